What follows belongs to an exercise in optimizing a design on an open flow for small area and a short achievable clock period; a production flow would make more cautious choices.
In this exercise RTL edits were held to simulation tests only and were not proved equivalent to the original.
The runs stand in the order in which they began. Some may have run side by side, so a run need not build on the results above it, and the first need not be the original design.
The series may have gaps, and a smaller design here may also do less where the tests do not look.
No activity file was given, so power comes from the tool's default toggle rates.

<file path="flow/config.mk">
export PLATFORM = sky130hd
export DESIGN_NAME = processador
export DESIGN_NICKNAME = processador
export VERILOG_FILES = /design/flow/design.v
export SDC_FILE = /design/flow/constraint.sdc
export NUM_CORES = 4
export LEC_CHECK = 0
export CAP_MARGIN = 20
export CORE_MARGIN = 2
export CORE_UTILIZATION = 40
export SLEW_MARGIN = 20
</file>
<file path="flow/constraint.sdc">
create_clock -name core_clock -period 140.0 [get_ports {clock}]
set_input_delay 28.0000 -clock core_clock [delete_from_list [all_inputs] [get_ports {clock}]]
set_output_delay 28.0000 -clock core_clock [all_outputs]
set_load 0.01 [all_outputs]
</file>
<file path="flow/design.v">
module PC(clock_pc, reset, prox_end, halt, pc);
	input wire clock_pc;
	input wire reset;
	input wire [31:0] prox_end;
	input wire halt;
	output reg [31:0] pc;
	always @(posedge clock_pc)
	begin
		if (reset) begin
            pc <= 32'h0; 
        end
        else if (halt) begin
            pc <= pc; 
        end
		  else begin
				pc <= prox_end; 
		  end
    end
endmodule
module adiciona(entrada1, entrada2, saida_adiciona);
	input[31:0] entrada1;
	input[31:0] entrada2;  
	output [31:0] saida_adiciona;
	assign saida_adiciona = entrada1 + entrada2;
endmodule
module extensor_sinal1
	#(parameter InputWidth = 14,
	  parameter OutputWidth = 32) 
	 (input [InputWidth-1:0]  in_sinal,
     output [OutputWidth-1:0] out_sinal);
assign out_sinal = {{OutputWidth-InputWidth{in_sinal[InputWidth-1]}}, in_sinal};
endmodule 
module extensor_sinal2
	#(parameter InputWidth = 26,
	  parameter OutputWidth = 32) 
	 (input [InputWidth-1:0]  in_sinal,
     output [OutputWidth-1:0] out_sinal);
assign out_sinal = {{OutputWidth-InputWidth{in_sinal[InputWidth-1]}}, in_sinal};
endmodule 
module entrada_fpga(switches, entrada_switch);
input wire [7:0] switches;
output wire [13:0] entrada_switch;
assign entrada_switch = {{14-8{switches[7]}}, switches};
endmodule 
module unidade_controle(
	input [5:0] opcode,
	output reg [3:0] AluOP,
	output reg [1:0] regdst, memtoreg, alusrc, emd, loadi,
	output reg jump, out, jumpreg, branch, memread,
	output reg memwrite, regwrite, halt, nop, in,
	output reg congela_in, congela_out);
	always @ (*) begin
		case(opcode) 
			6'b000000:begin  
				loadi <= 2'b00; 
				jump <= 1'b0;
				out <= 1'b0;
				jumpreg <= 1'b0;
				regdst <= 2'b01;
				branch <= 1'b0;
				memread <= 1'b0;
				memtoreg <= 2'b01;
				AluOP <= 4'b0001;
				memwrite <= 1'b0;
				nop <= 1'b0;
				in <= 1'b0;
				halt <= 1'b0;
				regwrite <= 1'b1;
				alusrc <= 2'b00;
				emd <= 2'b11;  
				congela_in = 0;
				congela_out = 0;
			end
			6'b000001:begin  
				loadi <= 2'b00;
				jump <= 1'b0;
				out <= 1'b0;
				jumpreg <= 1'b0;
				regdst <= 2'b01;
				branch <= 1'b0;
				memread <= 1'b0;
				memtoreg <= 2'b01;
				AluOP <= 4'b0001;
				memwrite <= 1'b0;
				nop <= 1'b0;
				in <= 1'b0;
				halt <= 1'b0;
				regwrite <= 1'b1;
				alusrc <= 2'b10;
				emd <= 2'b11;  
				congela_in = 0;
				congela_out = 0;
			end
			6'b000010:begin  
				loadi <= 2'b11; 
				jump <= 1'b0;
				out <= 1'b0;
				jumpreg <= 1'b1;
				regdst <= 2'b11;  
				branch <= 1'b0;
				memread <= 1'b0;
				memtoreg <= 2'b11; 
				AluOP <= 4'b0001;
				memwrite <= 1'b0;
				nop <= 1'b0;
				in <= 1'b0;
				halt <= 1'b0;
				regwrite <= 1'b0;
				alusrc <= 2'b11; 
				emd <= 2'b11; 
				congela_in = 0;
				congela_out = 0;
			end
			6'b000011:begin  
				loadi <= 2'b00;
				jump <= 1'b0;
				out <= 1'b0;
				jumpreg <= 1'b0;
				regdst <= 2'b00;
				branch <= 1'b0;
				memread <= 1'b0;
				memtoreg <= 2'b01;
				AluOP <= 4'b0110;
				memwrite <= 1'b0;
				nop <= 1'b0;
				in <= 1'b0;
				halt <= 1'b0;
				regwrite <= 1'b1;
				alusrc <= 2'b01;
				emd <= 2'b11;  
				congela_in = 0;
				congela_out = 0;
			end
			6'b000100:begin  
				loadi <= 2'b00;
				jump <= 1'b0;
				out <= 1'b0;
				jumpreg <= 1'b0;
				regdst <= 2'b00;
				branch <= 1'b0;
				memread <= 1'b0;
				memtoreg <= 2'b01;
				AluOP <= 4'b0111;
				memwrite <= 1'b0;
				nop <= 1'b0;
				in <= 1'b0;
				halt <= 1'b0;
				regwrite <= 1'b1;
				alusrc <= 2'b01;
				emd <= 2'b11;  
				congela_in = 0;
				congela_out = 0;
			end
			6'b000101:begin  
				loadi <= 2'b00;
				jump <= 1'b0;
				out <= 1'b0;
				jumpreg <= 1'b0;
				regdst <= 2'b00;
				branch <= 1'b0;
				memread <= 1'b0;
				memtoreg <= 2'b01;
				AluOP <= 4'b1000;
				memwrite <= 1'b0;
				nop <= 1'b0;
				in <= 1'b0;
				halt <= 1'b0;
				regwrite <= 1'b1;
				alusrc <= 2'b01;
				emd <= 2'b11;  
				congela_in = 0;
				congela_out = 0;
			end
			6'b000110:begin  
				loadi <= 2'b00;
				jump <= 1'b0;
				out <= 1'b0;
				jumpreg <= 1'b0;
				regdst <= 2'b00;
				branch <= 1'b0;
				memread <= 1'b0;
				memtoreg <= 2'b01;
				AluOP <= 4'b1001;
				memwrite <= 1'b0;
				nop <= 1'b0;
				in <= 1'b0;
				halt <= 1'b0;
				regwrite <= 1'b1;
				alusrc <= 2'b01;
				emd <= 2'b11;  
				congela_in = 0;
				congela_out = 0;
			end
			6'b000111:begin  
				loadi <= 2'b01;
				jump <= 1'b0;
				out <= 1'b0;
				jumpreg <= 1'b0;
				regdst <= 2'b00;
				branch <= 1'b0;
				memread <= 1'b0;
				memtoreg <= 2'b11; 
				AluOP <= 4'b1111;  
				memwrite <= 1'b0;
				nop <= 1'b0;
				in <= 1'b0;
				halt <= 1'b0;
				regwrite <= 1'b1;
				alusrc <= 2'b11;  
				emd <= 2'b11;  
				congela_in = 0;
				congela_out = 0;
			end
			6'b001000:begin  
				loadi <= 2'b00;
				jump <= 1'b0;
				out <= 1'b0;
				jumpreg <= 1'b0;
				regdst <= 2'b00;
				branch <= 1'b0;
				memread <= 1'b1;
				memtoreg <= 2'b00;
				AluOP <= 4'b0000;
				memwrite <= 1'b0;
				nop <= 1'b0;
				in <= 1'b0;
				halt <= 1'b0;
				regwrite <= 1'b1;
				alusrc <= 2'b01;
				emd <= 2'b00;
				congela_in = 0;
				congela_out = 0;
			end
			6'b001001:begin  
				loadi <= 2'b00;
				jump <= 1'b0;
				out <= 1'b0;
				jumpreg <= 1'b0;
				regdst <= 2'b00;
				branch <= 1'b0;
				memread <= 1'b1;
				memtoreg <= 2'b00;
				AluOP <= 4'b0000;
				memwrite <= 1'b0;
				nop <= 1'b0;
				in <= 1'b0;
				halt <= 1'b0;
				regwrite <= 1'b1;
				alusrc <= 2'b01;
				emd <= 2'b10;
				congela_in = 0;
				congela_out = 0;
			end
			6'b001010:begin  
				loadi <= 2'b00;
				jump <= 1'b0;
				out <= 1'b0;
				jumpreg <= 1'b0;
				regdst <= 2'b00;
				branch <= 1'b0;
				memread <= 1'b1;
				memtoreg <= 2'b00;
				AluOP <= 4'b0000;
				memwrite <= 1'b0;
				nop <= 1'b0;
				in <= 1'b0;
				halt <= 1'b0;
				regwrite <= 1'b1;
				alusrc <= 2'b01;
				emd <= 2'b01;
				congela_in = 0;
				congela_out = 0;
			end
			6'b001011:begin  
				loadi <= 2'b11;  
				jump <= 1'b0;
				out <= 1'b0;
				jumpreg <= 1'b0;
				regdst <= 2'b11;  
				branch <= 1'b0;
				memread <= 1'b0;
				memtoreg <= 2'b11;  
				AluOP <= 4'b0000;
				memwrite <= 1'b1;
				nop <= 1'b0;
				in <= 1'b0;
				halt <= 1'b0;
				regwrite <= 1'b0;
				alusrc <= 2'b01;
				emd <= 2'b00;
				congela_in = 0;
				congela_out = 0;
			end
			6'b001100:begin  
				loadi <= 2'b11;  
				jump <= 1'b0;
				out <= 1'b0;
				jumpreg <= 1'b0;
				regdst <= 2'b11;  
				branch <= 1'b1;
				memread <= 1'b0;
				memtoreg <= 2'b11; 
				AluOP <= 4'b0010;
				memwrite <= 1'b0;
				nop <= 1'b0;
				in <= 1'b0;
				halt <= 1'b0;
				regwrite <= 1'b0;
				alusrc <= 2'b00;
				emd <= 2'b11;  
				congela_in = 0;
				congela_out = 0;
			end
			6'b001101:begin  
				loadi <= 2'b11;  
				jump <= 1'b0;
				out <= 1'b0;
				jumpreg <= 1'b0;
				regdst <= 2'b11;  
				branch <= 1'b1;
				memread <= 1'b0;
				memtoreg <= 2'b11;  
				AluOP <= 4'b0011;
				memwrite <= 1'b0;
				nop <= 1'b0;
				in <= 1'b0;
				halt <= 1'b0;
				regwrite <= 1'b0;
				alusrc <= 2'b00;
				emd <= 2'b11;  
				congela_in = 0;
				congela_out = 0;
			end
			6'b001110:begin  
				loadi <= 2'b11;  
				jump <= 1'b0;
				out <= 1'b0;
				jumpreg <= 1'b0;
				regdst <= 2'b11;  
				branch <= 1'b1;
				memread <= 1'b0;
				memtoreg <= 2'b11;  
				AluOP <= 4'b0100;
				memwrite <= 1'b0;
				nop <= 1'b0;
				in <= 1'b0;
				halt <= 1'b0;
				regwrite <= 1'b0;
				alusrc <= 2'b00;
				emd <= 2'b11;  
				congela_in = 0;
				congela_out = 0;
			end
			6'b001111:begin  
				loadi <= 2'b11;  
				jump <= 1'b0;
				out <= 1'b0;
				jumpreg <= 1'b0;
				regdst <= 2'b11;  
				branch <= 1'b1;
				memread <= 1'b0;
				memtoreg <= 2'b11;  
				AluOP <= 4'b0101;
				memwrite <= 1'b0;
				nop <= 1'b0;
				in <= 1'b0;
				halt <= 1'b0;
				regwrite <= 1'b0;
				alusrc <= 2'b00;
				emd <= 2'b11;  
				congela_in = 0;
				congela_out = 0;
			end
			6'b010000:begin  
				loadi <= 2'b01;
				jump <= 1'b0;
				out <= 1'b1;
				jumpreg <= 1'b0;
				regdst <= 2'b00;
				branch <= 1'b0;
				memread <= 1'b0;
				memtoreg <= 2'b11;  
				AluOP <= 4'b1111;  
				memwrite <= 1'b0;
				nop <= 1'b0;
				in <= 1'b1;
				halt <= 1'b0;
				regwrite <= 1'b1;
				alusrc <= 2'b00;  
				emd <= 2'b01;  
				congela_in = 1;
				congela_out = 0;
			end
			6'b010001:begin  
				loadi <= 2'b00;
				jump <= 1'b0;
				out <= 1'b1;
				jumpreg <= 1'b0;
				regdst <= 2'b00;
				branch <= 1'b0;
				memread <= 1'b0;
				memtoreg <= 2'b11;  
				AluOP <= 4'b1111;
				memwrite <= 1'b0;
				nop <= 1'b1;
				in <= 1'b0;
				halt <= 1'b0;
				regwrite <= 1'b0;
				alusrc <= 2'b11;
				emd <= 2'b11;  
				congela_in = 0;
				congela_out = 1;
			end
			6'b010010:begin  
				loadi <= 2'b10;
				jump <= 1'b0;
				out <= 1'b0;
				jumpreg <= 1'b0;
				regdst <= 2'b00;
				branch <= 1'b0;
				memread <= 1'b0;
				memtoreg <= 2'b01;
				AluOP <= 4'b1111;
				memwrite <= 1'b0;
				nop <= 1'b1;
				in <= 1'b0;
				halt <= 1'b0;
				regwrite <= 1'b1;
				alusrc <= 2'b11;  
				emd <= 2'b11;  
				congela_in = 0;
				congela_out = 0;
			end
			6'b010011:begin  
				loadi <= 2'b11;  
				jump <= 1'b1;
				out <= 1'b0;
				jumpreg <= 1'b0;  
				regdst <= 2'b11;  
				branch <= 1'b0;
				memread <= 1'b0;
				memtoreg <= 2'b11;  
				AluOP <= 4'b1111;  
				memwrite <= 1'b0;
				nop <= 1'b0;
				in <= 1'b0;
				halt <= 1'b0;
				regwrite <= 1'b0;
				alusrc <= 2'b11;  
				emd <= 2'b11;  
				congela_in = 0;
				congela_out = 0;
			end
			6'b010100:begin  
				loadi <= 2'b00;
				jump <= 1'b1;
				out <= 1'b0;
				jumpreg <= 1'b0;  
				regdst <= 2'b10;
				branch <= 1'b0;
				memread <= 1'b0;
				memtoreg <= 2'b10;
				AluOP <= 4'b1111;  
				memwrite <= 1'b0;
				nop <= 1'b0;
				in <= 1'b0;
				halt <= 1'b0;
				regwrite <= 1'b1;
				alusrc <= 2'b11;  
				emd <= 2'b11;  
				congela_in = 0;
				congela_out = 0;
			end
			6'b010101:begin  
				loadi <= 2'b11;  
				jump <= 1'b0;
				out <= 1'b0;
				jumpreg <= 1'b0;
				regdst <= 2'b11; 
				branch <= 1'b0;
				memread <= 1'b0;
				memtoreg <= 2'b11;  
				AluOP <= 4'b1111; 
				memwrite <= 1'b0;
				nop <= 1'b0;
				in <= 1'b0;
				halt <= 1'b1;
				regwrite <= 1'b0;
				alusrc <= 2'b11;  
				emd <= 2'b11;  
				congela_in = 0;
				congela_out = 0;
			end
			6'b010110:begin  
				loadi <= 2'b11;  
				jump <= 1'b1;
				out <= 1'b0;
				jumpreg <= 1'b0;
				regdst <= 2'b11;  
				branch <= 1'b0;
				memread <= 1'b0;
				memtoreg <= 2'b00;
				AluOP <= 4'b1111;  
				memwrite <= 1'b0;
				nop <= 1'b1;
				in <= 1'b0;
				halt <= 1'b0;
				regwrite <= 1'b0;
				alusrc <= 2'b11;  
				emd <= 2'b11;  
				congela_in = 0;
				congela_out = 0;
			end
			6'b010111:begin  
				loadi <= 2'b11;  
				jump <= 1'b0;
				out <= 1'b0;
				jumpreg <= 1'b0;
				regdst <= 2'b11;  
				branch <= 1'b1;
				memread <= 1'b0;
				memtoreg <= 2'b11;  
				AluOP <= 4'b1010;
				memwrite <= 1'b0;
				nop <= 1'b0;
				in <= 1'b0;
				halt <= 1'b0;
				regwrite <= 1'b0;
				alusrc <= 2'b00;
				emd <= 2'b11;  
				congela_in = 0;
				congela_out = 0;
			end
			6'b011000:begin  
				loadi <= 2'b11;  
				jump <= 1'b0;
				out <= 1'b0;
				jumpreg <= 1'b0;
				regdst <= 2'b11;  
				branch <= 1'b1;
				memread <= 1'b0;
				memtoreg <= 2'b11;  
				AluOP <= 4'b1011;
				memwrite <= 1'b0;
				nop <= 1'b0;
				in <= 1'b0;
				halt <= 1'b0;
				regwrite <= 1'b0;
				alusrc <= 2'b00;
				emd <= 2'b11;  
				congela_in = 0;
				congela_out = 0;
			end
			default:
				begin
					loadi <= 2'b11;
					jump <= 1'b1;
					out <= 1'b0;
					jumpreg <= 1'b0;
					regdst <= 2'b11;
					branch <= 1'b0;
					memread <= 1'b0;
					memtoreg <= 2'b00;
					AluOP <= 4'b1111;
					memwrite <= 1'b0;
					nop <= 1'b1;
					in <= 1'b0;
					halt <= 1'b1;
					regwrite <= 1'b0;
					alusrc <= 2'b00;
					emd <= 2'b01;
					congela_in = 0;
					congela_out = 0;
				end
		endcase
	end
endmodule 
module ULA_controle(AluOP, funct, sinal_controle);
input [3:0] AluOP;
input [3:0] funct;
output reg [3:0] sinal_controle;
always @ (*)
begin
	case(AluOP)
		4'b0000: sinal_controle = 2; 
		4'b0001:  
			begin
				case (funct)
					4'b0000: sinal_controle = 0;  
					4'b0001: sinal_controle = 1;  
					4'b0010: sinal_controle = 2;  
					4'b0011: sinal_controle = 3;  
					4'b0100: sinal_controle = 4;  
					4'b0101: sinal_controle = 5;  
					4'b0110: sinal_controle = 6;  
				   4'b0111: sinal_controle = 7;  
					4'b1000: sinal_controle = 8;  
					4'b1001: sinal_controle = 15;  
					default: sinal_controle = 15; 
				endcase
			end
		4'b0010: sinal_controle = 9; 
		4'b0011: sinal_controle = 10; 
		4'b0100: sinal_controle = 11; 
		4'b0101: sinal_controle = 12; 
		4'b0110: sinal_controle = 0; 
		4'b0111: sinal_controle = 1; 
		4'b1000: sinal_controle = 2; 
		4'b1001: sinal_controle = 3; 
		4'b1010: sinal_controle = 13; 
		4'b1011: sinal_controle = 14; 
		default: sinal_controle = 15; 
	endcase
end	
endmodule 
module ULA(A, B, enable, controle_ULA, ZERO, saida);
input [31:0] A;
input [31:0] B;
input enable;  
input [3:0] controle_ULA;
output reg ZERO;
output reg [31:0] saida;
always @ (*)
begin
	if(enable == 1)
	begin
		case (controle_ULA)
       4'b0000: saida= A & B;  
		 4'b0001: saida= A | B;  
		 4'b0010: saida= A + B;  
		 4'b0011: saida= A - B;  
		 4'b0100: saida= A * B;  
		 4'b0101: saida= (B == 32'd0)? 32'hFFFFFFFF : A / B;  
		 4'b0110: saida= A >> B[4:0];  
		 4'b0111: saida= A << B[4:0];  
		 4'b1000: saida= ~(A | B);  
		 4'b1001: saida= (A == B)? 32'd0 : 32'd1;  
		 4'b1010: saida= (A < B)? 32'd0 : 32'd1;  
		 4'b1011: saida= (A > B)? 32'd0 : 32'd1;  
		 4'b1100: saida= (A != B)? 32'd0 : 32'd1;  
		 4'b1101: saida= (A < B)? 32'd1 : 32'd0;  
		 4'b1110: saida= (A > B)? 32'd1 : 32'd0;  
		 default: saida= 32'd0;  
	endcase
		if(saida == 32'd0)
		begin
				ZERO = 1'b1;
		end	
		else
		begin
				ZERO = 1'b0;
		end
	end
	else
	begin
		saida = 32'd0;
		ZERO = 1'b0;
	end
end	
endmodule 
module BANCO_REG(clock, reset, reg_write, reg_leitura1, reg_leitura2, 
					  reg_escrita, escreve_dado, dado1, dado2);
	input clock;
	input reset;
	input reg_write;
	input [5:0] reg_leitura1;  
	input [5:0] reg_leitura2;  
	input [5:0] reg_escrita;  
	input [31:0] escreve_dado;  
	output [31:0] dado1;  
	output [31:0] dado2;  
	reg [31:0] regs [63:0];
	integer i;
	always @  (posedge clock) 
	begin
		if (reset)
		begin
			for (i = 0; i < 64; i = i + 1) begin
				regs[i] <= 32'd0;
			end
			regs[1] <= 32'd9000;
			regs[61] <= 32'd1;
			regs[62] <= 32'd1;
		end
		else if (reg_write == 1)  
		begin
			regs[reg_escrita] <= escreve_dado;
		end
	end
	assign dado1 = regs[reg_leitura1];
	assign dado2 = regs[reg_leitura2];
endmodule
module mux1 (entrada1, entrada2, chave_mux1, saida_mux1); 
input [31:0] entrada1, entrada2;
input chave_mux1;  
output reg [31:0] saida_mux1;
	always @(*) begin
		case(chave_mux1)
			1'b0: saida_mux1 = entrada1;
			1'b1: saida_mux1 = entrada2;
		endcase
	end
endmodule 
module mux2 (entrada1, entrada2, entrada3, chave_mux2, saida_mux2); 
input [31:0] entrada1, entrada2, entrada3;
input [1:0] chave_mux2;  
output reg [31:0] saida_mux2;
	always @(*) begin
		case(chave_mux2)
			2'b00: saida_mux2 = entrada1;
			2'b01: saida_mux2 = entrada2;	
			2'b10: saida_mux2 = entrada3;
			default: saida_mux2 = 32'd0;
		endcase
	end
endmodule
module mux3 (entrada1, entrada2, chave_mux3, saida_mux3); 
input [5:0] entrada1, entrada2;  
input [1:0] chave_mux3;  
output reg [5:0] saida_mux3;
	always @(*) begin
		case(chave_mux3)
			2'b00: saida_mux3 = entrada1;
			2'b01: saida_mux3 = entrada2;	
			2'b10: saida_mux3 = 6'b011111;
			default: saida_mux3 = entrada1;
		endcase
	end
endmodule
module mux4 (entrada1, entrada2, chave_mux4, saida_mux4); 
input [13:0] entrada1, entrada2;
input chave_mux4;  
output reg [13:0] saida_mux4;
	always @(*) begin
		case(chave_mux4)
			1'b0: saida_mux4 = entrada1;
			1'b1: saida_mux4 = entrada2;
		endcase
	end
endmodule 
module mux5 (entrada1, entrada2, sinal_branch, zero, saida_mux5); 
input [31:0] entrada1, entrada2;
input sinal_branch, zero;  
output reg [31:0] saida_mux5;
	always @(*) begin
		case(sinal_branch & zero)
			1'b0: saida_mux5 = entrada1;
			1'b1: saida_mux5 = entrada2;
		endcase
	end
endmodule 
module mux6 (entrada1, entrada2, shamt, chave_mux6, saida_mux6); 
input [31:0] entrada1, entrada2; 
input [3:0] shamt;
input [1:0] chave_mux6;  
output reg [31:0] saida_mux6;
wire [31:0] entrada3 = {{32-4{shamt[3]}}, shamt};
	always @(*) begin
		case(chave_mux6)
			2'b00: saida_mux6 = entrada1;
			2'b01: saida_mux6 = entrada2;	
			2'b10: saida_mux6 = entrada3;
			default: saida_mux6 = entrada1;
		endcase
	end
endmodule
module processador
				  (clock, reset,
				   imem_addr, imem_data,
				   dmem_addr, dmem_wdata, dmem_we, dmem_re, dmem_rdata,
				   switches, in_read, out_valid, out_data, halt);
input clock, reset;
output [31:0] imem_addr;
input [31:0] imem_data;
output [7:0] dmem_addr;
output [31:0] dmem_wdata;
output dmem_we, dmem_re;
input [31:0] dmem_rdata;
input [7:0] switches;
output in_read, out_valid;
output [31:0] out_data;
output halt;
PC Chamada1 (.clock_pc(clock), .reset(reset), .prox_end(aux_saida_jump), .halt(halt), .pc(aux_pc));
wire [31:0] aux_pc;
localparam soma1 = 32'd1;
adiciona Chamada2 (.entrada1(aux_pc), .entrada2(soma1), .saida_adiciona(aux_saida_adic));
wire [31:0] aux_saida_adic;
assign imem_addr = aux_pc;
wire [31:0] saida_rom = imem_data;
reg [5:0] opcode, rs, rt, rd;		
reg [3:0] shamt, funct; 
reg [13:0] imediato; 
reg [25:0] salto;
always @(*)
begin
	opcode = saida_rom[31:26];
	rs = saida_rom[25:20];
	rt = saida_rom[19:14];
	rd = saida_rom[13:8];
	shamt = saida_rom[7:4];
	funct = saida_rom[3:0];
	imediato = saida_rom[13:0];
	salto = saida_rom[25:0];
end
extensor_sinal2 Chamada4 (.in_sinal(salto), .out_sinal(aux_out_sinal2));
wire [31:0] aux_out_sinal2;
unidade_controle Chamada5 (.opcode(opcode), .AluOP(AluOP), .regdst(regdst),
									.memtoreg(memtoreg), .alusrc(alusrc), .emd(emd),
									.loadi(loadi), .jump(jump), .out(out), .jumpreg(jumpreg),
									.branch(branch), .memread(memread), .memwrite(memwrite),
									.regwrite(regwrite), .halt(halt), .nop(nop), .in(in),
									.congela_in(congela_in), .congela_out(congela_out));
wire [3:0] AluOP;
wire [1:0] regdst, memtoreg, alusrc, emd, loadi;
wire jump, out, jumpreg, branch, memread, memwrite, regwrite, nop, in;
wire congela_in, congela_out;
assign in_read = congela_in;
assign out_valid = congela_out;
assign out_data = dado1;
ULA_controle Chamada6(.AluOP(AluOP), .funct(funct), .sinal_controle(sinal_aux_con));
wire [3:0] sinal_aux_con;
mux3 Chamada7 (.entrada1(rt), .entrada2(rd), .chave_mux3(regdst), 
					.saida_mux3(aux_saida_reg_mux3)); 
wire [5:0] aux_saida_reg_mux3;
BANCO_REG Chamada8(.clock(clock), .reset(reset), .reg_write(regwrite), .reg_leitura1(rs), 
          .reg_leitura2(rt), .reg_escrita(aux_saida_reg_mux3), 
			 .escreve_dado(aux_saida_mux_loadi), 
			 .dado1(dado1), .dado2(dado2));
wire [31:0] dado1, dado2;
mux6 Chamada9(.entrada1(dado2), .entrada2(aux_out_sinal1), .shamt(shamt), 
				  .chave_mux6(alusrc), .saida_mux6(aux_saida_mux6));
wire [31:0] aux_saida_mux6;
ULA Chamada10(.A(dado1), .B(aux_saida_mux6), .enable(~nop), 
              .controle_ULA(sinal_aux_con), .ZERO(ZERO), .saida(aux_saida_ULA));
wire [31:0] aux_saida_ULA;
wire ZERO;
entrada_fpga Chamada11 (.switches(switches), .entrada_switch(aux_switch));
wire [13:0] aux_switch;
mux4 Chamada12(.entrada1(imediato), .entrada2(aux_switch), 
               .chave_mux4(in), .saida_mux4(aux_saida_mux_in));
wire[13:0] aux_saida_mux_in;
extensor_sinal1 Chamada13 (.in_sinal(aux_saida_mux_in), .out_sinal(aux_out_sinal1));
wire [31:0] aux_out_sinal1;
mux2 Chamada14 (.entrada1(aux_saida_mux_mem), .entrada2(aux_out_sinal1), .entrada3(dado1), 
                .chave_mux2(loadi), .saida_mux2(aux_saida_mux_loadi));
wire [31:0] aux_saida_mux_loadi;
mux2 Chamada15 (.entrada1(aux_saida_ULA), .entrada2(dado2), .entrada3(aux_out_sinal1), 
					 .chave_mux2(emd), .saida_mux2(aux_saida_emd)); 
wire [31:0] aux_saida_emd;
assign dmem_addr = aux_saida_emd[7:0];
assign dmem_wdata = dado2;
assign dmem_we = memwrite;
assign dmem_re = memread;
wire [31:0] aux_saida_ram = dmem_rdata;
mux1 Chamada17 (.entrada1(aux_saida_adic), .entrada2(dado2), 
               .chave_mux1(jumpreg), .saida_mux1(aux_saida_jumpreg));
wire [31:0] aux_saida_jumpreg;
mux5 Chamada19 (.entrada1(aux_saida_jumpreg), .entrada2(aux_out_sinal1), 
              .sinal_branch(branch), .zero(ZERO), .saida_mux5(aux_saida_branch));
wire [31:0] aux_saida_branch;
mux1 Chamada20 (.entrada1(aux_saida_branch), .entrada2(entrada_jump), 
               .chave_mux1(jump), .saida_mux1(aux_saida_jump));
wire [31:0] entrada_jump = {aux_saida_adic[31:28], aux_out_sinal2[27:0]};				
wire [31:0] aux_saida_jump;				
mux2 Chamada21 (.entrada1(aux_saida_ram), .entrada2(aux_saida_ULA), 
					 .entrada3(aux_saida_adic), .chave_mux2(memtoreg), 
					 .saida_mux2(aux_saida_mux_mem));
wire [31:0] aux_saida_mux_mem;
endmodule
</file>
<file path="flow/run.sh">
#!/bin/bash
# synth_recipe.tcl (not shown) runs the flow's synth.tcl, then flattens the netlist and writes it again
# the make line also repeats each setting of config.mk as NAME=value (left out here)
make -C /OpenROAD-flow-scripts/flow DESIGN_CONFIG=/design/flow/config.mk WORK_HOME=/design/flow/orfs CLKGATE_MAP_FILE= SYNTH_SCRIPT=/design/flow/synth_recipe.tcl finish
</file>
==> results_dict.tcl, run 1 <==
set metrics [dict create \
    synth-simple-area-share 0.138 \
    final_common_cell "nor2_1" \
    drt-initial-drc-count 22100 \
    r2r-end "Chamada8.regs[62][0]" \
    endpoint_kind "output port" \
    io_pins 183 \
    path_max_fanout 24 \
    clock_skew_ns 0.0543 \
    ant_nets 0 \
    reg2reg_from "Chamada8.regs[23][27]" \
    dp_hpwl_mm 539 \
    nNetsFinal 16300 \
    drt_pass1_iterations 9 \
    synth_fa_ha_area_frac 0.110 \
    startpoint "imem_data[16]" \
    place_inst 20100 \
    antenna_found_initial 51 \
    wl_per_cell_microns 37.4 \
    ir_drop_mv 0.0835 \
    min_path_type "flip-flop to flip-flop" \
    cts_buffers 210 \
    tns_ns 0 \
    grt_pass1_vias 131000 \
    syn_avg_cell_area_sq_um 10.8 \
    rows 233 \
    start_util 0.401 \
    dieWidth_microns 638 \
    period_needed_ns 135.85 \
    final_util 0.448 \
    cp_slowest_stage_delay_ns 0.94 \
    ys_ff_latch 2080 \
    track_usage 0.368 \
    die_y_microns 638 \
    fmax_mhz 7.36 \
    report.final.slew_viol_count 0 \
    ys_seq_area_frac 0.386 \
    hold_viol_final 0 \
    cp.arrival_ns 107.85 \
    clk_path_buf_depth 4 \
    critical_path_class "primary input to output port" \
    r2r_slack_ns 59.05 \
    ys.flop_type "edfxtp_1" \
    cts_hold_buf 0 \
    synth_edf_count 2048 \
    grt_max_degree 109 \
    start_kind "primary input" \
    area_growth_pct 11.7 \
    cts_root_buffer "clkbuf_16" \
    clkLatencyLatePin_ns 0.90 \
    dieArea_sq_mm 0.408 \
    synth_area_sq_mm 0.161 \
    gp_congestion 1.06 \
    worstSetupEndpoint "dmem_addr[0]" \
    portBuffers 182 \
    slew_headroom 0.0740 \
    gr-total-overflow 0 \
    status "finished clean" \
    h-tree-depth 4 \
    cap_violations 0 \
    cts.sink_count 2080 \
    synth_fp_nets 16200 \
    drc 0 \
    cts_tree "yes" \
    grt_pass1_wl_mm 1050 \
    synth-compound-area-share 0.110 \
    setup-violations-final 0 \
    core_area_sq_mm 0.402 \
    worst_pin_slew_ns 1.39 \
    layout-drive-gt1-share 0.191 \
    crit_slowest_cell "a2111oi_0" \
    clkTransAtPathRegs_ns 0.06 \
    fillers 37300 \
    viasPerCell 6.74 \
    p_per_area_mw_per_mm2 29.4 \
    r2r.worst_path.cells 368 \
    final_cells 20600 \
    cp_common_cell "o21a_1" \
    wl_mm 768 \
    synth_top_family_by_area "multiplexers" \
    synth-warning-count 12 \
    syn_inst 14900 \
    required_ns 112.00 \
    synth_mux_area_frac 0.183 \
    finalCritPeriodShare 0.970 \
    layout_common_cells "nor2_1, edfxtp_1, mux4_2, nand2_1, buf_4" \
    async_flop_share 0 \
    synth_cell_types 117 \
    p_leak_nw 67.3 \
    vias 139000 \
    synth-xor-area-share 0.0225 \
]
per-stage QoR:
stage,power (W),setup slack [ns],area [sq um],hold slack [ns]
after detailed placement,0.00454,-1.99,172000,0.504
final,0.00529,4.15,180000,0.513
after global routing,0.00564,-0.268,180000,0.536
after CTS,0.00512,0.00294,179000,0.513
after global placement,0.00453,-1.37,172000,0.501
after floorplan,0.00344,1.64,161000,0.511
final cells by class:
| cell class | count | area [sq um] | share of cell area |
|---|---|---|---|
| timing repair buffer | 1068 | 9000 | 0.0500 |
| sequential | 2080 | 62100 | 0.346 |
| clock buffer | 248 | 5440 | 0.0302 |
| clock inverter | 124 | 1070 | 0.00593 |
| inverter | 751 | 2820 | 0.0157 |
| antenna | 47 | 118 | 0.000654 |
| multi-input combinational | 11000 | 92700 | 0.515 |
| tap | 5287 | 6620 | 0.0368 |
worst max-delay path: cells and delay by family:
family	cells	cell delay, ns
buffers and inverters	32	6.37
adders and majority gates	31	8.82
and+or+nand+nor	90	18.95
AOI/OAI and AO/OA	210	43.73
muxes	7	1.77
worst min-delay path by stage:
stage          cells after the start  slack (ns)       startpoint         endpoint
4_1_cts                            2        0.51  Chamada1.pc[24]  Chamada1.pc[24]
2_1_floorplan                      2        0.51  Chamada1.pc[16]  Chamada1.pc[16]
6_report                           2        0.51  Chamada1.pc[24]  Chamada1.pc[24]
3_5_place_dp                       2        0.50  Chamada1.pc[24]  Chamada1.pc[24]
5_1_grt                            2        0.54  Chamada1.pc[20]  Chamada1.pc[20]
3_3_place_gp                       2        0.50  Chamada1.pc[24]  Chamada1.pc[24]
cell families after synthesis:
group	count (synthesis)
AND/OR/NAND/NOR	5213
multiplexers	1533
flip-flops	2080
adder cells (fa/ha/maj)	1173
XOR/XNOR	412
AO/OA/AOI/OAI	2620
buffers and inverters	1875
timing repair:
action                                  in CTS  in global routing
gates cloned                                 0                  1
endpoints found under the setup margin       2                  3
endpoints found under the hold margin        0                  0
pin swaps                                    2                 30
buffers inserted                             2                 31
gates resized for setup                     26                158
sequential cells by signal, summed over array words and instances (netlist names):
signal         cells
Chamada1.pc       32
Chamada8.regs   2048
layer usage:
metal / track usage / up-vias / routed length (microns)
li1: - / 55400 / -
met1: 0.446 / 68700 / 255000
met2: 0.528 / 11700 / 317000
met3: 0.125 / 2893 / 115000
met4: 0.306 / 42 / 80700
met5: 0.00626 / - / 597
power by group:
part | switching (W) | total, W | internal [W]
sequential | 0.0000121 | 0.000717 | 0.000704
combinational | 0.00244 | 0.00401 | 0.00157
clock | 0.000254 | 0.000561 | 0.000308
total | 0.00271 | 0.00529 | 0.00258
synthesized netlist by cell type (128+ instances only):
cell         n  area, sq um
a21o_1     164         1230
a21oi_1    593         2970
a22oi_1    175         1310
a31oi_1    128          801
buf_2      229         1150
clkbuf_1   615         2310
edfxtp_1  2048        61500
fa_1       410         8210
ha_1       763         9550
inv_1      732         2750
mux2i_1    323         3230
mux4_2    1108        25000
nand2_1   1144         4290
nand2b_1   137          857
nand3_1    203         1020
nor2_1    2878        10800
nor3_1     244         1220
o21a_1     183         1370
o21ai_0    462         2310
xnor2_1    257         2250
xor2_1     154         1350
==> run 2, diff against run 1 <==
==> flow/design.v (replaced) <==
module ULA(A, B, sel, sub, saida, lt, eq);
	input [31:0] A, B;
	input [3:0] sel;
	input sub;
	output reg [31:0] saida;
	output lt, eq;
	wire [32:0] s = {1'b0, A} + {1'b0, B ^ {32{sub}}} + {32'd0, sub};
	assign lt = ~s[32];             
	assign eq = (A == B);
	wire shift = (sel[3:1] == 3'b011);
	wire right = shift & ~sel[0];
	reg [31:0] xin, pw, sh;
	integer k;
	always @(*) begin
		for (k = 0; k < 32; k = k + 1) xin[k] = right ? A[31-k] : A[k];
		pw = 32'd1 << B[4:0];
	end
	wire [31:0] prod;
	mult_lo mul (.x(xin), .y(shift ? pw : B), .p(prod));
	always @(*) begin
		for (k = 0; k < 32; k = k + 1) sh[k] = right ? prod[31-k] : prod[k];
	end
	always @(*) begin
		case (sel)
			4'd0: saida = A & B;
			4'd1: saida = A | B;
			4'd2, 4'd3: saida = s[31:0];
			4'd4, 4'd6, 4'd7: saida = sh;
			4'd8: saida = ~(A | B);
			default: saida = 32'd0;
		endcase
	end
endmodule
module divisor_r4 #(parameter S0 = 0, parameter S1 = 8)
	(input [31:0] rin, input [31:0] a, input [31:0] b, input [33:0] b3,
	 output [31:0] rout, output [31:0] q);
	wire [32*17-1:0] R;    
	genvar s;
	generate
		for (s = S0; s < S1; s = s + 1) begin : st
			localparam integer W = 2 * s + 2;
			wire [W-1:0] y;
			if (s == S0) begin : first
				if (s == 0) begin : z
					assign y = a[31:30];
				end else begin : nz
					assign y = {rin[W-3:0], a[33-W:32-W]};
				end
			end else begin : next
				assign y = {R[32*(s-1) +: W-2], a[33-W:32-W]};
			end
			wire z1, z2, z3;
			if (W == 32) begin : top
				assign z1 = 1'b1;
			end else begin : ntop
				assign z1 = ~|b[31:W];
			end
			assign z2 = ~|b[31:W-1];
			if (W == 32) begin : top3
				assign z3 = (b <= 32'h55555555);
			end else begin : ntop3
				assign z3 = ~|b[31:W] & (b[W-1:0] <= ((64'd1 << W) - 1) / 3);
			end
			wire [W:0] d1 = {1'b0, y} - {1'b0, b[W-1:0]};
			wire [W:0] d2 = {1'b0, y} - {1'b0, b[W-2:0], 1'b0};
			wire [W:0] d3 = {1'b0, y} - {1'b0, b3[W-1:0]};
			wire g1 = z1 & ~d1[W];
			wire g2 = z2 & ~d2[W];
			wire g3 = z3 & ~d3[W];
			assign q[33-W] = g2;
			assign q[32-W] = g3 | (g1 & ~g2);
			wire [W-1:0] rr = g2 ? (g3 ? d3[W-1:0] : d2[W-1:0]) : (g1 ? d1[W-1:0] : y);
			if (W == 32) begin : full
				assign R[32*s +: 32] = rr;
			end else begin : part
				assign R[32*s +: 32] = {{(32-W){1'b0}}, rr};
			end
		end
		for (s = 0; s < 16; s = s + 1) begin : qz
			if (s < S0 || s >= S1) begin : z
				assign q[31-2*s] = 1'b0;
				assign q[30-2*s] = 1'b0;
			end
		end
	endgenerate
	assign rout = R[32*(S1-1) +: 32];
endmodule
module divisor_linhas #(parameter J0 = 0, parameter J1 = 16)
	(input [31:0] rin, input [31:0] a, input [31:0] b,
	 output [31:0] rout, output [31:0] q);
	localparam integer W = 32 * 33;
	wire [W-1:0] R;    
	genvar j;
	generate
		for (j = J0; j < J1; j = j + 1) begin : row
			wire [j:0] x;
			if (j == J0) begin : first
				if (j == 0) begin : z
					assign x = a[31];
				end else begin : nz
					assign x = {rin[j-1:0], a[31-j]};
				end
			end else begin : next
				assign x = {R[32*(j-1) +: j], a[31-j]};
			end
			wire [j+1:0] d = {1'b0, x} - {1'b0, b[j:0]};
			wire hi_zero;
			if (j == 31) begin : top
				assign hi_zero = 1'b1;
			end else begin : ntop
				assign hi_zero = ~|b[31:j+1];
			end
			wire ge = hi_zero & ~d[j+1];
			assign q[31-j] = ge;
			wire [j:0] rr = ge ? d[j:0] : x;
			if (j == 31) begin : full
				assign R[32*j +: 32] = rr;
			end else begin : part
				assign R[32*j +: 32] = {{(31-j){1'b0}}, rr};
			end
		end
	endgenerate
	generate
		for (j = 0; j < 32; j = j + 1) begin : qz
			if (j < J0 || j >= J1) begin : z
				assign q[31-j] = 1'b0;
			end
		end
	endgenerate
	assign rout = R[32*(J1-1) +: 32];
endmodule
module BANCO_REG(clock, reset, we, waddr, wdata, ra1, ra2, rd1, rd2);
	input clock;
	input reset;
	input we;
	input [5:0] waddr;
	input [31:0] wdata;
	input [5:0] ra1, ra2;
	output [31:0] rd1, rd2;
	wire [31:0] d0   = reset ? 32'd0    : wdata;
	wire [31:0] d1   = reset ? 32'd9000 : wdata;
	wire [31:0] d61  = reset ? 32'd1    : wdata;
	wire [31:0] q [0:63];
	genvar i;
	generate
		for (i = 0; i < 64; i = i + 1) begin : r
			reg [31:0] val;
			wire en = reset | (we & (waddr == i));
			always @(posedge clock)
				if (en) val <= (i == 1) ? d1 : ((i == 61 || i == 62) ? d61 : d0);
			assign q[i] = val;
		end
	endgenerate
	wire [31:0] o1 = q[ra1];
	wire [31:0] o2 = q[ra2];
	assign rd1 = o1;
	assign rd2 = o2;
endmodule
module mult_lo(input [31:0] x, input [31:0] y, output [31:0] p);
	wire m0 = x[0] & y[0];
	wire m1 = x[1] & y[0];
	wire m2 = x[2] & y[0];
	wire m3 = x[3] & y[0];
	wire m4 = x[4] & y[0];
	wire m5 = x[5] & y[0];
	wire m6 = x[6] & y[0];
	wire m7 = x[7] & y[0];
	wire m8 = x[8] & y[0];
	wire m9 = x[9] & y[0];
	wire m10 = x[10] & y[0];
	wire m11 = x[11] & y[0];
	wire m12 = x[12] & y[0];
	wire m13 = x[13] & y[0];
	wire m14 = x[14] & y[0];
	wire m15 = x[15] & y[0];
	wire m16 = x[16] & y[0];
	wire m17 = x[17] & y[0];
	wire m18 = x[18] & y[0];
	wire m19 = x[19] & y[0];
	wire m20 = x[20] & y[0];
	wire m21 = x[21] & y[0];
	wire m22 = x[22] & y[0];
	wire m23 = x[23] & y[0];
	wire m24 = x[24] & y[0];
	wire m25 = x[25] & y[0];
	wire m26 = x[26] & y[0];
	wire m27 = x[27] & y[0];
	wire m28 = x[28] & y[0];
	wire m29 = x[29] & y[0];
	wire m30 = x[30] & y[0];
	wire m31 = x[31] & y[0];
	wire m32 = x[0] & y[1];
	wire m33 = x[1] & y[1];
	wire m34 = x[2] & y[1];
	wire m35 = x[3] & y[1];
	wire m36 = x[4] & y[1];
	wire m37 = x[5] & y[1];
	wire m38 = x[6] & y[1];
	wire m39 = x[7] & y[1];
	wire m40 = x[8] & y[1];
	wire m41 = x[9] & y[1];
	wire m42 = x[10] & y[1];
	wire m43 = x[11] & y[1];
	wire m44 = x[12] & y[1];
	wire m45 = x[13] & y[1];
	wire m46 = x[14] & y[1];
	wire m47 = x[15] & y[1];
	wire m48 = x[16] & y[1];
	wire m49 = x[17] & y[1];
	wire m50 = x[18] & y[1];
	wire m51 = x[19] & y[1];
	wire m52 = x[20] & y[1];
	wire m53 = x[21] & y[1];
	wire m54 = x[22] & y[1];
	wire m55 = x[23] & y[1];
	wire m56 = x[24] & y[1];
	wire m57 = x[25] & y[1];
	wire m58 = x[26] & y[1];
	wire m59 = x[27] & y[1];
	wire m60 = x[28] & y[1];
	wire m61 = x[29] & y[1];
	wire m62 = x[30] & y[1];
	wire m63 = x[0] & y[2];
	wire m64 = x[1] & y[2];
	wire m65 = x[2] & y[2];
	wire m66 = x[3] & y[2];
	wire m67 = x[4] & y[2];
	wire m68 = x[5] & y[2];
	wire m69 = x[6] & y[2];
	wire m70 = x[7] & y[2];
	wire m71 = x[8] & y[2];
	wire m72 = x[9] & y[2];
	wire m73 = x[10] & y[2];
	wire m74 = x[11] & y[2];
	wire m75 = x[12] & y[2];
	wire m76 = x[13] & y[2];
	wire m77 = x[14] & y[2];
	wire m78 = x[15] & y[2];
	wire m79 = x[16] & y[2];
	wire m80 = x[17] & y[2];
	wire m81 = x[18] & y[2];
	wire m82 = x[19] & y[2];
	wire m83 = x[20] & y[2];
	wire m84 = x[21] & y[2];
	wire m85 = x[22] & y[2];
	wire m86 = x[23] & y[2];
	wire m87 = x[24] & y[2];
	wire m88 = x[25] & y[2];
	wire m89 = x[26] & y[2];
	wire m90 = x[27] & y[2];
	wire m91 = x[28] & y[2];
	wire m92 = x[29] & y[2];
	wire m93 = x[0] & y[3];
	wire m94 = x[1] & y[3];
	wire m95 = x[2] & y[3];
	wire m96 = x[3] & y[3];
	wire m97 = x[4] & y[3];
	wire m98 = x[5] & y[3];
	wire m99 = x[6] & y[3];
	wire m100 = x[7] & y[3];
	wire m101 = x[8] & y[3];
	wire m102 = x[9] & y[3];
	wire m103 = x[10] & y[3];
	wire m104 = x[11] & y[3];
	wire m105 = x[12] & y[3];
	wire m106 = x[13] & y[3];
	wire m107 = x[14] & y[3];
	wire m108 = x[15] & y[3];
	wire m109 = x[16] & y[3];
	wire m110 = x[17] & y[3];
	wire m111 = x[18] & y[3];
	wire m112 = x[19] & y[3];
	wire m113 = x[20] & y[3];
	wire m114 = x[21] & y[3];
	wire m115 = x[22] & y[3];
	wire m116 = x[23] & y[3];
	wire m117 = x[24] & y[3];
	wire m118 = x[25] & y[3];
	wire m119 = x[26] & y[3];
	wire m120 = x[27] & y[3];
	wire m121 = x[28] & y[3];
	wire m122 = x[0] & y[4];
	wire m123 = x[1] & y[4];
	wire m124 = x[2] & y[4];
	wire m125 = x[3] & y[4];
	wire m126 = x[4] & y[4];
	wire m127 = x[5] & y[4];
	wire m128 = x[6] & y[4];
	wire m129 = x[7] & y[4];
	wire m130 = x[8] & y[4];
	wire m131 = x[9] & y[4];
	wire m132 = x[10] & y[4];
	wire m133 = x[11] & y[4];
	wire m134 = x[12] & y[4];
	wire m135 = x[13] & y[4];
	wire m136 = x[14] & y[4];
	wire m137 = x[15] & y[4];
	wire m138 = x[16] & y[4];
	wire m139 = x[17] & y[4];
	wire m140 = x[18] & y[4];
	wire m141 = x[19] & y[4];
	wire m142 = x[20] & y[4];
	wire m143 = x[21] & y[4];
	wire m144 = x[22] & y[4];
	wire m145 = x[23] & y[4];
	wire m146 = x[24] & y[4];
	wire m147 = x[25] & y[4];
	wire m148 = x[26] & y[4];
	wire m149 = x[27] & y[4];
	wire m150 = x[0] & y[5];
	wire m151 = x[1] & y[5];
	wire m152 = x[2] & y[5];
	wire m153 = x[3] & y[5];
	wire m154 = x[4] & y[5];
	wire m155 = x[5] & y[5];
	wire m156 = x[6] & y[5];
	wire m157 = x[7] & y[5];
	wire m158 = x[8] & y[5];
	wire m159 = x[9] & y[5];
	wire m160 = x[10] & y[5];
	wire m161 = x[11] & y[5];
	wire m162 = x[12] & y[5];
	wire m163 = x[13] & y[5];
	wire m164 = x[14] & y[5];
	wire m165 = x[15] & y[5];
	wire m166 = x[16] & y[5];
	wire m167 = x[17] & y[5];
	wire m168 = x[18] & y[5];
	wire m169 = x[19] & y[5];
	wire m170 = x[20] & y[5];
	wire m171 = x[21] & y[5];
	wire m172 = x[22] & y[5];
	wire m173 = x[23] & y[5];
	wire m174 = x[24] & y[5];
	wire m175 = x[25] & y[5];
	wire m176 = x[26] & y[5];
	wire m177 = x[0] & y[6];
	wire m178 = x[1] & y[6];
	wire m179 = x[2] & y[6];
	wire m180 = x[3] & y[6];
	wire m181 = x[4] & y[6];
	wire m182 = x[5] & y[6];
	wire m183 = x[6] & y[6];
	wire m184 = x[7] & y[6];
	wire m185 = x[8] & y[6];
	wire m186 = x[9] & y[6];
	wire m187 = x[10] & y[6];
	wire m188 = x[11] & y[6];
	wire m189 = x[12] & y[6];
	wire m190 = x[13] & y[6];
	wire m191 = x[14] & y[6];
	wire m192 = x[15] & y[6];
	wire m193 = x[16] & y[6];
	wire m194 = x[17] & y[6];
	wire m195 = x[18] & y[6];
	wire m196 = x[19] & y[6];
	wire m197 = x[20] & y[6];
	wire m198 = x[21] & y[6];
	wire m199 = x[22] & y[6];
	wire m200 = x[23] & y[6];
	wire m201 = x[24] & y[6];
	wire m202 = x[25] & y[6];
	wire m203 = x[0] & y[7];
	wire m204 = x[1] & y[7];
	wire m205 = x[2] & y[7];
	wire m206 = x[3] & y[7];
	wire m207 = x[4] & y[7];
	wire m208 = x[5] & y[7];
	wire m209 = x[6] & y[7];
	wire m210 = x[7] & y[7];
	wire m211 = x[8] & y[7];
	wire m212 = x[9] & y[7];
	wire m213 = x[10] & y[7];
	wire m214 = x[11] & y[7];
	wire m215 = x[12] & y[7];
	wire m216 = x[13] & y[7];
	wire m217 = x[14] & y[7];
	wire m218 = x[15] & y[7];
	wire m219 = x[16] & y[7];
	wire m220 = x[17] & y[7];
	wire m221 = x[18] & y[7];
	wire m222 = x[19] & y[7];
	wire m223 = x[20] & y[7];
	wire m224 = x[21] & y[7];
	wire m225 = x[22] & y[7];
	wire m226 = x[23] & y[7];
	wire m227 = x[24] & y[7];
	wire m228 = x[0] & y[8];
	wire m229 = x[1] & y[8];
	wire m230 = x[2] & y[8];
	wire m231 = x[3] & y[8];
	wire m232 = x[4] & y[8];
	wire m233 = x[5] & y[8];
	wire m234 = x[6] & y[8];
	wire m235 = x[7] & y[8];
	wire m236 = x[8] & y[8];
	wire m237 = x[9] & y[8];
	wire m238 = x[10] & y[8];
	wire m239 = x[11] & y[8];
	wire m240 = x[12] & y[8];
	wire m241 = x[13] & y[8];
	wire m242 = x[14] & y[8];
	wire m243 = x[15] & y[8];
	wire m244 = x[16] & y[8];
	wire m245 = x[17] & y[8];
	wire m246 = x[18] & y[8];
	wire m247 = x[19] & y[8];
	wire m248 = x[20] & y[8];
	wire m249 = x[21] & y[8];
	wire m250 = x[22] & y[8];
	wire m251 = x[23] & y[8];
	wire m252 = x[0] & y[9];
	wire m253 = x[1] & y[9];
	wire m254 = x[2] & y[9];
	wire m255 = x[3] & y[9];
	wire m256 = x[4] & y[9];
	wire m257 = x[5] & y[9];
	wire m258 = x[6] & y[9];
	wire m259 = x[7] & y[9];
	wire m260 = x[8] & y[9];
	wire m261 = x[9] & y[9];
	wire m262 = x[10] & y[9];
	wire m263 = x[11] & y[9];
	wire m264 = x[12] & y[9];
	wire m265 = x[13] & y[9];
	wire m266 = x[14] & y[9];
	wire m267 = x[15] & y[9];
	wire m268 = x[16] & y[9];
	wire m269 = x[17] & y[9];
	wire m270 = x[18] & y[9];
	wire m271 = x[19] & y[9];
	wire m272 = x[20] & y[9];
	wire m273 = x[21] & y[9];
	wire m274 = x[22] & y[9];
	wire m275 = x[0] & y[10];
	wire m276 = x[1] & y[10];
	wire m277 = x[2] & y[10];
	wire m278 = x[3] & y[10];
	wire m279 = x[4] & y[10];
	wire m280 = x[5] & y[10];
	wire m281 = x[6] & y[10];
	wire m282 = x[7] & y[10];
	wire m283 = x[8] & y[10];
	wire m284 = x[9] & y[10];
	wire m285 = x[10] & y[10];
	wire m286 = x[11] & y[10];
	wire m287 = x[12] & y[10];
	wire m288 = x[13] & y[10];
	wire m289 = x[14] & y[10];
	wire m290 = x[15] & y[10];
	wire m291 = x[16] & y[10];
	wire m292 = x[17] & y[10];
	wire m293 = x[18] & y[10];
	wire m294 = x[19] & y[10];
	wire m295 = x[20] & y[10];
	wire m296 = x[21] & y[10];
	wire m297 = x[0] & y[11];
	wire m298 = x[1] & y[11];
	wire m299 = x[2] & y[11];
	wire m300 = x[3] & y[11];
	wire m301 = x[4] & y[11];
	wire m302 = x[5] & y[11];
	wire m303 = x[6] & y[11];
	wire m304 = x[7] & y[11];
	wire m305 = x[8] & y[11];
	wire m306 = x[9] & y[11];
	wire m307 = x[10] & y[11];
	wire m308 = x[11] & y[11];
	wire m309 = x[12] & y[11];
	wire m310 = x[13] & y[11];
	wire m311 = x[14] & y[11];
	wire m312 = x[15] & y[11];
	wire m313 = x[16] & y[11];
	wire m314 = x[17] & y[11];
	wire m315 = x[18] & y[11];
	wire m316 = x[19] & y[11];
	wire m317 = x[20] & y[11];
	wire m318 = x[0] & y[12];
	wire m319 = x[1] & y[12];
	wire m320 = x[2] & y[12];
	wire m321 = x[3] & y[12];
	wire m322 = x[4] & y[12];
	wire m323 = x[5] & y[12];
	wire m324 = x[6] & y[12];
	wire m325 = x[7] & y[12];
	wire m326 = x[8] & y[12];
	wire m327 = x[9] & y[12];
	wire m328 = x[10] & y[12];
	wire m329 = x[11] & y[12];
	wire m330 = x[12] & y[12];
	wire m331 = x[13] & y[12];
	wire m332 = x[14] & y[12];
	wire m333 = x[15] & y[12];
	wire m334 = x[16] & y[12];
	wire m335 = x[17] & y[12];
	wire m336 = x[18] & y[12];
	wire m337 = x[19] & y[12];
	wire m338 = x[0] & y[13];
	wire m339 = x[1] & y[13];
	wire m340 = x[2] & y[13];
	wire m341 = x[3] & y[13];
	wire m342 = x[4] & y[13];
	wire m343 = x[5] & y[13];
	wire m344 = x[6] & y[13];
	wire m345 = x[7] & y[13];
	wire m346 = x[8] & y[13];
	wire m347 = x[9] & y[13];
	wire m348 = x[10] & y[13];
	wire m349 = x[11] & y[13];
	wire m350 = x[12] & y[13];
	wire m351 = x[13] & y[13];
	wire m352 = x[14] & y[13];
	wire m353 = x[15] & y[13];
	wire m354 = x[16] & y[13];
	wire m355 = x[17] & y[13];
	wire m356 = x[18] & y[13];
	wire m357 = x[0] & y[14];
	wire m358 = x[1] & y[14];
	wire m359 = x[2] & y[14];
	wire m360 = x[3] & y[14];
	wire m361 = x[4] & y[14];
	wire m362 = x[5] & y[14];
	wire m363 = x[6] & y[14];
	wire m364 = x[7] & y[14];
	wire m365 = x[8] & y[14];
	wire m366 = x[9] & y[14];
	wire m367 = x[10] & y[14];
	wire m368 = x[11] & y[14];
	wire m369 = x[12] & y[14];
	wire m370 = x[13] & y[14];
	wire m371 = x[14] & y[14];
	wire m372 = x[15] & y[14];
	wire m373 = x[16] & y[14];
	wire m374 = x[17] & y[14];
	wire m375 = x[0] & y[15];
	wire m376 = x[1] & y[15];
	wire m377 = x[2] & y[15];
	wire m378 = x[3] & y[15];
	wire m379 = x[4] & y[15];
	wire m380 = x[5] & y[15];
	wire m381 = x[6] & y[15];
	wire m382 = x[7] & y[15];
	wire m383 = x[8] & y[15];
	wire m384 = x[9] & y[15];
	wire m385 = x[10] & y[15];
	wire m386 = x[11] & y[15];
	wire m387 = x[12] & y[15];
	wire m388 = x[13] & y[15];
	wire m389 = x[14] & y[15];
	wire m390 = x[15] & y[15];
	wire m391 = x[16] & y[15];
	wire m392 = x[0] & y[16];
	wire m393 = x[1] & y[16];
	wire m394 = x[2] & y[16];
	wire m395 = x[3] & y[16];
	wire m396 = x[4] & y[16];
	wire m397 = x[5] & y[16];
	wire m398 = x[6] & y[16];
	wire m399 = x[7] & y[16];
	wire m400 = x[8] & y[16];
	wire m401 = x[9] & y[16];
	wire m402 = x[10] & y[16];
	wire m403 = x[11] & y[16];
	wire m404 = x[12] & y[16];
	wire m405 = x[13] & y[16];
	wire m406 = x[14] & y[16];
	wire m407 = x[15] & y[16];
	wire m408 = x[0] & y[17];
	wire m409 = x[1] & y[17];
	wire m410 = x[2] & y[17];
	wire m411 = x[3] & y[17];
	wire m412 = x[4] & y[17];
	wire m413 = x[5] & y[17];
	wire m414 = x[6] & y[17];
	wire m415 = x[7] & y[17];
	wire m416 = x[8] & y[17];
	wire m417 = x[9] & y[17];
	wire m418 = x[10] & y[17];
	wire m419 = x[11] & y[17];
	wire m420 = x[12] & y[17];
	wire m421 = x[13] & y[17];
	wire m422 = x[14] & y[17];
	wire m423 = x[0] & y[18];
	wire m424 = x[1] & y[18];
	wire m425 = x[2] & y[18];
	wire m426 = x[3] & y[18];
	wire m427 = x[4] & y[18];
	wire m428 = x[5] & y[18];
	wire m429 = x[6] & y[18];
	wire m430 = x[7] & y[18];
	wire m431 = x[8] & y[18];
	wire m432 = x[9] & y[18];
	wire m433 = x[10] & y[18];
	wire m434 = x[11] & y[18];
	wire m435 = x[12] & y[18];
	wire m436 = x[13] & y[18];
	wire m437 = x[0] & y[19];
	wire m438 = x[1] & y[19];
	wire m439 = x[2] & y[19];
	wire m440 = x[3] & y[19];
	wire m441 = x[4] & y[19];
	wire m442 = x[5] & y[19];
	wire m443 = x[6] & y[19];
	wire m444 = x[7] & y[19];
	wire m445 = x[8] & y[19];
	wire m446 = x[9] & y[19];
	wire m447 = x[10] & y[19];
	wire m448 = x[11] & y[19];
	wire m449 = x[12] & y[19];
	wire m450 = x[0] & y[20];
	wire m451 = x[1] & y[20];
	wire m452 = x[2] & y[20];
	wire m453 = x[3] & y[20];
	wire m454 = x[4] & y[20];
	wire m455 = x[5] & y[20];
	wire m456 = x[6] & y[20];
	wire m457 = x[7] & y[20];
	wire m458 = x[8] & y[20];
	wire m459 = x[9] & y[20];
	wire m460 = x[10] & y[20];
	wire m461 = x[11] & y[20];
	wire m462 = x[0] & y[21];
	wire m463 = x[1] & y[21];
	wire m464 = x[2] & y[21];
	wire m465 = x[3] & y[21];
	wire m466 = x[4] & y[21];
	wire m467 = x[5] & y[21];
	wire m468 = x[6] & y[21];
	wire m469 = x[7] & y[21];
	wire m470 = x[8] & y[21];
	wire m471 = x[9] & y[21];
	wire m472 = x[10] & y[21];
	wire m473 = x[0] & y[22];
	wire m474 = x[1] & y[22];
	wire m475 = x[2] & y[22];
	wire m476 = x[3] & y[22];
	wire m477 = x[4] & y[22];
	wire m478 = x[5] & y[22];
	wire m479 = x[6] & y[22];
	wire m480 = x[7] & y[22];
	wire m481 = x[8] & y[22];
	wire m482 = x[9] & y[22];
	wire m483 = x[0] & y[23];
	wire m484 = x[1] & y[23];
	wire m485 = x[2] & y[23];
	wire m486 = x[3] & y[23];
	wire m487 = x[4] & y[23];
	wire m488 = x[5] & y[23];
	wire m489 = x[6] & y[23];
	wire m490 = x[7] & y[23];
	wire m491 = x[8] & y[23];
	wire m492 = x[0] & y[24];
	wire m493 = x[1] & y[24];
	wire m494 = x[2] & y[24];
	wire m495 = x[3] & y[24];
	wire m496 = x[4] & y[24];
	wire m497 = x[5] & y[24];
	wire m498 = x[6] & y[24];
	wire m499 = x[7] & y[24];
	wire m500 = x[0] & y[25];
	wire m501 = x[1] & y[25];
	wire m502 = x[2] & y[25];
	wire m503 = x[3] & y[25];
	wire m504 = x[4] & y[25];
	wire m505 = x[5] & y[25];
	wire m506 = x[6] & y[25];
	wire m507 = x[0] & y[26];
	wire m508 = x[1] & y[26];
	wire m509 = x[2] & y[26];
	wire m510 = x[3] & y[26];
	wire m511 = x[4] & y[26];
	wire m512 = x[5] & y[26];
	wire m513 = x[0] & y[27];
	wire m514 = x[1] & y[27];
	wire m515 = x[2] & y[27];
	wire m516 = x[3] & y[27];
	wire m517 = x[4] & y[27];
	wire m518 = x[0] & y[28];
	wire m519 = x[1] & y[28];
	wire m520 = x[2] & y[28];
	wire m521 = x[3] & y[28];
	wire m522 = x[0] & y[29];
	wire m523 = x[1] & y[29];
	wire m524 = x[2] & y[29];
	wire m525 = x[0] & y[30];
	wire m526 = x[1] & y[30];
	wire m527 = x[0] & y[31];
	wire m528 = m2 ^ m33 ^ m63;
	wire m529 = (m2 & m33) | (m2 & m63) | (m33 & m63);
	wire m530 = m3 ^ m34 ^ m64;
	wire m531 = (m3 & m34) | (m3 & m64) | (m34 & m64);
	wire m532 = m4 ^ m35 ^ m65;
	wire m533 = (m4 & m35) | (m4 & m65) | (m35 & m65);
	wire m534 = m5 ^ m36 ^ m66;
	wire m535 = (m5 & m36) | (m5 & m66) | (m36 & m66);
	wire m536 = m95 ^ m123 ^ m150;
	wire m537 = (m95 & m123) | (m95 & m150) | (m123 & m150);
	wire m538 = m6 ^ m37 ^ m67;
	wire m539 = (m6 & m37) | (m6 & m67) | (m37 & m67);
	wire m540 = m96 ^ m124 ^ m151;
	wire m541 = (m96 & m124) | (m96 & m151) | (m124 & m151);
	wire m542 = m7 ^ m38 ^ m68;
	wire m543 = (m7 & m38) | (m7 & m68) | (m38 & m68);
	wire m544 = m97 ^ m125 ^ m152;
	wire m545 = (m97 & m125) | (m97 & m152) | (m125 & m152);
	wire m546 = m8 ^ m39 ^ m69;
	wire m547 = (m8 & m39) | (m8 & m69) | (m39 & m69);
	wire m548 = m98 ^ m126 ^ m153;
	wire m549 = (m98 & m126) | (m98 & m153) | (m126 & m153);
	wire m550 = m179 ^ m204 ^ m228;
	wire m551 = (m179 & m204) | (m179 & m228) | (m204 & m228);
	wire m552 = m9 ^ m40 ^ m70;
	wire m553 = (m9 & m40) | (m9 & m70) | (m40 & m70);
	wire m554 = m99 ^ m127 ^ m154;
	wire m555 = (m99 & m127) | (m99 & m154) | (m127 & m154);
	wire m556 = m180 ^ m205 ^ m229;
	wire m557 = (m180 & m205) | (m180 & m229) | (m205 & m229);
	wire m558 = m10 ^ m41 ^ m71;
	wire m559 = (m10 & m41) | (m10 & m71) | (m41 & m71);
	wire m560 = m100 ^ m128 ^ m155;
	wire m561 = (m100 & m128) | (m100 & m155) | (m128 & m155);
	wire m562 = m181 ^ m206 ^ m230;
	wire m563 = (m181 & m206) | (m181 & m230) | (m206 & m230);
	wire m564 = m11 ^ m42 ^ m72;
	wire m565 = (m11 & m42) | (m11 & m72) | (m42 & m72);
	wire m566 = m101 ^ m129 ^ m156;
	wire m567 = (m101 & m129) | (m101 & m156) | (m129 & m156);
	wire m568 = m182 ^ m207 ^ m231;
	wire m569 = (m182 & m207) | (m182 & m231) | (m207 & m231);
	wire m570 = m254 ^ m276 ^ m297;
	wire m571 = (m254 & m276) | (m254 & m297) | (m276 & m297);
	wire m572 = m12 ^ m43 ^ m73;
	wire m573 = (m12 & m43) | (m12 & m73) | (m43 & m73);
	wire m574 = m102 ^ m130 ^ m157;
	wire m575 = (m102 & m130) | (m102 & m157) | (m130 & m157);
	wire m576 = m183 ^ m208 ^ m232;
	wire m577 = (m183 & m208) | (m183 & m232) | (m208 & m232);
	wire m578 = m255 ^ m277 ^ m298;
	wire m579 = (m255 & m277) | (m255 & m298) | (m277 & m298);
	wire m580 = m13 ^ m44 ^ m74;
	wire m581 = (m13 & m44) | (m13 & m74) | (m44 & m74);
	wire m582 = m103 ^ m131 ^ m158;
	wire m583 = (m103 & m131) | (m103 & m158) | (m131 & m158);
	wire m584 = m184 ^ m209 ^ m233;
	wire m585 = (m184 & m209) | (m184 & m233) | (m209 & m233);
	wire m586 = m256 ^ m278 ^ m299;
	wire m587 = (m256 & m278) | (m256 & m299) | (m278 & m299);
	wire m588 = m14 ^ m45 ^ m75;
	wire m589 = (m14 & m45) | (m14 & m75) | (m45 & m75);
	wire m590 = m104 ^ m132 ^ m159;
	wire m591 = (m104 & m132) | (m104 & m159) | (m132 & m159);
	wire m592 = m185 ^ m210 ^ m234;
	wire m593 = (m185 & m210) | (m185 & m234) | (m210 & m234);
	wire m594 = m257 ^ m279 ^ m300;
	wire m595 = (m257 & m279) | (m257 & m300) | (m279 & m300);
	wire m596 = m320 ^ m339 ^ m357;
	wire m597 = (m320 & m339) | (m320 & m357) | (m339 & m357);
	wire m598 = m15 ^ m46 ^ m76;
	wire m599 = (m15 & m46) | (m15 & m76) | (m46 & m76);
	wire m600 = m105 ^ m133 ^ m160;
	wire m601 = (m105 & m133) | (m105 & m160) | (m133 & m160);
	wire m602 = m186 ^ m211 ^ m235;
	wire m603 = (m186 & m211) | (m186 & m235) | (m211 & m235);
	wire m604 = m258 ^ m280 ^ m301;
	wire m605 = (m258 & m280) | (m258 & m301) | (m280 & m301);
	wire m606 = m321 ^ m340 ^ m358;
	wire m607 = (m321 & m340) | (m321 & m358) | (m340 & m358);
	wire m608 = m16 ^ m47 ^ m77;
	wire m609 = (m16 & m47) | (m16 & m77) | (m47 & m77);
	wire m610 = m106 ^ m134 ^ m161;
	wire m611 = (m106 & m134) | (m106 & m161) | (m134 & m161);
	wire m612 = m187 ^ m212 ^ m236;
	wire m613 = (m187 & m212) | (m187 & m236) | (m212 & m236);
	wire m614 = m259 ^ m281 ^ m302;
	wire m615 = (m259 & m281) | (m259 & m302) | (m281 & m302);
	wire m616 = m322 ^ m341 ^ m359;
	wire m617 = (m322 & m341) | (m322 & m359) | (m341 & m359);
	wire m618 = m17 ^ m48 ^ m78;
	wire m619 = (m17 & m48) | (m17 & m78) | (m48 & m78);
	wire m620 = m107 ^ m135 ^ m162;
	wire m621 = (m107 & m135) | (m107 & m162) | (m135 & m162);
	wire m622 = m188 ^ m213 ^ m237;
	wire m623 = (m188 & m213) | (m188 & m237) | (m213 & m237);
	wire m624 = m260 ^ m282 ^ m303;
	wire m625 = (m260 & m282) | (m260 & m303) | (m282 & m303);
	wire m626 = m323 ^ m342 ^ m360;
	wire m627 = (m323 & m342) | (m323 & m360) | (m342 & m360);
	wire m628 = m377 ^ m393 ^ m408;
	wire m629 = (m377 & m393) | (m377 & m408) | (m393 & m408);
	wire m630 = m18 ^ m49 ^ m79;
	wire m631 = (m18 & m49) | (m18 & m79) | (m49 & m79);
	wire m632 = m108 ^ m136 ^ m163;
	wire m633 = (m108 & m136) | (m108 & m163) | (m136 & m163);
	wire m634 = m189 ^ m214 ^ m238;
	wire m635 = (m189 & m214) | (m189 & m238) | (m214 & m238);
	wire m636 = m261 ^ m283 ^ m304;
	wire m637 = (m261 & m283) | (m261 & m304) | (m283 & m304);
	wire m638 = m324 ^ m343 ^ m361;
	wire m639 = (m324 & m343) | (m324 & m361) | (m343 & m361);
	wire m640 = m378 ^ m394 ^ m409;
	wire m641 = (m378 & m394) | (m378 & m409) | (m394 & m409);
	wire m642 = m19 ^ m50 ^ m80;
	wire m643 = (m19 & m50) | (m19 & m80) | (m50 & m80);
	wire m644 = m109 ^ m137 ^ m164;
	wire m645 = (m109 & m137) | (m109 & m164) | (m137 & m164);
	wire m646 = m190 ^ m215 ^ m239;
	wire m647 = (m190 & m215) | (m190 & m239) | (m215 & m239);
	wire m648 = m262 ^ m284 ^ m305;
	wire m649 = (m262 & m284) | (m262 & m305) | (m284 & m305);
	wire m650 = m325 ^ m344 ^ m362;
	wire m651 = (m325 & m344) | (m325 & m362) | (m344 & m362);
	wire m652 = m379 ^ m395 ^ m410;
	wire m653 = (m379 & m395) | (m379 & m410) | (m395 & m410);
	wire m654 = m20 ^ m51 ^ m81;
	wire m655 = (m20 & m51) | (m20 & m81) | (m51 & m81);
	wire m656 = m110 ^ m138 ^ m165;
	wire m657 = (m110 & m138) | (m110 & m165) | (m138 & m165);
	wire m658 = m191 ^ m216 ^ m240;
	wire m659 = (m191 & m216) | (m191 & m240) | (m216 & m240);
	wire m660 = m263 ^ m285 ^ m306;
	wire m661 = (m263 & m285) | (m263 & m306) | (m285 & m306);
	wire m662 = m326 ^ m345 ^ m363;
	wire m663 = (m326 & m345) | (m326 & m363) | (m345 & m363);
	wire m664 = m380 ^ m396 ^ m411;
	wire m665 = (m380 & m396) | (m380 & m411) | (m396 & m411);
	wire m666 = m425 ^ m438 ^ m450;
	wire m667 = (m425 & m438) | (m425 & m450) | (m438 & m450);
	wire m668 = m21 ^ m52 ^ m82;
	wire m669 = (m21 & m52) | (m21 & m82) | (m52 & m82);
	wire m670 = m111 ^ m139 ^ m166;
	wire m671 = (m111 & m139) | (m111 & m166) | (m139 & m166);
	wire m672 = m192 ^ m217 ^ m241;
	wire m673 = (m192 & m217) | (m192 & m241) | (m217 & m241);
	wire m674 = m264 ^ m286 ^ m307;
	wire m675 = (m264 & m286) | (m264 & m307) | (m286 & m307);
	wire m676 = m327 ^ m346 ^ m364;
	wire m677 = (m327 & m346) | (m327 & m364) | (m346 & m364);
	wire m678 = m381 ^ m397 ^ m412;
	wire m679 = (m381 & m397) | (m381 & m412) | (m397 & m412);
	wire m680 = m426 ^ m439 ^ m451;
	wire m681 = (m426 & m439) | (m426 & m451) | (m439 & m451);
	wire m682 = m22 ^ m53 ^ m83;
	wire m683 = (m22 & m53) | (m22 & m83) | (m53 & m83);
	wire m684 = m112 ^ m140 ^ m167;
	wire m685 = (m112 & m140) | (m112 & m167) | (m140 & m167);
	wire m686 = m193 ^ m218 ^ m242;
	wire m687 = (m193 & m218) | (m193 & m242) | (m218 & m242);
	wire m688 = m265 ^ m287 ^ m308;
	wire m689 = (m265 & m287) | (m265 & m308) | (m287 & m308);
	wire m690 = m328 ^ m347 ^ m365;
	wire m691 = (m328 & m347) | (m328 & m365) | (m347 & m365);
	wire m692 = m382 ^ m398 ^ m413;
	wire m693 = (m382 & m398) | (m382 & m413) | (m398 & m413);
	wire m694 = m427 ^ m440 ^ m452;
	wire m695 = (m427 & m440) | (m427 & m452) | (m440 & m452);
	wire m696 = m23 ^ m54 ^ m84;
	wire m697 = (m23 & m54) | (m23 & m84) | (m54 & m84);
	wire m698 = m113 ^ m141 ^ m168;
	wire m699 = (m113 & m141) | (m113 & m168) | (m141 & m168);
	wire m700 = m194 ^ m219 ^ m243;
	wire m701 = (m194 & m219) | (m194 & m243) | (m219 & m243);
	wire m702 = m266 ^ m288 ^ m309;
	wire m703 = (m266 & m288) | (m266 & m309) | (m288 & m309);
	wire m704 = m329 ^ m348 ^ m366;
	wire m705 = (m329 & m348) | (m329 & m366) | (m348 & m366);
	wire m706 = m383 ^ m399 ^ m414;
	wire m707 = (m383 & m399) | (m383 & m414) | (m399 & m414);
	wire m708 = m428 ^ m441 ^ m453;
	wire m709 = (m428 & m441) | (m428 & m453) | (m441 & m453);
	wire m710 = m464 ^ m474 ^ m483;
	wire m711 = (m464 & m474) | (m464 & m483) | (m474 & m483);
	wire m712 = m24 ^ m55 ^ m85;
	wire m713 = (m24 & m55) | (m24 & m85) | (m55 & m85);
	wire m714 = m114 ^ m142 ^ m169;
	wire m715 = (m114 & m142) | (m114 & m169) | (m142 & m169);
	wire m716 = m195 ^ m220 ^ m244;
	wire m717 = (m195 & m220) | (m195 & m244) | (m220 & m244);
	wire m718 = m267 ^ m289 ^ m310;
	wire m719 = (m267 & m289) | (m267 & m310) | (m289 & m310);
	wire m720 = m330 ^ m349 ^ m367;
	wire m721 = (m330 & m349) | (m330 & m367) | (m349 & m367);
	wire m722 = m384 ^ m400 ^ m415;
	wire m723 = (m384 & m400) | (m384 & m415) | (m400 & m415);
	wire m724 = m429 ^ m442 ^ m454;
	wire m725 = (m429 & m442) | (m429 & m454) | (m442 & m454);
	wire m726 = m465 ^ m475 ^ m484;
	wire m727 = (m465 & m475) | (m465 & m484) | (m475 & m484);
	wire m728 = m25 ^ m56 ^ m86;
	wire m729 = (m25 & m56) | (m25 & m86) | (m56 & m86);
	wire m730 = m115 ^ m143 ^ m170;
	wire m731 = (m115 & m143) | (m115 & m170) | (m143 & m170);
	wire m732 = m196 ^ m221 ^ m245;
	wire m733 = (m196 & m221) | (m196 & m245) | (m221 & m245);
	wire m734 = m268 ^ m290 ^ m311;
	wire m735 = (m268 & m290) | (m268 & m311) | (m290 & m311);
	wire m736 = m331 ^ m350 ^ m368;
	wire m737 = (m331 & m350) | (m331 & m368) | (m350 & m368);
	wire m738 = m385 ^ m401 ^ m416;
	wire m739 = (m385 & m401) | (m385 & m416) | (m401 & m416);
	wire m740 = m430 ^ m443 ^ m455;
	wire m741 = (m430 & m443) | (m430 & m455) | (m443 & m455);
	wire m742 = m466 ^ m476 ^ m485;
	wire m743 = (m466 & m476) | (m466 & m485) | (m476 & m485);
	wire m744 = m26 ^ m57 ^ m87;
	wire m745 = (m26 & m57) | (m26 & m87) | (m57 & m87);
	wire m746 = m116 ^ m144 ^ m171;
	wire m747 = (m116 & m144) | (m116 & m171) | (m144 & m171);
	wire m748 = m197 ^ m222 ^ m246;
	wire m749 = (m197 & m222) | (m197 & m246) | (m222 & m246);
	wire m750 = m269 ^ m291 ^ m312;
	wire m751 = (m269 & m291) | (m269 & m312) | (m291 & m312);
	wire m752 = m332 ^ m351 ^ m369;
	wire m753 = (m332 & m351) | (m332 & m369) | (m351 & m369);
	wire m754 = m386 ^ m402 ^ m417;
	wire m755 = (m386 & m402) | (m386 & m417) | (m402 & m417);
	wire m756 = m431 ^ m444 ^ m456;
	wire m757 = (m431 & m444) | (m431 & m456) | (m444 & m456);
	wire m758 = m467 ^ m477 ^ m486;
	wire m759 = (m467 & m477) | (m467 & m486) | (m477 & m486);
	wire m760 = m494 ^ m501 ^ m507;
	wire m761 = (m494 & m501) | (m494 & m507) | (m501 & m507);
	wire m762 = m27 ^ m58 ^ m88;
	wire m763 = (m27 & m58) | (m27 & m88) | (m58 & m88);
	wire m764 = m117 ^ m145 ^ m172;
	wire m765 = (m117 & m145) | (m117 & m172) | (m145 & m172);
	wire m766 = m198 ^ m223 ^ m247;
	wire m767 = (m198 & m223) | (m198 & m247) | (m223 & m247);
	wire m768 = m270 ^ m292 ^ m313;
	wire m769 = (m270 & m292) | (m270 & m313) | (m292 & m313);
	wire m770 = m333 ^ m352 ^ m370;
	wire m771 = (m333 & m352) | (m333 & m370) | (m352 & m370);
	wire m772 = m387 ^ m403 ^ m418;
	wire m773 = (m387 & m403) | (m387 & m418) | (m403 & m418);
	wire m774 = m432 ^ m445 ^ m457;
	wire m775 = (m432 & m445) | (m432 & m457) | (m445 & m457);
	wire m776 = m468 ^ m478 ^ m487;
	wire m777 = (m468 & m478) | (m468 & m487) | (m478 & m487);
	wire m778 = m495 ^ m502 ^ m508;
	wire m779 = (m495 & m502) | (m495 & m508) | (m502 & m508);
	wire m780 = m28 ^ m59 ^ m89;
	wire m781 = (m28 & m59) | (m28 & m89) | (m59 & m89);
	wire m782 = m118 ^ m146 ^ m173;
	wire m783 = (m118 & m146) | (m118 & m173) | (m146 & m173);
	wire m784 = m199 ^ m224 ^ m248;
	wire m785 = (m199 & m224) | (m199 & m248) | (m224 & m248);
	wire m786 = m271 ^ m293 ^ m314;
	wire m787 = (m271 & m293) | (m271 & m314) | (m293 & m314);
	wire m788 = m334 ^ m353 ^ m371;
	wire m789 = (m334 & m353) | (m334 & m371) | (m353 & m371);
	wire m790 = m388 ^ m404 ^ m419;
	wire m791 = (m388 & m404) | (m388 & m419) | (m404 & m419);
	wire m792 = m433 ^ m446 ^ m458;
	wire m793 = (m433 & m446) | (m433 & m458) | (m446 & m458);
	wire m794 = m469 ^ m479 ^ m488;
	wire m795 = (m469 & m479) | (m469 & m488) | (m479 & m488);
	wire m796 = m496 ^ m503 ^ m509;
	wire m797 = (m496 & m503) | (m496 & m509) | (m503 & m509);
	wire m798 = m29 ^ m60 ^ m90;
	wire m799 = (m29 & m60) | (m29 & m90) | (m60 & m90);
	wire m800 = m119 ^ m147 ^ m174;
	wire m801 = (m119 & m147) | (m119 & m174) | (m147 & m174);
	wire m802 = m200 ^ m225 ^ m249;
	wire m803 = (m200 & m225) | (m200 & m249) | (m225 & m249);
	wire m804 = m272 ^ m294 ^ m315;
	wire m805 = (m272 & m294) | (m272 & m315) | (m294 & m315);
	wire m806 = m335 ^ m354 ^ m372;
	wire m807 = (m335 & m354) | (m335 & m372) | (m354 & m372);
	wire m808 = m389 ^ m405 ^ m420;
	wire m809 = (m389 & m405) | (m389 & m420) | (m405 & m420);
	wire m810 = m434 ^ m447 ^ m459;
	wire m811 = (m434 & m447) | (m434 & m459) | (m447 & m459);
	wire m812 = m470 ^ m480 ^ m489;
	wire m813 = (m470 & m480) | (m470 & m489) | (m480 & m489);
	wire m814 = m497 ^ m504 ^ m510;
	wire m815 = (m497 & m504) | (m497 & m510) | (m504 & m510);
	wire m816 = m515 ^ m519 ^ m522;
	wire m817 = (m515 & m519) | (m515 & m522) | (m519 & m522);
	wire m818 = m30 ^ m61 ^ m91;
	wire m819 = (m30 & m61) | (m30 & m91) | (m61 & m91);
	wire m820 = m120 ^ m148 ^ m175;
	wire m821 = (m120 & m148) | (m120 & m175) | (m148 & m175);
	wire m822 = m201 ^ m226 ^ m250;
	wire m823 = (m201 & m226) | (m201 & m250) | (m226 & m250);
	wire m824 = m273 ^ m295 ^ m316;
	wire m825 = (m273 & m295) | (m273 & m316) | (m295 & m316);
	wire m826 = m336 ^ m355 ^ m373;
	wire m827 = (m336 & m355) | (m336 & m373) | (m355 & m373);
	wire m828 = m390 ^ m406 ^ m421;
	wire m829 = (m390 & m406) | (m390 & m421) | (m406 & m421);
	wire m830 = m435 ^ m448 ^ m460;
	wire m831 = (m435 & m448) | (m435 & m460) | (m448 & m460);
	wire m832 = m471 ^ m481 ^ m490;
	wire m833 = (m471 & m481) | (m471 & m490) | (m481 & m490);
	wire m834 = m498 ^ m505 ^ m511;
	wire m835 = (m498 & m505) | (m498 & m511) | (m505 & m511);
	wire m836 = m516 ^ m520 ^ m523;
	wire m837 = (m516 & m520) | (m516 & m523) | (m520 & m523);
	wire m838 = m31 ^ m62 ^ m92;
	wire m839 = m121 ^ m149 ^ m176;
	wire m840 = m202 ^ m227 ^ m251;
	wire m841 = m274 ^ m296 ^ m317;
	wire m842 = m337 ^ m356 ^ m374;
	wire m843 = m391 ^ m407 ^ m422;
	wire m844 = m436 ^ m449 ^ m461;
	wire m845 = m472 ^ m482 ^ m491;
	wire m846 = m499 ^ m506 ^ m512;
	wire m847 = m517 ^ m521 ^ m524;
	wire m848 = m529 ^ m530 ^ m93;
	wire m849 = (m529 & m530) | (m529 & m93) | (m530 & m93);
	wire m850 = m531 ^ m532 ^ m94;
	wire m851 = (m531 & m532) | (m531 & m94) | (m532 & m94);
	wire m852 = m533 ^ m534 ^ m536;
	wire m853 = (m533 & m534) | (m533 & m536) | (m534 & m536);
	wire m854 = m535 ^ m537 ^ m538;
	wire m855 = (m535 & m537) | (m535 & m538) | (m537 & m538);
	wire m856 = m539 ^ m541 ^ m542;
	wire m857 = (m539 & m541) | (m539 & m542) | (m541 & m542);
	wire m858 = m544 ^ m178 ^ m203;
	wire m859 = (m544 & m178) | (m544 & m203) | (m178 & m203);
	wire m860 = m543 ^ m545 ^ m546;
	wire m861 = (m543 & m545) | (m543 & m546) | (m545 & m546);
	wire m862 = m547 ^ m549 ^ m551;
	wire m863 = (m547 & m549) | (m547 & m551) | (m549 & m551);
	wire m864 = m552 ^ m554 ^ m556;
	wire m865 = (m552 & m554) | (m552 & m556) | (m554 & m556);
	wire m866 = m553 ^ m555 ^ m557;
	wire m867 = (m553 & m555) | (m553 & m557) | (m555 & m557);
	wire m868 = m558 ^ m560 ^ m562;
	wire m869 = (m558 & m560) | (m558 & m562) | (m560 & m562);
	wire m870 = m559 ^ m561 ^ m563;
	wire m871 = (m559 & m561) | (m559 & m563) | (m561 & m563);
	wire m872 = m564 ^ m566 ^ m568;
	wire m873 = (m564 & m566) | (m564 & m568) | (m566 & m568);
	wire m874 = m565 ^ m567 ^ m569;
	wire m875 = (m565 & m567) | (m565 & m569) | (m567 & m569);
	wire m876 = m571 ^ m572 ^ m574;
	wire m877 = (m571 & m572) | (m571 & m574) | (m572 & m574);
	wire m878 = m576 ^ m578 ^ m318;
	wire m879 = (m576 & m578) | (m576 & m318) | (m578 & m318);
	wire m880 = m573 ^ m575 ^ m577;
	wire m881 = (m573 & m575) | (m573 & m577) | (m575 & m577);
	wire m882 = m579 ^ m580 ^ m582;
	wire m883 = (m579 & m580) | (m579 & m582) | (m580 & m582);
	wire m884 = m584 ^ m586 ^ m319;
	wire m885 = (m584 & m586) | (m584 & m319) | (m586 & m319);
	wire m886 = m581 ^ m583 ^ m585;
	wire m887 = (m581 & m583) | (m581 & m585) | (m583 & m585);
	wire m888 = m587 ^ m588 ^ m590;
	wire m889 = (m587 & m588) | (m587 & m590) | (m588 & m590);
	wire m890 = m592 ^ m594 ^ m596;
	wire m891 = (m592 & m594) | (m592 & m596) | (m594 & m596);
	wire m892 = m589 ^ m591 ^ m593;
	wire m893 = (m589 & m591) | (m589 & m593) | (m591 & m593);
	wire m894 = m595 ^ m597 ^ m598;
	wire m895 = (m595 & m597) | (m595 & m598) | (m597 & m598);
	wire m896 = m600 ^ m602 ^ m604;
	wire m897 = (m600 & m602) | (m600 & m604) | (m602 & m604);
	wire m898 = m599 ^ m601 ^ m603;
	wire m899 = (m599 & m601) | (m599 & m603) | (m601 & m603);
	wire m900 = m605 ^ m607 ^ m608;
	wire m901 = (m605 & m607) | (m605 & m608) | (m607 & m608);
	wire m902 = m610 ^ m612 ^ m614;
	wire m903 = (m610 & m612) | (m610 & m614) | (m612 & m614);
	wire m904 = m616 ^ m376 ^ m392;
	wire m905 = (m616 & m376) | (m616 & m392) | (m376 & m392);
	wire m906 = m609 ^ m611 ^ m613;
	wire m907 = (m609 & m611) | (m609 & m613) | (m611 & m613);
	wire m908 = m615 ^ m617 ^ m618;
	wire m909 = (m615 & m617) | (m615 & m618) | (m617 & m618);
	wire m910 = m620 ^ m622 ^ m624;
	wire m911 = (m620 & m622) | (m620 & m624) | (m622 & m624);
	wire m912 = m619 ^ m621 ^ m623;
	wire m913 = (m619 & m621) | (m619 & m623) | (m621 & m623);
	wire m914 = m625 ^ m627 ^ m629;
	wire m915 = (m625 & m627) | (m625 & m629) | (m627 & m629);
	wire m916 = m630 ^ m632 ^ m634;
	wire m917 = (m630 & m632) | (m630 & m634) | (m632 & m634);
	wire m918 = m636 ^ m638 ^ m640;
	wire m919 = (m636 & m638) | (m636 & m640) | (m638 & m640);
	wire m920 = m631 ^ m633 ^ m635;
	wire m921 = (m631 & m633) | (m631 & m635) | (m633 & m635);
	wire m922 = m637 ^ m639 ^ m641;
	wire m923 = (m637 & m639) | (m637 & m641) | (m639 & m641);
	wire m924 = m642 ^ m644 ^ m646;
	wire m925 = (m642 & m644) | (m642 & m646) | (m644 & m646);
	wire m926 = m648 ^ m650 ^ m652;
	wire m927 = (m648 & m650) | (m648 & m652) | (m650 & m652);
	wire m928 = m643 ^ m645 ^ m647;
	wire m929 = (m643 & m645) | (m643 & m647) | (m645 & m647);
	wire m930 = m649 ^ m651 ^ m653;
	wire m931 = (m649 & m651) | (m649 & m653) | (m651 & m653);
	wire m932 = m654 ^ m656 ^ m658;
	wire m933 = (m654 & m656) | (m654 & m658) | (m656 & m658);
	wire m934 = m660 ^ m662 ^ m664;
	wire m935 = (m660 & m662) | (m660 & m664) | (m662 & m664);
	wire m936 = m655 ^ m657 ^ m659;
	wire m937 = (m655 & m657) | (m655 & m659) | (m657 & m659);
	wire m938 = m661 ^ m663 ^ m665;
	wire m939 = (m661 & m663) | (m661 & m665) | (m663 & m665);
	wire m940 = m667 ^ m668 ^ m670;
	wire m941 = (m667 & m668) | (m667 & m670) | (m668 & m670);
	wire m942 = m672 ^ m674 ^ m676;
	wire m943 = (m672 & m674) | (m672 & m676) | (m674 & m676);
	wire m944 = m678 ^ m680 ^ m462;
	wire m945 = (m678 & m680) | (m678 & m462) | (m680 & m462);
	wire m946 = m669 ^ m671 ^ m673;
	wire m947 = (m669 & m671) | (m669 & m673) | (m671 & m673);
	wire m948 = m675 ^ m677 ^ m679;
	wire m949 = (m675 & m677) | (m675 & m679) | (m677 & m679);
	wire m950 = m681 ^ m682 ^ m684;
	wire m951 = (m681 & m682) | (m681 & m684) | (m682 & m684);
	wire m952 = m686 ^ m688 ^ m690;
	wire m953 = (m686 & m688) | (m686 & m690) | (m688 & m690);
	wire m954 = m692 ^ m694 ^ m463;
	wire m955 = (m692 & m694) | (m692 & m463) | (m694 & m463);
	wire m956 = m683 ^ m685 ^ m687;
	wire m957 = (m683 & m685) | (m683 & m687) | (m685 & m687);
	wire m958 = m689 ^ m691 ^ m693;
	wire m959 = (m689 & m691) | (m689 & m693) | (m691 & m693);
	wire m960 = m695 ^ m696 ^ m698;
	wire m961 = (m695 & m696) | (m695 & m698) | (m696 & m698);
	wire m962 = m700 ^ m702 ^ m704;
	wire m963 = (m700 & m702) | (m700 & m704) | (m702 & m704);
	wire m964 = m706 ^ m708 ^ m710;
	wire m965 = (m706 & m708) | (m706 & m710) | (m708 & m710);
	wire m966 = m697 ^ m699 ^ m701;
	wire m967 = (m697 & m699) | (m697 & m701) | (m699 & m701);
	wire m968 = m703 ^ m705 ^ m707;
	wire m969 = (m703 & m705) | (m703 & m707) | (m705 & m707);
	wire m970 = m709 ^ m711 ^ m712;
	wire m971 = (m709 & m711) | (m709 & m712) | (m711 & m712);
	wire m972 = m714 ^ m716 ^ m718;
	wire m973 = (m714 & m716) | (m714 & m718) | (m716 & m718);
	wire m974 = m720 ^ m722 ^ m724;
	wire m975 = (m720 & m722) | (m720 & m724) | (m722 & m724);
	wire m976 = m713 ^ m715 ^ m717;
	wire m977 = (m713 & m715) | (m713 & m717) | (m715 & m717);
	wire m978 = m719 ^ m721 ^ m723;
	wire m979 = (m719 & m721) | (m719 & m723) | (m721 & m723);
	wire m980 = m725 ^ m727 ^ m728;
	wire m981 = (m725 & m727) | (m725 & m728) | (m727 & m728);
	wire m982 = m730 ^ m732 ^ m734;
	wire m983 = (m730 & m732) | (m730 & m734) | (m732 & m734);
	wire m984 = m736 ^ m738 ^ m740;
	wire m985 = (m736 & m738) | (m736 & m740) | (m738 & m740);
	wire m986 = m742 ^ m493 ^ m500;
	wire m987 = (m742 & m493) | (m742 & m500) | (m493 & m500);
	wire m988 = m729 ^ m731 ^ m733;
	wire m989 = (m729 & m731) | (m729 & m733) | (m731 & m733);
	wire m990 = m735 ^ m737 ^ m739;
	wire m991 = (m735 & m737) | (m735 & m739) | (m737 & m739);
	wire m992 = m741 ^ m743 ^ m744;
	wire m993 = (m741 & m743) | (m741 & m744) | (m743 & m744);
	wire m994 = m746 ^ m748 ^ m750;
	wire m995 = (m746 & m748) | (m746 & m750) | (m748 & m750);
	wire m996 = m752 ^ m754 ^ m756;
	wire m997 = (m752 & m754) | (m752 & m756) | (m754 & m756);
	wire m998 = m745 ^ m747 ^ m749;
	wire m999 = (m745 & m747) | (m745 & m749) | (m747 & m749);
	wire m1000 = m751 ^ m753 ^ m755;
	wire m1001 = (m751 & m753) | (m751 & m755) | (m753 & m755);
	wire m1002 = m757 ^ m759 ^ m761;
	wire m1003 = (m757 & m759) | (m757 & m761) | (m759 & m761);
	wire m1004 = m762 ^ m764 ^ m766;
	wire m1005 = (m762 & m764) | (m762 & m766) | (m764 & m766);
	wire m1006 = m768 ^ m770 ^ m772;
	wire m1007 = (m768 & m770) | (m768 & m772) | (m770 & m772);
	wire m1008 = m774 ^ m776 ^ m778;
	wire m1009 = (m774 & m776) | (m774 & m778) | (m776 & m778);
	wire m1010 = m763 ^ m765 ^ m767;
	wire m1011 = (m763 & m765) | (m763 & m767) | (m765 & m767);
	wire m1012 = m769 ^ m771 ^ m773;
	wire m1013 = (m769 & m771) | (m769 & m773) | (m771 & m773);
	wire m1014 = m775 ^ m777 ^ m779;
	wire m1015 = (m775 & m777) | (m775 & m779) | (m777 & m779);
	wire m1016 = m780 ^ m782 ^ m784;
	wire m1017 = (m780 & m782) | (m780 & m784) | (m782 & m784);
	wire m1018 = m786 ^ m788 ^ m790;
	wire m1019 = (m786 & m788) | (m786 & m790) | (m788 & m790);
	wire m1020 = m792 ^ m794 ^ m796;
	wire m1021 = (m792 & m794) | (m792 & m796) | (m794 & m796);
	wire m1022 = m781 ^ m783 ^ m785;
	wire m1023 = (m781 & m783) | (m781 & m785) | (m783 & m785);
	wire m1024 = m787 ^ m789 ^ m791;
	wire m1025 = (m787 & m789) | (m787 & m791) | (m789 & m791);
	wire m1026 = m793 ^ m795 ^ m797;
	wire m1027 = (m793 & m795) | (m793 & m797) | (m795 & m797);
	wire m1028 = m798 ^ m800 ^ m802;
	wire m1029 = (m798 & m800) | (m798 & m802) | (m800 & m802);
	wire m1030 = m804 ^ m806 ^ m808;
	wire m1031 = (m804 & m806) | (m804 & m808) | (m806 & m808);
	wire m1032 = m810 ^ m812 ^ m814;
	wire m1033 = (m810 & m812) | (m810 & m814) | (m812 & m814);
	wire m1034 = m799 ^ m801 ^ m803;
	wire m1035 = (m799 & m801) | (m799 & m803) | (m801 & m803);
	wire m1036 = m805 ^ m807 ^ m809;
	wire m1037 = (m805 & m807) | (m805 & m809) | (m807 & m809);
	wire m1038 = m811 ^ m813 ^ m815;
	wire m1039 = (m811 & m813) | (m811 & m815) | (m813 & m815);
	wire m1040 = m817 ^ m818 ^ m820;
	wire m1041 = (m817 & m818) | (m817 & m820) | (m818 & m820);
	wire m1042 = m822 ^ m824 ^ m826;
	wire m1043 = (m822 & m824) | (m822 & m826) | (m824 & m826);
	wire m1044 = m828 ^ m830 ^ m832;
	wire m1045 = (m828 & m830) | (m828 & m832) | (m830 & m832);
	wire m1046 = m834 ^ m836 ^ m525;
	wire m1047 = (m834 & m836) | (m834 & m525) | (m836 & m525);
	wire m1048 = m819 ^ m821 ^ m823;
	wire m1049 = m825 ^ m827 ^ m829;
	wire m1050 = m831 ^ m833 ^ m835;
	wire m1051 = m837 ^ m838 ^ m839;
	wire m1052 = m840 ^ m841 ^ m842;
	wire m1053 = m843 ^ m844 ^ m845;
	wire m1054 = m846 ^ m847 ^ m526;
	wire m1055 = m849 ^ m850 ^ m122;
	wire m1056 = (m849 & m850) | (m849 & m122) | (m850 & m122);
	wire m1057 = m853 ^ m854 ^ m540;
	wire m1058 = (m853 & m854) | (m853 & m540) | (m854 & m540);
	wire m1059 = m855 ^ m856 ^ m858;
	wire m1060 = (m855 & m856) | (m855 & m858) | (m856 & m858);
	wire m1061 = m857 ^ m859 ^ m860;
	wire m1062 = (m857 & m859) | (m857 & m860) | (m859 & m860);
	wire m1063 = m861 ^ m862 ^ m864;
	wire m1064 = (m861 & m862) | (m861 & m864) | (m862 & m864);
	wire m1065 = m863 ^ m865 ^ m866;
	wire m1066 = (m863 & m865) | (m863 & m866) | (m865 & m866);
	wire m1067 = m868 ^ m253 ^ m275;
	wire m1068 = (m868 & m253) | (m868 & m275) | (m253 & m275);
	wire m1069 = m867 ^ m869 ^ m870;
	wire m1070 = (m867 & m869) | (m867 & m870) | (m869 & m870);
	wire m1071 = m871 ^ m873 ^ m874;
	wire m1072 = (m871 & m873) | (m871 & m874) | (m873 & m874);
	wire m1073 = m875 ^ m877 ^ m879;
	wire m1074 = (m875 & m877) | (m875 & m879) | (m877 & m879);
	wire m1075 = m880 ^ m882 ^ m884;
	wire m1076 = (m880 & m882) | (m880 & m884) | (m882 & m884);
	wire m1077 = m881 ^ m883 ^ m885;
	wire m1078 = (m881 & m883) | (m881 & m885) | (m883 & m885);
	wire m1079 = m886 ^ m888 ^ m890;
	wire m1080 = (m886 & m888) | (m886 & m890) | (m888 & m890);
	wire m1081 = m887 ^ m889 ^ m891;
	wire m1082 = (m887 & m889) | (m887 & m891) | (m889 & m891);
	wire m1083 = m892 ^ m894 ^ m896;
	wire m1084 = (m892 & m894) | (m892 & m896) | (m894 & m896);
	wire m1085 = m893 ^ m895 ^ m897;
	wire m1086 = (m893 & m895) | (m893 & m897) | (m895 & m897);
	wire m1087 = m898 ^ m900 ^ m902;
	wire m1088 = (m898 & m900) | (m898 & m902) | (m900 & m902);
	wire m1089 = m899 ^ m901 ^ m903;
	wire m1090 = (m899 & m901) | (m899 & m903) | (m901 & m903);
	wire m1091 = m905 ^ m906 ^ m908;
	wire m1092 = (m905 & m906) | (m905 & m908) | (m906 & m908);
	wire m1093 = m910 ^ m626 ^ m628;
	wire m1094 = (m910 & m626) | (m910 & m628) | (m626 & m628);
	wire m1095 = m907 ^ m909 ^ m911;
	wire m1096 = (m907 & m909) | (m907 & m911) | (m909 & m911);
	wire m1097 = m912 ^ m914 ^ m916;
	wire m1098 = (m912 & m914) | (m912 & m916) | (m914 & m916);
	wire m1099 = m913 ^ m915 ^ m917;
	wire m1100 = (m913 & m915) | (m913 & m917) | (m915 & m917);
	wire m1101 = m919 ^ m920 ^ m922;
	wire m1102 = (m919 & m920) | (m919 & m922) | (m920 & m922);
	wire m1103 = m924 ^ m926 ^ m424;
	wire m1104 = (m924 & m926) | (m924 & m424) | (m926 & m424);
	wire m1105 = m921 ^ m923 ^ m925;
	wire m1106 = (m921 & m923) | (m921 & m925) | (m923 & m925);
	wire m1107 = m927 ^ m928 ^ m930;
	wire m1108 = (m927 & m928) | (m927 & m930) | (m928 & m930);
	wire m1109 = m932 ^ m934 ^ m666;
	wire m1110 = (m932 & m934) | (m932 & m666) | (m934 & m666);
	wire m1111 = m929 ^ m931 ^ m933;
	wire m1112 = (m929 & m931) | (m929 & m933) | (m931 & m933);
	wire m1113 = m935 ^ m936 ^ m938;
	wire m1114 = (m935 & m936) | (m935 & m938) | (m936 & m938);
	wire m1115 = m940 ^ m942 ^ m944;
	wire m1116 = (m940 & m942) | (m940 & m944) | (m942 & m944);
	wire m1117 = m937 ^ m939 ^ m941;
	wire m1118 = (m937 & m939) | (m937 & m941) | (m939 & m941);
	wire m1119 = m943 ^ m945 ^ m946;
	wire m1120 = (m943 & m945) | (m943 & m946) | (m945 & m946);
	wire m1121 = m948 ^ m950 ^ m952;
	wire m1122 = (m948 & m950) | (m948 & m952) | (m950 & m952);
	wire m1123 = m947 ^ m949 ^ m951;
	wire m1124 = (m947 & m949) | (m947 & m951) | (m949 & m951);
	wire m1125 = m953 ^ m955 ^ m956;
	wire m1126 = (m953 & m955) | (m953 & m956) | (m955 & m956);
	wire m1127 = m958 ^ m960 ^ m962;
	wire m1128 = (m958 & m960) | (m958 & m962) | (m960 & m962);
	wire m1129 = m957 ^ m959 ^ m961;
	wire m1130 = (m957 & m959) | (m957 & m961) | (m959 & m961);
	wire m1131 = m963 ^ m965 ^ m966;
	wire m1132 = (m963 & m965) | (m963 & m966) | (m965 & m966);
	wire m1133 = m968 ^ m970 ^ m972;
	wire m1134 = (m968 & m970) | (m968 & m972) | (m970 & m972);
	wire m1135 = m974 ^ m726 ^ m492;
	wire m1136 = (m974 & m726) | (m974 & m492) | (m726 & m492);
	wire m1137 = m967 ^ m969 ^ m971;
	wire m1138 = (m967 & m969) | (m967 & m971) | (m969 & m971);
	wire m1139 = m973 ^ m975 ^ m976;
	wire m1140 = (m973 & m975) | (m973 & m976) | (m975 & m976);
	wire m1141 = m978 ^ m980 ^ m982;
	wire m1142 = (m978 & m980) | (m978 & m982) | (m980 & m982);
	wire m1143 = m977 ^ m979 ^ m981;
	wire m1144 = (m977 & m979) | (m977 & m981) | (m979 & m981);
	wire m1145 = m983 ^ m985 ^ m987;
	wire m1146 = (m983 & m985) | (m983 & m987) | (m985 & m987);
	wire m1147 = m988 ^ m990 ^ m992;
	wire m1148 = (m988 & m990) | (m988 & m992) | (m990 & m992);
	wire m1149 = m994 ^ m996 ^ m758;
	wire m1150 = (m994 & m996) | (m994 & m758) | (m996 & m758);
	wire m1151 = m989 ^ m991 ^ m993;
	wire m1152 = (m989 & m991) | (m989 & m993) | (m991 & m993);
	wire m1153 = m995 ^ m997 ^ m998;
	wire m1154 = (m995 & m997) | (m995 & m998) | (m997 & m998);
	wire m1155 = m1000 ^ m1002 ^ m1004;
	wire m1156 = (m1000 & m1002) | (m1000 & m1004) | (m1002 & m1004);
	wire m1157 = m1006 ^ m1008 ^ m513;
	wire m1158 = (m1006 & m1008) | (m1006 & m513) | (m1008 & m513);
	wire m1159 = m999 ^ m1001 ^ m1003;
	wire m1160 = (m999 & m1001) | (m999 & m1003) | (m1001 & m1003);
	wire m1161 = m1005 ^ m1007 ^ m1009;
	wire m1162 = (m1005 & m1007) | (m1005 & m1009) | (m1007 & m1009);
	wire m1163 = m1010 ^ m1012 ^ m1014;
	wire m1164 = (m1010 & m1012) | (m1010 & m1014) | (m1012 & m1014);
	wire m1165 = m1016 ^ m1018 ^ m1020;
	wire m1166 = (m1016 & m1018) | (m1016 & m1020) | (m1018 & m1020);
	wire m1167 = m1011 ^ m1013 ^ m1015;
	wire m1168 = (m1011 & m1013) | (m1011 & m1015) | (m1013 & m1015);
	wire m1169 = m1017 ^ m1019 ^ m1021;
	wire m1170 = (m1017 & m1019) | (m1017 & m1021) | (m1019 & m1021);
	wire m1171 = m1022 ^ m1024 ^ m1026;
	wire m1172 = (m1022 & m1024) | (m1022 & m1026) | (m1024 & m1026);
	wire m1173 = m1028 ^ m1030 ^ m1032;
	wire m1174 = (m1028 & m1030) | (m1028 & m1032) | (m1030 & m1032);
	wire m1175 = m1023 ^ m1025 ^ m1027;
	wire m1176 = (m1023 & m1025) | (m1023 & m1027) | (m1025 & m1027);
	wire m1177 = m1029 ^ m1031 ^ m1033;
	wire m1178 = (m1029 & m1031) | (m1029 & m1033) | (m1031 & m1033);
	wire m1179 = m1034 ^ m1036 ^ m1038;
	wire m1180 = (m1034 & m1036) | (m1034 & m1038) | (m1036 & m1038);
	wire m1181 = m1040 ^ m1042 ^ m1044;
	wire m1182 = (m1040 & m1042) | (m1040 & m1044) | (m1042 & m1044);
	wire m1183 = m1035 ^ m1037 ^ m1039;
	wire m1184 = m1041 ^ m1043 ^ m1045;
	wire m1185 = m1047 ^ m1048 ^ m1049;
	wire m1186 = m1050 ^ m1051 ^ m1052;
	wire m1187 = m1053 ^ m1054 ^ m527;
	wire m1188 = m1056 ^ m851 ^ m852;
	wire m1189 = (m1056 & m851) | (m1056 & m852) | (m851 & m852);
	wire m1190 = m1060 ^ m1061 ^ m548;
	wire m1191 = (m1060 & m1061) | (m1060 & m548) | (m1061 & m548);
	wire m1192 = m1062 ^ m1063 ^ m252;
	wire m1193 = (m1062 & m1063) | (m1062 & m252) | (m1063 & m252);
	wire m1194 = m1064 ^ m1065 ^ m1067;
	wire m1195 = (m1064 & m1065) | (m1064 & m1067) | (m1065 & m1067);
	wire m1196 = m1066 ^ m1068 ^ m1069;
	wire m1197 = (m1066 & m1068) | (m1066 & m1069) | (m1068 & m1069);
	wire m1198 = m1070 ^ m1071 ^ m876;
	wire m1199 = (m1070 & m1071) | (m1070 & m876) | (m1071 & m876);
	wire m1200 = m1072 ^ m1073 ^ m1075;
	wire m1201 = (m1072 & m1073) | (m1072 & m1075) | (m1073 & m1075);
	wire m1202 = m1074 ^ m1076 ^ m1077;
	wire m1203 = (m1074 & m1076) | (m1074 & m1077) | (m1076 & m1077);
	wire m1204 = m1078 ^ m1080 ^ m1081;
	wire m1205 = (m1078 & m1080) | (m1078 & m1081) | (m1080 & m1081);
	wire m1206 = m1083 ^ m606 ^ m375;
	wire m1207 = (m1083 & m606) | (m1083 & m375) | (m606 & m375);
	wire m1208 = m1082 ^ m1084 ^ m1085;
	wire m1209 = (m1082 & m1084) | (m1082 & m1085) | (m1084 & m1085);
	wire m1210 = m1086 ^ m1088 ^ m1089;
	wire m1211 = (m1086 & m1088) | (m1086 & m1089) | (m1088 & m1089);
	wire m1212 = m1090 ^ m1092 ^ m1094;
	wire m1213 = (m1090 & m1092) | (m1090 & m1094) | (m1092 & m1094);
	wire m1214 = m1095 ^ m1097 ^ m918;
	wire m1215 = (m1095 & m1097) | (m1095 & m918) | (m1097 & m918);
	wire m1216 = m1096 ^ m1098 ^ m1099;
	wire m1217 = (m1096 & m1098) | (m1096 & m1099) | (m1098 & m1099);
	wire m1218 = m1101 ^ m1103 ^ m437;
	wire m1219 = (m1101 & m1103) | (m1101 & m437) | (m1103 & m437);
	wire m1220 = m1100 ^ m1102 ^ m1104;
	wire m1221 = (m1100 & m1102) | (m1100 & m1104) | (m1102 & m1104);
	wire m1222 = m1105 ^ m1107 ^ m1109;
	wire m1223 = (m1105 & m1107) | (m1105 & m1109) | (m1107 & m1109);
	wire m1224 = m1106 ^ m1108 ^ m1110;
	wire m1225 = (m1106 & m1108) | (m1106 & m1110) | (m1108 & m1110);
	wire m1226 = m1111 ^ m1113 ^ m1115;
	wire m1227 = (m1111 & m1113) | (m1111 & m1115) | (m1113 & m1115);
	wire m1228 = m1112 ^ m1114 ^ m1116;
	wire m1229 = (m1112 & m1114) | (m1112 & m1116) | (m1114 & m1116);
	wire m1230 = m1117 ^ m1119 ^ m1121;
	wire m1231 = (m1117 & m1119) | (m1117 & m1121) | (m1119 & m1121);
	wire m1232 = m1118 ^ m1120 ^ m1122;
	wire m1233 = (m1118 & m1120) | (m1118 & m1122) | (m1120 & m1122);
	wire m1234 = m1123 ^ m1125 ^ m1127;
	wire m1235 = (m1123 & m1125) | (m1123 & m1127) | (m1125 & m1127);
	wire m1236 = m1124 ^ m1126 ^ m1128;
	wire m1237 = (m1124 & m1126) | (m1124 & m1128) | (m1126 & m1128);
	wire m1238 = m1129 ^ m1131 ^ m1133;
	wire m1239 = (m1129 & m1131) | (m1129 & m1133) | (m1131 & m1133);
	wire m1240 = m1130 ^ m1132 ^ m1134;
	wire m1241 = (m1130 & m1132) | (m1130 & m1134) | (m1132 & m1134);
	wire m1242 = m1136 ^ m1137 ^ m1139;
	wire m1243 = (m1136 & m1137) | (m1136 & m1139) | (m1137 & m1139);
	wire m1244 = m1141 ^ m984 ^ m986;
	wire m1245 = (m1141 & m984) | (m1141 & m986) | (m984 & m986);
	wire m1246 = m1138 ^ m1140 ^ m1142;
	wire m1247 = (m1138 & m1140) | (m1138 & m1142) | (m1140 & m1142);
	wire m1248 = m1143 ^ m1145 ^ m1147;
	wire m1249 = (m1143 & m1145) | (m1143 & m1147) | (m1145 & m1147);
	wire m1250 = m1144 ^ m1146 ^ m1148;
	wire m1251 = (m1144 & m1146) | (m1144 & m1148) | (m1146 & m1148);
	wire m1252 = m1150 ^ m1151 ^ m1153;
	wire m1253 = (m1150 & m1151) | (m1150 & m1153) | (m1151 & m1153);
	wire m1254 = m1152 ^ m1154 ^ m1156;
	wire m1255 = (m1152 & m1154) | (m1152 & m1156) | (m1154 & m1156);
	wire m1256 = m1158 ^ m1159 ^ m1161;
	wire m1257 = (m1158 & m1159) | (m1158 & m1161) | (m1159 & m1161);
	wire m1258 = m1163 ^ m1165 ^ m514;
	wire m1259 = (m1163 & m1165) | (m1163 & m514) | (m1165 & m514);
	wire m1260 = m1160 ^ m1162 ^ m1164;
	wire m1261 = (m1160 & m1162) | (m1160 & m1164) | (m1162 & m1164);
	wire m1262 = m1166 ^ m1167 ^ m1169;
	wire m1263 = (m1166 & m1167) | (m1166 & m1169) | (m1167 & m1169);
	wire m1264 = m1171 ^ m1173 ^ m816;
	wire m1265 = (m1171 & m1173) | (m1171 & m816) | (m1173 & m816);
	wire m1266 = m1168 ^ m1170 ^ m1172;
	wire m1267 = (m1168 & m1170) | (m1168 & m1172) | (m1170 & m1172);
	wire m1268 = m1174 ^ m1175 ^ m1177;
	wire m1269 = (m1174 & m1175) | (m1174 & m1177) | (m1175 & m1177);
	wire m1270 = m1179 ^ m1181 ^ m1046;
	wire m1271 = (m1179 & m1181) | (m1179 & m1046) | (m1181 & m1046);
	wire m1272 = m1176 ^ m1178 ^ m1180;
	wire m1273 = m1182 ^ m1183 ^ m1184;
	wire m1274 = m1185 ^ m1186 ^ m1187;
	wire m1275 = m1189 ^ m1057 ^ m177;
	wire m1276 = (m1189 & m1057) | (m1189 & m177) | (m1057 & m177);
	wire m1277 = m1195 ^ m1196 ^ m872;
	wire m1278 = (m1195 & m1196) | (m1195 & m872) | (m1196 & m872);
	wire m1279 = m1197 ^ m1198 ^ m878;
	wire m1280 = (m1197 & m1198) | (m1197 & m878) | (m1198 & m878);
	wire m1281 = m1199 ^ m1200 ^ m338;
	wire m1282 = (m1199 & m1200) | (m1199 & m338) | (m1200 & m338);
	wire m1283 = m1201 ^ m1202 ^ m1079;
	wire m1284 = (m1201 & m1202) | (m1201 & m1079) | (m1202 & m1079);
	wire m1285 = m1203 ^ m1204 ^ m1206;
	wire m1286 = (m1203 & m1204) | (m1203 & m1206) | (m1204 & m1206);
	wire m1287 = m1205 ^ m1207 ^ m1208;
	wire m1288 = (m1205 & m1207) | (m1205 & m1208) | (m1207 & m1208);
	wire m1289 = m1209 ^ m1210 ^ m1091;
	wire m1290 = (m1209 & m1210) | (m1209 & m1091) | (m1210 & m1091);
	wire m1291 = m1211 ^ m1212 ^ m1214;
	wire m1292 = (m1211 & m1212) | (m1211 & m1214) | (m1212 & m1214);
	wire m1293 = m1213 ^ m1215 ^ m1216;
	wire m1294 = (m1213 & m1215) | (m1213 & m1216) | (m1215 & m1216);
	wire m1295 = m1217 ^ m1219 ^ m1220;
	wire m1296 = (m1217 & m1219) | (m1217 & m1220) | (m1219 & m1220);
	wire m1297 = m1221 ^ m1223 ^ m1224;
	wire m1298 = (m1221 & m1223) | (m1221 & m1224) | (m1223 & m1224);
	wire m1299 = m1225 ^ m1227 ^ m1228;
	wire m1300 = (m1225 & m1227) | (m1225 & m1228) | (m1227 & m1228);
	wire m1301 = m1230 ^ m954 ^ m473;
	wire m1302 = (m1230 & m954) | (m1230 & m473) | (m954 & m473);
	wire m1303 = m1229 ^ m1231 ^ m1232;
	wire m1304 = (m1229 & m1231) | (m1229 & m1232) | (m1231 & m1232);
	wire m1305 = m1233 ^ m1235 ^ m1236;
	wire m1306 = (m1233 & m1235) | (m1233 & m1236) | (m1235 & m1236);
	wire m1307 = m1237 ^ m1239 ^ m1240;
	wire m1308 = (m1237 & m1239) | (m1237 & m1240) | (m1239 & m1240);
	wire m1309 = m1241 ^ m1243 ^ m1245;
	wire m1310 = (m1241 & m1243) | (m1241 & m1245) | (m1243 & m1245);
	wire m1311 = m1246 ^ m1248 ^ m1149;
	wire m1312 = (m1246 & m1248) | (m1246 & m1149) | (m1248 & m1149);
	wire m1313 = m1247 ^ m1249 ^ m1250;
	wire m1314 = (m1247 & m1249) | (m1247 & m1250) | (m1249 & m1250);
	wire m1315 = m1252 ^ m1155 ^ m1157;
	wire m1316 = (m1252 & m1155) | (m1252 & m1157) | (m1155 & m1157);
	wire m1317 = m1251 ^ m1253 ^ m1254;
	wire m1318 = (m1251 & m1253) | (m1251 & m1254) | (m1253 & m1254);
	wire m1319 = m1256 ^ m1258 ^ m518;
	wire m1320 = (m1256 & m1258) | (m1256 & m518) | (m1258 & m518);
	wire m1321 = m1255 ^ m1257 ^ m1259;
	wire m1322 = (m1255 & m1257) | (m1255 & m1259) | (m1257 & m1259);
	wire m1323 = m1260 ^ m1262 ^ m1264;
	wire m1324 = (m1260 & m1262) | (m1260 & m1264) | (m1262 & m1264);
	wire m1325 = m1261 ^ m1263 ^ m1265;
	wire m1326 = (m1261 & m1263) | (m1261 & m1265) | (m1263 & m1265);
	wire m1327 = m1266 ^ m1268 ^ m1270;
	wire m1328 = (m1266 & m1268) | (m1266 & m1270) | (m1268 & m1270);
	wire m1329 = m1267 ^ m1269 ^ m1271;
	wire m1330 = m1272 ^ m1273 ^ m1274;
	wire m1331 = m1276 ^ m1058 ^ m1059;
	wire m1332 = (m1276 & m1058) | (m1276 & m1059) | (m1058 & m1059);
	wire m1333 = m1286 ^ m1287 ^ m1087;
	wire m1334 = (m1286 & m1287) | (m1286 & m1087) | (m1287 & m1087);
	wire m1335 = m1288 ^ m1289 ^ m1093;
	wire m1336 = (m1288 & m1289) | (m1288 & m1093) | (m1289 & m1093);
	wire m1337 = m1290 ^ m1291 ^ m423;
	wire m1338 = (m1290 & m1291) | (m1290 & m423) | (m1291 & m423);
	wire m1339 = m1292 ^ m1293 ^ m1218;
	wire m1340 = (m1292 & m1293) | (m1292 & m1218) | (m1293 & m1218);
	wire m1341 = m1294 ^ m1295 ^ m1222;
	wire m1342 = (m1294 & m1295) | (m1294 & m1222) | (m1295 & m1222);
	wire m1343 = m1296 ^ m1297 ^ m1226;
	wire m1344 = (m1296 & m1297) | (m1296 & m1226) | (m1297 & m1226);
	wire m1345 = m1298 ^ m1299 ^ m1301;
	wire m1346 = (m1298 & m1299) | (m1298 & m1301) | (m1299 & m1301);
	wire m1347 = m1300 ^ m1302 ^ m1303;
	wire m1348 = (m1300 & m1302) | (m1300 & m1303) | (m1302 & m1303);
	wire m1349 = m1304 ^ m1305 ^ m1238;
	wire m1350 = (m1304 & m1305) | (m1304 & m1238) | (m1305 & m1238);
	wire m1351 = m1306 ^ m1307 ^ m1242;
	wire m1352 = (m1306 & m1307) | (m1306 & m1242) | (m1307 & m1242);
	wire m1353 = m1308 ^ m1309 ^ m1311;
	wire m1354 = (m1308 & m1309) | (m1308 & m1311) | (m1309 & m1311);
	wire m1355 = m1310 ^ m1312 ^ m1313;
	wire m1356 = (m1310 & m1312) | (m1310 & m1313) | (m1312 & m1313);
	wire m1357 = m1314 ^ m1316 ^ m1317;
	wire m1358 = (m1314 & m1316) | (m1314 & m1317) | (m1316 & m1317);
	wire m1359 = m1318 ^ m1320 ^ m1321;
	wire m1360 = (m1318 & m1320) | (m1318 & m1321) | (m1320 & m1321);
	wire m1361 = m1322 ^ m1324 ^ m1325;
	wire m1362 = (m1322 & m1324) | (m1322 & m1325) | (m1324 & m1325);
	wire m1363 = m1326 ^ m1328 ^ m1329;
	wire m1364 = m1332 ^ m1190 ^ m550;
	wire m1365 = (m1332 & m1190) | (m1332 & m550) | (m1190 & m550);
	wire m1366 = m1346 ^ m1347 ^ m1234;
	wire m1367 = (m1346 & m1347) | (m1346 & m1234) | (m1347 & m1234);
	wire m1368 = m1348 ^ m1349 ^ m1135;
	wire m1369 = (m1348 & m1349) | (m1348 & m1135) | (m1349 & m1135);
	wire m1370 = m1350 ^ m1351 ^ m1244;
	wire m1371 = (m1350 & m1351) | (m1350 & m1244) | (m1351 & m1244);
	wire m1372 = m1352 ^ m1353 ^ m760;
	wire m1373 = (m1352 & m1353) | (m1352 & m760) | (m1353 & m760);
	wire m1374 = m1354 ^ m1355 ^ m1315;
	wire m1375 = (m1354 & m1355) | (m1354 & m1315) | (m1355 & m1315);
	wire m1376 = m1356 ^ m1357 ^ m1319;
	wire m1377 = (m1356 & m1357) | (m1356 & m1319) | (m1357 & m1319);
	wire m1378 = m1358 ^ m1359 ^ m1323;
	wire m1379 = (m1358 & m1359) | (m1358 & m1323) | (m1359 & m1323);
	wire m1380 = m1360 ^ m1361 ^ m1327;
	wire m1381 = (m1360 & m1361) | (m1360 & m1327) | (m1361 & m1327);
	wire m1382 = m1362 ^ m1363 ^ m1330;
	wire m1383 = m1365 ^ m1191 ^ m1192;
	wire m1384 = (m1365 & m1191) | (m1365 & m1192) | (m1191 & m1192);
	wire m1385 = m1384 ^ m1193 ^ m1194;
	wire m1386 = (m1384 & m1193) | (m1384 & m1194) | (m1193 & m1194);
	wire m1387 = m1386 ^ m1277 ^ m570;
	wire m1388 = (m1386 & m1277) | (m1386 & m570) | (m1277 & m570);
	wire m1389 = m1388 ^ m1278 ^ m1279;
	wire m1390 = (m1388 & m1278) | (m1388 & m1279) | (m1278 & m1279);
	wire m1391 = m1390 ^ m1280 ^ m1281;
	wire m1392 = (m1390 & m1280) | (m1390 & m1281) | (m1280 & m1281);
	wire m1393 = m1392 ^ m1282 ^ m1283;
	wire m1394 = (m1392 & m1282) | (m1392 & m1283) | (m1282 & m1283);
	wire m1395 = m1394 ^ m1284 ^ m1285;
	wire m1396 = (m1394 & m1284) | (m1394 & m1285) | (m1284 & m1285);
	wire m1397 = m1396 ^ m1333 ^ m904;
	wire m1398 = (m1396 & m1333) | (m1396 & m904) | (m1333 & m904);
	wire m1399 = m1398 ^ m1334 ^ m1335;
	wire m1400 = (m1398 & m1334) | (m1398 & m1335) | (m1334 & m1335);
	wire m1401 = m1400 ^ m1336 ^ m1337;
	wire m1402 = (m1400 & m1336) | (m1400 & m1337) | (m1336 & m1337);
	wire m1403 = m1402 ^ m1338 ^ m1339;
	wire m1404 = (m1402 & m1338) | (m1402 & m1339) | (m1338 & m1339);
	wire m1405 = m1404 ^ m1340 ^ m1341;
	wire m1406 = (m1404 & m1340) | (m1404 & m1341) | (m1340 & m1341);
	wire m1407 = m1406 ^ m1342 ^ m1343;
	wire m1408 = (m1406 & m1342) | (m1406 & m1343) | (m1342 & m1343);
	wire m1409 = m1408 ^ m1344 ^ m1345;
	wire m1410 = (m1408 & m1344) | (m1408 & m1345) | (m1344 & m1345);
	wire m1411 = m1410 ^ m1366 ^ m964;
	wire m1412 = (m1410 & m1366) | (m1410 & m964) | (m1366 & m964);
	wire m1413 = m1412 ^ m1367 ^ m1368;
	wire m1414 = (m1412 & m1367) | (m1412 & m1368) | (m1367 & m1368);
	wire m1415 = m1414 ^ m1369 ^ m1370;
	wire m1416 = (m1414 & m1369) | (m1414 & m1370) | (m1369 & m1370);
	wire m1417 = m1416 ^ m1371 ^ m1372;
	wire m1418 = (m1416 & m1371) | (m1416 & m1372) | (m1371 & m1372);
	wire m1419 = m1418 ^ m1373 ^ m1374;
	wire m1420 = (m1418 & m1373) | (m1418 & m1374) | (m1373 & m1374);
	wire m1421 = m1420 ^ m1375 ^ m1376;
	wire m1422 = (m1420 & m1375) | (m1420 & m1376) | (m1375 & m1376);
	wire m1423 = m1422 ^ m1377 ^ m1378;
	wire m1424 = (m1422 & m1377) | (m1422 & m1378) | (m1377 & m1378);
	wire m1425 = m1424 ^ m1379 ^ m1380;
	wire m1426 = (m1424 & m1379) | (m1424 & m1380) | (m1379 & m1380);
	wire m1427 = m1426 ^ m1381 ^ m1382;
	wire [31:0] s0 = {m1427, m1425, m1423, m1421, m1419, m1417, m1415, m1413, m1411, m1409, m1407, m1405, m1403, m1401, m1399, m1397, m1395, m1393, m1391, m1389, m1387, m1385, m1383, m1364, m1331, m1275, m1188, m1055, m848, m528, m1, m0};
	wire [31:0] s1 = {1'b0, 1'b0, 1'b0, 1'b0, 1'b0, 1'b0, 1'b0, 1'b0, 1'b0, 1'b0, 1'b0, 1'b0, 1'b0, 1'b0, 1'b0, 1'b0, 1'b0, 1'b0, 1'b0, 1'b0, 1'b0, 1'b0, 1'b0, 1'b0, 1'b0, 1'b0, 1'b0, 1'b0, 1'b0, 1'b0, m32, 1'b0};
	assign p = s0 + s1;
endmodule
module processador
				  (clock, reset,
				   imem_addr, imem_data,
				   dmem_addr, dmem_wdata, dmem_we, dmem_re, dmem_rdata,
				   switches, in_read, out_valid, out_data, halt);
input clock, reset;
output [31:0] imem_addr;
input [31:0] imem_data;
output [7:0] dmem_addr;
output [31:0] dmem_wdata;
output dmem_we, dmem_re;
input [31:0] dmem_rdata;
input [7:0] switches;
output in_read, out_valid;
output [31:0] out_data;
output halt;
localparam integer NS = 8;
localparam integer K = 2 * NS;
localparam integer NS2 = 16;
wire [5:0]  op     = imem_data[31:26];
wire [5:0]  rs     = imem_data[25:20];
wire [5:0]  rt     = imem_data[19:14];
wire [5:0]  rd     = imem_data[13:8];
wire [3:0]  shamt  = imem_data[7:4];
wire [3:0]  funct  = imem_data[3:0];
wire [13:0] imm    = imem_data[13:0];
wire [25:0] target = imem_data[25:0];
wire [31:0] I = {{18{imm[13]}}, imm};
wire [31:0] S = {{28{shamt[3]}}, shamt};
wire opR    = (op == 6'd0);
wire opSh   = (op == 6'd1);
wire opJR   = (op == 6'd2);
wire opANDI = (op == 6'd3);
wire opORI  = (op == 6'd4);
wire opADDI = (op == 6'd5);
wire opSUBI = (op == 6'd6);
wire opLI   = (op == 6'd7);
wire opLW1  = (op == 6'd8);
wire opLW2  = (op == 6'd9);
wire opLW3  = (op == 6'd10);
wire opSW   = (op == 6'd11);
wire opBEQ  = (op == 6'd12);
wire opBLT  = (op == 6'd13);
wire opBGT  = (op == 6'd14);
wire opBNE  = (op == 6'd15);
wire opIN   = (op == 6'd16);
wire opOUT  = (op == 6'd17);
wire opMOVE = (op == 6'd18);
wire opJ    = (op == 6'd19);
wire opJAL  = (op == 6'd20);
wire opHALT = (op == 6'd21);
wire opNOP  = (op == 6'd22);
wire opBGE  = (op == 6'd23);
wire opBLE  = (op == 6'd24);
wire undef  = (op >= 6'd25);
wire alu_op = opR | opSh;
wire isDIV  = alu_op & (funct == 4'd5);
wire use_I  = opANDI | opORI | opADDI | opSUBI;
wire lw     = opLW1 | opLW2 | opLW3;
wire branch = opBEQ | opBLT | opBGT | opBNE | opBGE | opBLE;
assign halt = opHALT | undef;
reg pv;
reg [5:0] pd;
wire [31:0] q_p;
wire [31:0] rf_a, rf_b;
wire [31:0] a = (pv && pd == rs) ? q_p : rf_a;
wire [31:0] b = (pv && pd == rt) ? q_p : rf_b;
wire [31:0] b2 = opSh ? S : (use_I ? I : b);
reg [3:0] sel;
always @(*) begin
	if (alu_op) sel = funct;
	else if (opANDI) sel = 4'd0;
	else if (opORI) sel = 4'd1;
	else if (opADDI) sel = 4'd2;
	else sel = 4'd3;
end
wire sub = ~((alu_op & funct == 4'd2) | opADDI);
wire [31:0] alu_res;
wire lt, eq;
ULA ula (.A(a), .B(b2), .sel(sel), .sub(sub), .saida(alu_res), .lt(lt), .eq(eq));
reg [31:0] pc;
wire [31:0] pc1 = pc + 32'd1;
wire gt = ~lt & ~eq;
wire taken = (opBEQ & eq) | (opBNE & ~eq) | (opBLT & lt) | (opBGT & gt) |
             (opBGE & ~lt) | (opBLE & ~gt);
wire [31:0] npc = halt ? pc :
                  opJR ? b :
                  (opJ | opJAL | opNOP) ? {pc1[31:28], target[25], target[25], target} :
                  taken ? I : pc1;
always @(posedge clock)
	pc <= reset ? 32'd0 : npc;
assign imem_addr = pc;
wire [31:0] sw_ext = {{24{switches[7]}}, switches};
wire [31:0] wdata_n = lw     ? dmem_rdata :
                      opLI   ? I :
                      opIN   ? sw_ext :
                      opMOVE ? a :
                      opJAL  ? pc1 : alu_res;
wire [5:0] wdst = alu_op ? rd : (opJAL ? 6'd31 : rt);
wire wen_n = (alu_op & ~isDIV) | use_I | opLI | lw | opIN | opMOVE | opJAL;
wire rf_we = isDIV ? pv : wen_n;
wire [5:0] rf_wa = isDIV ? pd : wdst;
wire [31:0] rf_wd = isDIV ? q_p : wdata_n;
BANCO_REG banco (.clock(clock), .reset(reset), .we(rf_we), .waddr(rf_wa), .wdata(rf_wd),
                 .ra1(rs), .ra2(rt), .rd1(rf_a), .rd2(rf_b));
wire [33:0] b3 = {2'b0, b2} + {1'b0, b2, 1'b0};
wire [31:0] r1, q1;
divisor_r4 #(.S0(0), .S1(NS)) div1 (.rin(32'd0), .a(a), .b(b2), .b3(b3), .rout(r1), .q(q1));
reg [K-1:0] p_r;
reg [31-K:0] p_a;
reg [31:0] p_b;
reg [33:0] p_b3;
reg [31:32-K] p_q;
always @(posedge clock) begin
	if (reset) pv <= 1'b0;
	else if (isDIV) pv <= 1'b1;
	else if (wen_n && wdst == pd) pv <= 1'b0;
	if (isDIV) begin
		pd   <= rd;
		p_r  <= r1[K-1:0];
		p_a  <= a[31-K:0];
		p_b  <= b2;
		p_b3 <= b3;
		p_q  <= q1[31:32-K];
	end
end
wire [31:0] r2, q2, r3, q3;
divisor_r4 #(.S0(NS), .S1(NS2)) div2 (.rin({{(32-K){1'b0}}, p_r}), .a({{K{1'b0}}, p_a}),
                                     .b(p_b), .b3(p_b3), .rout(r2), .q(q2));
generate
	if (NS2 < 16) begin : tail
		divisor_linhas #(.J0(2*NS2), .J1(32)) div3 (.rin(r2), .a({{K{1'b0}}, p_a}), .b(p_b),
		                                            .rout(r3), .q(q3));
	end else begin : notail
		assign q3 = 32'd0;
	end
endgenerate
assign q_p = {p_q, q2[31-K:0] | q3[31-K:0]};
assign dmem_we   = opSW;
assign dmem_re   = lw;
assign in_read   = opIN;
assign out_valid = opOUT;
assign out_data  = a;
assign dmem_wdata = b;
wire byp_a = pv && pd == rs;
wire [4:0] lo_rf  = {1'b0, rf_a[3:0]} + {1'b0, imm[3:0]};
wire [3:0] hi0_rf = rf_a[7:4] + imm[7:4];
wire [3:0] hi1_rf = rf_a[7:4] + imm[7:4] + 4'd1;
wire [7:0] sum_rf = {lo_rf[4] ? hi1_rf : hi0_rf, lo_rf[3:0]};
wire [7:0] sum_q  = q_p[7:0] + imm[7:0];
wire [7:0] addr_sum = byp_a ? sum_q : sum_rf;
assign dmem_addr = (opLW1 | opSW) ? addr_sum :
                   opLW2 ? imm[7:0] :
                   (opLW3 | opIN | undef) ? b[7:0] : 8'd0;
endmodule
--- a/flow/config.mk
+++ b/flow/config.mk
@@ -6,6 +6,9 @@
 export NUM_CORES = 4
 export LEC_CHECK = 0
 export CAP_MARGIN = 20
+export CELL_PAD_IN_SITES_DETAIL_PLACEMENT = 1
+export CELL_PAD_IN_SITES_GLOBAL_PLACEMENT = 2
 export CORE_MARGIN = 2
-export CORE_UTILIZATION = 40
+export CORE_UTILIZATION = 30
+export PLACE_DENSITY = 0.42
 export SLEW_MARGIN = 20
==> run 2 against run 1 <==
Total power is 34% higher. Critical path type is now flip-flop to output port. Via count is 18% higher. Clock power increased by about 30%. Fmax grew 110%. Highest routed layer unchanged. Worst setup slack improved by 72 ns. Worst hold slack improved by 0.059 ns. Still clean on timing, DRC and antenna. Wire length is 58% higher.
==> results_dict.tcl, run 2 <==
set metrics [dict create \
    status "finished clean" \
    critical_path_class "flip-flop to output port" \
    cp_common_cell "a21oi_1" \
    grt_max_degree 81 \
    ys_seq_area_frac 0.420 \
    slew_headroom 0.118 \
    ys.flop_type "edfxtp_1" \
    finalCritPeriodShare 0.456 \
    area_growth_pct 15.8 \
    endpoint_kind "output port" \
    gr-total-overflow 0 \
    cts_resized 0 \
    cp_slowest_stage_delay_ns 0.94 \
    synth-warning-count 3 \
    yosysMostFrequentCell "edfxtp_1" \
    drt-initial-drc-count 32400 \
    clk_path_buf_depth 4 \
    fillers 57700 \
    period_needed_ns 63.90 \
    gp_congestion 1.03 \
    synth_top_area_cell "edfxtp_1" \
    cts_hold_buf 0 \
    rows 265 \
    r2r_slack_ns 79.38 \
    clkLatencyLatePin_ns 1.02 \
    clock_skew_ns 0.108 \
    p_per_area_mw_per_mm2 39.1 \
    hold_viol_final 0 \
    dieArea_sq_mm 0.527 \
    track_usage 0.444 \
    syn_avg_cell_area_sq_um 10.1 \
    dieWidth_microns 726 \
    crit_slowest_cell "a2111oi_0" \
    worst_pin_slew_ns 1.32 \
    wl_per_cell_microns 52.5 \
    synth_edf_count 2165 \
    cts.sink_count 2198 \
    setup-violations-final 0 \
    drc 0 \
    report.final.slew_viol_count 0 \
    fin_hold_ws_ns 0.572 \
    cts_buffers 270 \
    p_total_w 0.00708 \
    cp.arrival_ns 35.90 \
    die_y_microns 726 \
    p_leak_nw 68.9 \
    cts_tree "yes" \
    async_flop_share 0 \
    ys_ff_latch 2198 \
    viasPerCell 7.04 \
    largest-register "banco.r.val" \
    final_common_cell "edfxtp_1" \
    grt_setup_unrepaired "false" \
    tns_ns 0 \
    clkTransAtPathRegs_ns 0.07 \
    synthTopCellsByCount "edfxtp_1, a22oi_1, nor2_1, nand2_1, ha_1" \
    cts_root_buffer "clkbuf_16" \
    h-tree-depth 5 \
    ant_nets 0 \
    antenna_found_initial 222 \
    post_cts_buffers 0 \
    layout_common_cells "edfxtp_1, a22oi_1, nor2_1, nand2_1, ha_1" \
    core_area_sq_mm 0.520 \
    min_path_type "flip-flop to flip-flop" \
    drt_pass1_iterations 9 \
    start_kind "flip-flop" \
    netlist.area_leader.share 0.416 \
    path_max_fanout 56 \
    dp_hpwl_mm 834 \
    portBuffers 182 \
    synth_area_leaders "edfxtp_1, a22oi_1, ha_1" \
    cap_violations 0 \
    synth_area_sq_mm 0.156 \
    grt_pass1_wl_mm 1550 \
    reg.largest.list "banco.r.val: 2048 flops, p_b: 32 flops, pc: 32 flops" \
    layout-drive-gt1-share 0.104 \
    syn_inst 15400 \
    largest_reg_flops 2048 \
    io_pins 183 \
    synth_fp_nets 16900 \
    grt_pass1_vias 153000 \
    required_ns 112.00 \
    wl_mm 1220 \
    vias 163000 \
    start_util 0.301 \
    final_util 0.348 \
    ir_drop_mv 0.251 \
    fmax_mhz 15.6 \
    nNetsFinal 17400 \
    synth_cell_types 115 \
]
[run 2: kinds of logic (layout without fill, tap and decap cells)]
| family | count (synthesis) | in the layout | share of synthesized area |
|---|---|---|---|
| AO/OA/AOI/OAI | 4916 | 4916 | 0.216 |
| AND/OR/NAND/NOR | 4357 | 4357 | 0.136 |
| flip-flops | 2198 | 2198 | 0.420 |
| buffers and inverters | 1708 | 2347 | 0.0424 |
| adder cells (fa/ha/maj) | 1447 | 1447 | 0.139 |
| XOR/XNOR | 669 | 669 | 0.0383 |
| multiplexers | 126 | 126 | 0.00817 |
| other | 0 | 198 | 0 |
[run 2: layout make-up]
cell class	count	area [sq um]	area share
well taps	6942	8690	0.0480
multi-input cells	11500	86300	0.477
flip-flops and latches	2198	65700	0.363
clock inverters	159	1490	0.00826
repair buffers	959	7730	0.0427
diodes	198	495	0.00274
inverters	907	3420	0.0189
clock buffers	322	7130	0.0394
[run 2: routing by layer]
layer | vias up | global-route usage | routed length (microns)
met3 | 3929 | 0.171 | 164000
met1 | 84400 | 0.582 | 480000
met2 | 15200 | 0.605 | 477000
met4 | 78 | 0.281 | 95000
li1 | 59800 | - | -
met5 | - | 0.00825 | 1550
[run 2: power breakdown]
part | internal, W | switching (W) | total, W
Sequential | 0.00119 | 0.000311 | 0.00150
Combinational | 0.00173 | 0.00311 | 0.00484
Clock | 0.000406 | 0.000325 | 0.000731
[run 2: worst paths after layout]
kind,start,endpoint,depth (start not counted)
setup / recovery,p_b[0],dmem_addr[6],111
hold / removal,pc[14],pc[14],2
setup reg to reg,p_b[0],p_r[7],206
hold reg to reg,pc[14],pc[14],2
[run 2: critical path, delay by kind of cell (launching register included)]
family / cells / cell delay (ns)
adders and majority gates: 11 / 4.06
and+or+nand+nor: 19 / 3.79
xor gates and xnor gates: 1 / 0.09
muxes: 2 / 1.62
buffers and inverters: 10 / 3.05
DFF: 1 / 0.64
AOI/OAI and AO/OA: 68 / 21.56
[run 2: stage by stage]
| step | worst slack [ns] | area [sq um] | instances |
|---|---|---|---|
| floorplan | 80.22 | 156000 | 15400 |
| global placement | 76.51 | 172000 | 22500 |
| detailed placement | 76.57 | 172000 | 22500 |
| CTS | 76.37 | 180000 | 23000 |
| global route | 73.88 | 180000 | 23000 |
| finish | 76.10 | 181000 | 23200 |

## afterwards: timing with drivers on the ports
The results above use ideal ports. As a check the final layouts listed here were re-extracted and re-timed, cells and wires unchanged.
Step 1 assumes that a clkbuf_16 drives the clock port and a buf_2 every other input.
Step 2 moves the port delays by t, midway between the first and last clock arrival at a register: inputs arrive t later, outputs are due t later. That takes back most of the time a late clock gives input paths.
Three values: ideal, step 1, step 2; two values: the first two.
run | shift t [ns] | slack for setup (ns) | worst data-port slew with drivers (ns) | pins driven straight from the clock port
run 1 | 0.980 | 4.150 / 4.125 / 4.125 | 0.23 | 1
run 2 | 1.110 | 76.096 / 75.950 / 76.007 | 0.24 | 1
After both steps every run listed still meets setup and hold. The setup slack of run 2, which loses most, moves by -0.146 ns with the drivers and by -0.089 ns with both steps.
